Source: an optimization exercise on an open RTL-to-GDS flow (aim: small area). Production flows keep margins and buffers that such runs may drop. In this exercise RTL edits were held to simulation tests only and were not proved equivalent to the original. Order is by start time. A run may have started before the one above it ended, and the first run may already hold edits. Not every run is shown, and edits may drop behaviour that the tests do not exercise. Power and IR drop assume default switching activity.

`flow/design.v`:
```
module adder #(parameter WIDTH = 32) (
    input       [WIDTH-1:0] a, b,
    output      [WIDTH-1:0] sum
);
assign sum = a + b;
endmodule
module mux2 #(parameter WIDTH = 32) (
    input       [WIDTH-1:0] d0, d1,
    input       sel,
    output      [WIDTH-1:0] y
);
assign y = sel ? d1 : d0;
endmodule
module mux4 #(parameter WIDTH = 32) (
    input       [WIDTH-1:0] d0, d1, d2, d3,
    input       [1:0] sel,
    output      [WIDTH-1:0] y
);
assign y = sel[1] ? (sel[0] ? d3 : d2) : (sel[0] ? d1 : d0);
endmodule
module reset_ff #(parameter WIDTH = 32) (
    input       clk, rst,
    input       [WIDTH-1:0] d,
    output reg  [WIDTH-1:0] q
);
always @(posedge clk or posedge rst) begin
    if (rst) q <= 0;
    else     q <= d;
end
endmodule
module reg_file #(parameter DATA_WIDTH = 32) (
    input       clk,
    input       wr_en,
    input       [4:0] rd_addr1, rd_addr2, wr_addr,
    input       [DATA_WIDTH-1:0] wr_data,
    output      [DATA_WIDTH-1:0] rd_data1, rd_data2
);
reg [DATA_WIDTH-1:0] reg_file_arr [0:31];
always @(posedge clk) begin
    if (wr_en) reg_file_arr[wr_addr] <= wr_data;
end
assign rd_data1 = ( rd_addr1 != 0 ) ? reg_file_arr[rd_addr1] : 0;
assign rd_data2 = ( rd_addr2 != 0 ) ? reg_file_arr[rd_addr2] : 0;
endmodule
module imm_extend (
    input  [31:7]     instr,
    input  [ 1:0]     immsrc,
    output reg [31:0] immext
);
always @(*) begin
case (immsrc)
    2'b00: immext = {{20{instr[31]}}, instr[31:20]};
    2'b01: immext = {{20{instr[31]}}, instr[31:25], instr[11:7]};
    2'b10: immext = {{20{instr[31]}}, instr[7], instr[30:25], instr[11:8], 1'b0};
    2'b11: immext = {{12{instr[31]}}, instr[19:12], instr[20], instr[30:21], 1'b0};
    default:immext = 32'bx; 
endcase    
end
endmodule
module alu #(parameter WIDTH = 32) (
    input [WIDTH-1:0] a, b,
    input [2:0] ALUControl,
    output reg [WIDTH-1:0] Result,
    output Zero,
    input funct7b6, funct3_bit
);
always @(*) begin
    case(ALUControl)
        3'b000: Result = a + b;  
        3'b001: Result = a - b;  
        3'b010: Result = a & b;  
        3'b011: Result = a | b;  
        3'b100: Result = a << b[4:0];  
        3'b101: case (funct3_bit)
            1'b0:begin 
                if(a[31]!= b[31]) Result = a[31] ?1:0; 
                else Result = (a < b) ? 1:0;
            end 
            1'b1: Result = (a < b) ? 1 : 0;  
                endcase
        3'b110: begin
            if(funct7b6) Result = $signed(a) >>> b[4:0];  
            else Result = a >> b[4:0];  
        end
        3'b111: Result = a ^ b;  
        default: Result = 32'b0;
        endcase
end
assign Zero = (Result == 0)?1:0;
endmodule
module alu_decoder (
    input            opb5,
    input [2:0]      funct3,
    input            funct7b5,
    input [1:0]      ALUOp,
    output reg [2:0] ALUControl
);
always @(*) begin
    case (ALUOp)
        2'b00: ALUControl = 3'b000;              
        2'b01: ALUControl = 3'b001;              
        2'b10: begin case (funct3)  
                3'b000: begin
                    if   (funct7b5 & opb5) ALUControl = 3'b001;  
                    else                   ALUControl = 3'b000;  
                end
                3'b001:  ALUControl = 3'b100; 
                3'b010:  ALUControl = 3'b101;  
				3'b011:  ALUControl = 3'b101;  
                3'b100:  ALUControl = 3'b111; 
				3'b101:  ALUControl = 3'b110;  
                3'b110:  ALUControl = 3'b011;  
                3'b111:  ALUControl = 3'b010;  
                default: ALUControl = 3'bxxx;  
            endcase
        end
        default: ALUControl = 3'b000;
    endcase
end
endmodule
module main_decoder (
    input  [6:0] op,
	 input  [2:0] funct3,
	 input        Zero,Lt,Ltu,
    output [1:0] ResultSrc,
    output       MemWrite, Branch, ALUSrc,
    output       RegWrite, Jump,jalr,
    output [1:0] ImmSrc,
    output [1:0] ALUOp
);
reg [10:0] controls;
reg Takebranch;
always @(*) begin
    Takebranch = 0;
    casez (op)
        7'b0000011: controls = 11'b1_00_1_0_01_00_0_0;  
        7'b0100011: controls = 11'b0_01_1_1_00_00_0_0;  
        7'b0110011: controls = 11'b1_xx_0_0_00_10_0_0;  
        7'b1100011: begin  
		  controls = 11'b0_10_0_0_00_01_0_0; 
		  case(funct3)
		  3'b000: Takebranch =Zero; 
		  3'b001: Takebranch =!Zero; 
		  3'b101: Takebranch =!Lt; 
		  3'b111: Takebranch =!Ltu; 
		  3'b100: Takebranch =Lt; 
		  3'b110: Takebranch =Ltu; 
		  endcase
		  end
        7'b0010011: controls = 11'b1_00_1_0_00_10_0_0;  
		7'b0?10111: controls = 11'b1_xx_x_0_11_xx_0_0;   
		7'b1100111: controls = 11'b1_00_1_0_10_00_0_1;   
        7'b1101111: controls = 11'b1_11_0_0_10_00_1_0;  
        default:    controls = 11'bx_xx_x_x_xx_xx_x_x;  
    endcase
end
assign Branch = Takebranch;
assign {RegWrite, ImmSrc, ALUSrc, MemWrite, ResultSrc, ALUOp, Jump,jalr} = controls;
endmodule
module controller (
    input [6:0]  op,
    input [2:0]  funct3,
    input        funct7b5,
    input        Zero,Lt,Ltu,
    output       [1:0] ResultSrc,
    output       MemWrite,
    output       PCSrc, ALUSrc,
    output       RegWrite, Jump, jalr,
    output [1:0] ImmSrc,
    output [2:0] ALUControl
);
wire [1:0] ALUOp;
wire       Branch;
main_decoder    md (op, funct3,Zero,Lt,Ltu,ResultSrc, MemWrite, Branch,
                    ALUSrc, RegWrite, Jump,jalr, ImmSrc, ALUOp);
alu_decoder     ad (op[5], funct3, funct7b5, ALUOp, ALUControl);
assign PCSrc = Branch | Jump;
endmodule
	module datapath(
    input         clk, reset,
    input [1:0]   ResultSrc,
    input         PCSrc, ALUSrc,
    input         RegWrite,
    input [1:0]   ImmSrc,
    input [2:0]   ALUControl,
	 input         jalr,
    output        Zero,Lt,Ltu,
    output [31:0] PC,
    input  [31:0] Instr,
    output [31:0] Mem_WrAddr, Mem_WrData,
    input  [31:0] ReadData,
    output [31:0] Result
);
wire [31:0] PCPlus4, PCTarget, PCNext,WriteData,ImmExt,ALUResult;
wire [31:0] Auipc,lAuipc,PCjalr,SrcA,SrcB;
wire [4:0]  rs1,rs2,rd;
mux2  pcmux(PCPlus4, PCTarget, PCSrc, PCNext);
mux2 jalrmux(PCNext, {ALUResult[31:1],1'b0}, jalr, PCjalr);
reset_ff pcff(clk, reset,PCjalr,PC);
adder pcadd4(PC, 32'd4, PCPlus4);
reg_file  rf (clk, RegWrite, rs1, rs2, rd, Result, SrcA, WriteData);
imm_extend imm( Instr[31:7], ImmSrc,ImmExt);
adder pcaddbranch(PC, ImmExt, PCTarget);
mux2  srcbmux(WriteData, ImmExt, ALUSrc, SrcB);
alu alu( SrcA, SrcB, ALUControl, ALUResult, Zero, Instr[30], Instr[12]);
adder auipcadder({Instr[31:12],12'b0},PC,Auipc);
mux2 luipcmux(Auipc,{Instr[31:12],12'b0},Instr[5],lAuipc);
mux4 Resmux(ALUResult, ReadData, PCPlus4,lAuipc, ResultSrc, Result);
assign Mem_WrAddr = ALUResult;
assign Mem_WrData = WriteData;
assign Lt  = $signed(SrcA) < $signed(SrcB);
assign Ltu = SrcA < SrcB;
assign rs1 = Instr[19:15];
assign rs2 = Instr[24:20];
assign rd = Instr[11:7];
endmodule
module riscv_cpu (
    input         clk, reset,
    output [31:0] PC,
    input  [31:0] Instr,
    output        MemWrite,
    output [31:0] Mem_WrAddr, Mem_WrData,
    input  [31:0] ReadData,
    output [31:0] Result
);
wire        funct7b5,ALUSrc, RegWrite, Jump, jalr,Zero,Lt,Ltu,PCSrc;
wire [1:0]  ResultSrc, ImmSrc;
wire [2:0]  ALUControl,funct3;
controller  c   (Instr[6:0], funct3, funct7b5, Zero,Lt,Ltu,
                ResultSrc, MemWrite, PCSrc, ALUSrc, RegWrite, Jump,jalr,
                ImmSrc, ALUControl);
datapath    dp  (clk, reset, ResultSrc, PCSrc,
                ALUSrc, RegWrite, ImmSrc, ALUControl,jalr,
                Zero, Lt, Ltu,PC, Instr, Mem_WrAddr, Mem_WrData, ReadData, Result);
assign funct3 = Instr[14:12];
assign funct7b5 = Instr[30];
endmodule
```
`flow/run.sh`:
```
#!/bin/bash
# synth_recipe.tcl (not shown) runs the flow's synth.tcl, then flattens the netlist and writes it again
# the make line also repeats each setting of config.mk as NAME=value (left out here)
make -C /OpenROAD-flow-scripts/flow DESIGN_CONFIG=/design/flow/config.mk WORK_HOME=/design/flow/orfs CLKGATE_MAP_FILE= SYNTH_SCRIPT=/design/flow/synth_recipe.tcl finish
```
`flow/config.mk`:
```
export PLATFORM = sky130hd
export DESIGN_NAME = riscv_cpu
export DESIGN_NICKNAME = riscv_cpu
export VERILOG_FILES = /design/flow/design.v
export SDC_FILE = /design/flow/constraint.sdc
export NUM_CORES = 4
export LEC_CHECK = 0
export CAP_MARGIN = 20
export CORE_MARGIN = 2
export CORE_UTILIZATION = 40
export SETUP_SLACK_MARGIN = 0.5
export SLEW_MARGIN = 20
```
`flow/constraint.sdc`:
```
create_clock -name core_clock -period 12.0 [get_ports {clk}]
set_input_delay 2.4000 -clock core_clock [delete_from_list [all_inputs] [get_ports {clk}]]
set_output_delay 2.4000 -clock core_clock [all_outputs]
set_load 0.01 [all_outputs]
```
==> results of run 1 <==
[stage by stage]
step / instances / TNS [ns] / util
after floorplan: 4719 / 0 / -
after global placement: 6989 / -0.3144 / 0.4409
after detailed placement: 6989 / -0.2197 / 0.4410
after CTS: 7194 / 0 / 0.4649
after global routing: 7201 / 0 / 0.4668
final: 7206 / 0 / 0.4669
[registers in the layout, summed over array words and instances, names as in the netlist]
| name | count |
|---|---|
| dp.pcff.q | 32 |
| dp.rf.reg_file_arr | 1024 |
[synth_stat cells, types with 53 or more instances]
cell type | instances | area (um^2)
xnor2_1 | 54 | 473.0
mux2i_1 | 333 | 3333
edfxtp_1 | 1024 | 30750
inv_1 | 131 | 491.7
nor3_1 | 66 | 330.3
a21o_1 | 53 | 397.9
buf_2 | 66 | 330.3
o22ai_1 | 76 | 475.5
ha_1 | 150 | 1877
clkbuf_1 | 190 | 713.2
nand2_1 | 294 | 1104
o21ai_0 | 156 | 780.8
a21oi_1 | 242 | 1211
a211oi_1 | 77 | 578.1
mux4_2 | 488 | 10990
a22oi_1 | 62 | 465.5
nand3_1 | 72 | 360.4
nor2_1 | 275 | 1032
[area by class of cell]
class,instances,share of cell area
flip-flops and latches,1056,0.4267
diodes,5,0.0001692
clock inverters,77,0.01147
clock buffers,128,0.03785
repair inverters,1,0.0001184
inverters,141,0.007529
well taps,2072,0.03506
repair buffers,564,0.06865
multi-input cells,3162,0.4125
[timing repair]
item	in CTS	in global routing
pin swaps	1	6
resized for setup	29	40
setup buffers	0	3
endpoints found under the setup margin	18	24
hold buffers	0	0
gates cloned	0	4
[power breakdown]
group          switching, mW  total [mW]  internal, mW  leakage [nW]
Sequential             0.160        4.36          4.20          9.60
Combinational           2.03        3.33          1.29          14.3
Clock                   1.53        3.47          1.95          1.78
[critical path: stages]
cell,delay [ns]
buf_12,0.20
buf_12,0.25
mux4_2,0.53
mux4_2,0.49
mux2i_1,0.32
buf_4,0.19
nor3_1,0.04
a21oi_1,0.23
ha_1,0.33
and3_1,0.24
a221oi_1,0.40
o21ai_0,0.26
o21ai_0,0.32
a211oi_2,0.15
a31oi_2,0.23
o21ai_1,0.18
a31o_2,0.31
a31o_2,0.29
a221o_1,0.33
a221o_1,0.37
mux2i_1,0.15
o211ai_1,0.10
o21a_2,0.26
clkdlybuf4s50_1,0.52
[cell usage in the layout (no fill, tap or decap), drive strengths merged, types with 43 or more instances in the layout]
cell type,instances
edfxtp,1024
mux4,488
buf,377
mux2i,334
nand2,294
nor2,276
a21oi,245
clkdlybuf4s50,180
o21ai,160
ha,150
inv,147
clkbuf,131
a211oi,91
o22ai,76
nand3,72
nor3,68
a22oi,62
clkinv,56
xnor2,54
a21o,53
and3,44
a211o,44
nor2b,44
mux2,43
[how the worst max path moves through the flow]
stage	startpoint	endpoint	slack, ns
2_1_floorplan	Instr[21]	Result[31]	0.50
3_3_place_gp	Instr[23]	Result[22]	-0.20
3_5_place_dp	Instr[23]	Result[22]	-0.16
4_1_cts	Instr[20]	Result[29]	0.46
5_1_grt	Instr[20]	Result[29]	0.29
6_report	Instr[20]	Result[29]	0.42
[layer usage]
| metal | global-route usage | up-vias | routed length, um |
|---|---|---|---|
| met1 | 0.4288 | 24947 | 101100 |
| li1 | - | 19688 | - |
| met3 | 0.06690 | 664 | 29030 |
| met4 | 0.1710 | 6 | 16890 |
| met5 | 0 | - | 36 |
| met2 | 0.4950 | 3235 | 119400 |
[cell families (layout without fill, tap and decap cells)]
logic type,Yosys count,count (layout),share of synthesized area
xor+xnor,88,88,0.01209
simple gates,981,981,0.07376
mux,865,865,0.2326
buf+inv,501,911,0.03812
fa+ha+maj,154,154,0.03070
other cells,0,5,0
compound gates,1074,1074,0.1177
flops,1056,1056,0.4950
==> results.cfg, run 1 <==
[status]
outcome = finished clean

[layout]
drive_gt1_frac = 0.2474
layout-area-overhead-vs-synth_pct = 16.02
finalInstanceArea_um2 = 73950
final-seq-area_um2 = 31550
fill_cells = 13882
multi_input_area_um2 = 30500
nNetsFinal = 5255

[sta]
finClkSkew_ns = 0.05186
fin_crit_ns = 11.58
layout_setup_ws_ns = 0.4191
worst_pin_slew_ns = 1.093
fin_hold_ws_ns = 0.7381
slew_viol_final = 0
rsz0062_at_grt = yes
hold_viol_final = 0
max_freq_mhz = 86.35
finalCritPeriodShare = 0.9651
slew_headroom = 0.2682
setup_viol = 0

[die]
core_um2 = 158400
num_rows = 146
dieArea_um2 = 162500
start_util = 0.4024
dieWidth_um = 403.2
ios = 195
die_y_um = 403.2

[worst_setup_path]
reg2reg_slack_ns = 3.93
cp-end-kind = output pin
r2r-end = dp.pcff.q[7]
critPathLaunchType = input pin
setup.worst_path.class = in2out
crit_path_max_fanout = 20
required_ns = 9.60
r2r_cells = 29
r2r_start = dp.rf.reg_file_arr[30][0]
arrival_ns = 9.18

[clock_tree]
ctsRootBufferMaster = clkbuf_16
clock_latency_ns = 0.77
cts.sinks = 1056
cts_tree = done
path_clk_slew_ns = 0.07
cts_buffer_depth = 3
htreeDepth = 3
cts_buffers = 109

[synthesis]
synthArstFlopShare = 0.03030
netlist_instances = 4719
ys_seq_area_frac = 0.4950
ys.flop_type = edfxtp_1
yosysWarnings = 6
avgSynthCellArea_um2 = 13.51
ys_ff_latch = 1056
yosysUniqueCellTypes = 109
synth_edf_count = 1024
synth_area_um2 = 63730

[global_route]
grt_start_max_net_pins = 91
grt_first_pass_wirelength_um = 369000
grtUsageTotal = 0.3215
grt_pass1_vias = 46788
grt_overflow = 0
antenna_found_initial = 7

[drt]
dr.first_iter.drc_count = 6938
wl_um = 266500
wl_per_cell_um = 36.98
ant_nets = 0
vias = 48540
first_pass_iters = 6
vias_per_cell = 6.736
drc_errors = 0

[place]
dp_slack_ns = -0.1571
dpl.hpwl_um = 180200
place_congestion = 1.056
io_buffers = 194
placed_area_um2 = 69840

[min_path]
worstHoldEndpoint = dp.pcff.q[0]
hold_class = reg2reg
hold_path.startpoint = dp.pcff.q[0]
min_path_cells = 1

[pwr]
p_leak_nw = 25.69
p_per_area_nw_per_um2 = 150.9
ir_worst_vdd_v = 0.0001208
fin_total_pwr_mw = 11.16

[job]
maxCapViolations = 0
==> run 2: changes to the inputs <==
==> flow/design.v (replaced) <==
module reg_file (
    input             clk,
    input      [31:0] we,       
    input      [31:0] wd,
    input      [31:0] sel1,     
    input      [31:0] sel2,
    output reg [31:0] rd1,
    output reg [31:0] rd2
);
reg [31:0] r [1:31];
integer i;
genvar g;
generate for (g = 1; g < 32; g = g + 1) begin : row
    always @(posedge clk)
        if (we[g]) r[g] <= wd;
end endgenerate
always @(*) begin
    rd1 = 32'b0;
    rd2 = 32'b0;
    for (i = 1; i < 32; i = i + 1) begin
        rd1 = rd1 | (r[i] & {32{sel1[i]}});
        rd2 = rd2 | (r[i] & {32{sel2[i]}});
    end
end
endmodule
module riscv_cpu (
    input         clk, reset,
    output [31:0] PC,
    input  [31:0] Instr,
    output        MemWrite,
    output [31:0] Mem_WrAddr, Mem_WrData,
    input  [31:0] ReadData,
    output [31:0] Result
);
wire b2 = Instr[2], b3 = Instr[3], b4 = Instr[4], b5 = Instr[5], b6 = Instr[6];
wire [2:0] f3 = Instr[14:12];
wire isJ    = b6 & b3;               
wire isJR   = b6 & b2 & ~b3;         
wire isBr   = b6 & ~b2;              
wire isU    = ~b6 & b2;              
wire isLUI  = isU & b5;
wire isAUI  = isU & ~b5;
wire isLd   = ~b6 & ~b4 & ~b5;       
wire isSt   = ~b6 & ~b4 & b5;        
wire isAlu  = ~b6 & b4 & ~b2;        
wire isOp   = isAlu & b5;            
assign MemWrite = isSt;
wire regWrite = ~(isBr | isSt);
reg [31:1] pcq;
assign PC = {pcq, 1'b0};
wire [4:0] rs1 = Instr[19:15], rs2 = Instr[24:20], rd = Instr[11:7];
wire useRs1 = ~(isU | isJ);
wire [31:0] sel1, sel2, we;
genvar g;
generate for (g = 0; g < 32; g = g + 1) begin : dec
    assign sel1[g] = (rs1 == g) & useRs1;
    assign sel2[g] = (rs2 == g);
    assign we[g]   = (rd == g) & regWrite;
end endgenerate
wire [31:0] r1, r2;
reg_file rf (.clk(clk), .we(we), .wd(Result), .sel1(sel1), .sel2(sel2), .rd1(r1), .rd2(r2));
wire i31 = Instr[31];
reg [31:0] imm;
always @(*) begin
    if (isU)       imm = {Instr[31:12], 12'b0};
    else if (isJ)  imm = {{12{i31}}, Instr[19:12], Instr[20], Instr[30:21], 1'b0};
    else if (isBr) imm = {{20{i31}}, Instr[7], Instr[30:25], Instr[11:8], 1'b0};
    else if (isSt) imm = {{20{i31}}, Instr[31:25], Instr[11:7]};
    else           imm = {{20{i31}}, Instr[31:20]};
end
wire usePC = isBr | isJ | isAUI;
wire [31:0] A = usePC ? PC : r1;            
wire [31:0] srcB = isOp ? r2 : imm;
wire sub = isAlu & ((f3 == 3'b010) | (f3 == 3'b011) | (isOp & (f3 == 3'b000) & Instr[30]));
wire [31:0] Bx = srcB ^ {32{sub}};
wire [32:0] sum = {1'b0, A} + {1'b0, Bx} + {32'b0, sub};
wire ltu_s = ~sum[32];
wire lt_s  = (A[31] ^ srcB[31]) ? A[31] : sum[31];
wire slt   = f3[0] ? ltu_s : lt_s;
wire [4:0] sh = srcB[4:0];
wire left = ~f3[2];
function [31:0] rev(input [31:0] x);
    integer k;
    for (k = 0; k < 32; k = k + 1) rev[k] = x[31-k];
endfunction
wire [31:0] shIn = left ? rev(r1) : r1;
wire fill = Instr[30] & r1[31] & ~left;
wire [63:0] shX = {{32{fill}}, shIn} >> sh;
wire [31:0] shR = shX[31:0];
wire [31:0] shOut = left ? rev(shR) : shR;
wire [31:0] lg = f3[1] ? (f3[0] ? (r1 & srcB) : (r1 | srcB)) : (r1 ^ srcB);
wire eq  = (r1 == r2);
wire ltu = r1 < r2;
wire lt  = (r1[31] ^ r2[31]) ? r1[31] : ltu;
reg take;
always @(*) begin
    case ({f3[2], f3[1]})
        2'b00: take = eq;
        2'b10: take = lt;
        2'b11: take = ltu;
        default: take = 1'bx;
    endcase
    take = take ^ f3[0];
end
wire [31:2] pc4 = pcq[31:2] + 30'd1;
wire [31:0] pcPlus4 = {pc4, pcq[1], 1'b0};
wire aluSum   = isU | (isAlu & (f3 == 3'b000));
wire aluShift = isAlu & (f3[1:0] == 2'b01);
wire aluSlt   = isAlu & (f3[2:1] == 2'b01);
wire aluLog   = isAlu & f3[2] & (f3[1] | ~f3[0]);
wire link     = isJ | isJR;
assign Result = ({32{aluSum}} & sum[31:0])
              | ({32{aluShift}} & shOut)
              | ({31'b0, aluSlt & slt})
              | ({32{aluLog}} & lg)
              | ({32{link}} & pcPlus4)
              | ReadData;     
assign Mem_WrAddr = sum[31:0];
assign Mem_WrData = r2;
wire jump = isJ | isJR | (isBr & take);
wire [31:1] pcNext = jump ? sum[31:1] : {pc4, pcq[1]};
always @(posedge clk or posedge reset)
    if (reset) pcq <= 31'b0;
    else       pcq <= pcNext;
endmodule
--- a/flow/config.mk
+++ b/flow/config.mk
@@ -7,6 +7,10 @@
 export LEC_CHECK = 0
 export CAP_MARGIN = 20
 export CORE_MARGIN = 2
-export CORE_UTILIZATION = 40
-export SETUP_SLACK_MARGIN = 0.5
+export CORE_UTILIZATION = 60
+export CTS_BUF_LIST = sky130_fd_sc_hd__clkbuf_4 sky130_fd_sc_hd__clkbuf_8
+export CTS_CLUSTER_DIAMETER = 60
+export CTS_CLUSTER_SIZE = 20
+export GPL_TIMING_DRIVEN = 0
+export SETUP_SLACK_MARGIN = 0.1
 export SLEW_MARGIN = 20
==> run 2 against run 1 <==
- the flow now stops in global routing (5_1_grt)
- area after synthesis decreased by 13%
- synthesized cell count increased by 2.6%
==> results.cfg, run 2 <==
[synthesis]
yosysUniqueCellTypes = 98
synthMuxAreaShare = 0.04499
yosysWarnings = 3
ys_top_cells_by_count = edfxtp_1, a22oi_1, nand2_1
synth_top_family_by_area = compound AO/OA/AOI/OAI gates
synth_xor_area_frac = 0.01391
ys_seq_area_frac = 0.5514
synth.top_cell.area_share = 0.5374
synth_area_leaders = edfxtp_1, a22oi_1, ha_1, nand2_1, a21oi_1
synthArstFlopShare = 0.03030
synthSimpleGateAreaFrac = 0.1178
synth_compound_area_frac = 0.2039
ys_ff_latch = 1023
netlist_instances = 4841
synth_edf_count = 992
synth_area_um2 = 55430
ys.flop_type = edfxtp_1
yosys.area.top_type = edfxtp_1
synthAdderAreaFrac = 0.02926
avgSynthCellArea_um2 = 11.45
synth_most_common_cell = edfxtp_1

[die]
dieWidth_um = 307.9
die_y_um = 307.9
ios = 195
num_rows = 111
start_util = 0.6047

[place]
dpl.hpwl_um = 254900
place_congestion = 1.233
io_buffers = 185

[global_route]
grt_start_max_net_pins = 33
grt_overflow = 18
grtUsageTotal = 0.8248

[clock_tree]
cts.sinks = 1023
htreeDepth = 3
cts_buffers = 81
cts_buffer_depth = 3
ctsRootBufferMaster = clkbuf_8

[status]
haltStage = global routing (5_1_grt)
error = [ERROR GRT-0232] Routing congestion too high. Check the congestion heatmap in the GUI.
outcome = stopped before the end
-- run 2: cell types whose count changed after synthesis, sizes merged, moves of 32 or more --
| cell | previous run | this run |
|---|---|---|
| a211oi | 91 | 57 |
| nand4 | 22 | 100 |
| o22ai | 76 | 43 |
| a222oi | 3 | 42 |
| nand2 | 294 | 339 |
| a221oi | 25 | 71 |
| edfxtp | 1024 | 992 |
| mux4 | 488 | 25 |
| mux2i | 334 | 119 |
| nand3 | 72 | 212 |
| clkbuf | 190 | 259 |
| a22oi | 62 | 534 |
| and3 | 44 | 99 |
-- run 2: stage by stage --
| step | power, mW | worst slack, ns | cell area, um^2 | std cells | hold WS, ns |
|---|---|---|---|---|---|
| after floorplan | 5.825 | 1.328 | 55430 | 4841 | 0.5528 |
| after global placement | 7.223 | -6.640 | 58760 | 6212 | 0.5443 |
| after detailed placement | 7.377 | -3.384 | 62080 | 6346 | 0.5573 |
| after CTS | 9.647 | 0.04278 | 65570 | 6522 | 0.5832 |
-- run 2: worst max-delay path by stage --
stage / from / to / slack [ns] / depth (start not counted)
after global placement: Instr[15] / Result[17] / -6.64 / 16
after CTS: Instr[23] / Result[29] / 0.04 / 28
after detailed placement: Instr[20] / Result[30] / -3.38 / 28
after floorplan: Instr[22] / Result[0] / 1.33 / 24
-- run 2: repair_timing --
action | CTS
cloned | 4
endpoints found under the setup margin | 60
hold buffers | 0
gates resized for setup | 442
setup buffers | 40
pin swaps | 19
-- run 2: power groups by stage --
stage	Sequential (mW)	Combinational, mW	Clock, mW
after floorplan	4.43	1.39	0
after global placement	4.46	2.76	0
after detailed placement	4.43	2.95	0
after CTS	4.34	3.15	2.16
-- run 2: per-layer routing --
metal  GRT usage  overflow
met4      0.7825         4
met3      0.7555         5
met5      0.5793         0
met1      0.8373         1
met2      0.9079         8
-- run 2: logic make-up after synthesis --
logic type / count (synthesis)
AOI/OAI and AO/OA: 1554
xor gates and xnor gates: 88
adders and majority gates: 129
buffers and inverters: 535
DFF: 1023
muxes: 209
other: 1
and+or+nand+nor: 1302
==> run 3: changes to the inputs <==
==> flow/design.v (replaced) <==
module k_wr (input q, nwe, d, we, output y);
assign y = (q & nwe) | (d & we);
endmodule
module k_aoi222 (input a1, a2, b1, b2, c1, c2, output y);
assign y = ~((a1 & a2) | (b1 & b2) | (c1 & c2));
endmodule
module k_aoi2221 (input a1, a2, b1, b2, c1, c2, d, output y);
assign y = ~((a1 & a2) | (b1 & b2) | (c1 & c2) | d);
endmodule
module k_or3n (input an, b, c, output y);
assign y = ~(~an & b & c);
endmodule
module k_a21o (input a1, a2, b1, output y);
assign y = (a1 & a2) | b1;
endmodule
module k_nor2 (input a, b, output y);
assign y = ~(a | b);
endmodule
module k_nand2 (input a, b, output y);
assign y = ~(a & b);
endmodule
module k_or11n (input [10:0] t, output y);
assign y = ~&t;
endmodule
module rd_bit (input [31:1] d, input [31:1] s, output y);
wire [10:0] t;
genvar g;
generate for (g = 0; g < 10; g = g + 1) begin : grp
    k_aoi222 a (.a1(d[3*g+1]), .a2(s[3*g+1]), .b1(d[3*g+2]), .b2(s[3*g+2]),
                .c1(d[3*g+3]), .c2(s[3*g+3]), .y(t[g]));
end endgenerate
k_nand2 n31 (.a(d[31]), .b(s[31]), .y(t[10]));
k_or11n o (.t(t), .y(y));
endmodule
module reg_file (
    input         clk,
    input  [31:1] we,       
    input  [31:1] nwe,      
    input  [31:0] wd,
    input  [31:1] sel1,     
    input  [31:1] sel2,
    output [31:0] rd1,
    output [31:0] rd2
);
genvar i, b;
generate for (i = 1; i < 32; i = i + 1) begin : row
    reg  [31:0] q;
    wire [31:0] nx;
    for (b = 0; b < 32; b = b + 1) begin : col
        k_wr w (.q(q[b]), .nwe(nwe[i]), .d(wd[b]), .we(we[i]), .y(nx[b]));
    end
    always @(posedge clk) q <= nx;
end endgenerate
generate for (b = 0; b < 32; b = b + 1) begin : rbit
    wire [31:1] d;
    for (i = 1; i < 32; i = i + 1) begin : g
        assign d[i] = row[i].q[b];
    end
    rd_bit p1 (.d(d), .s(sel1), .y(rd1[b]));
    rd_bit p2 (.d(d), .s(sel2), .y(rd2[b]));
end endgenerate
endmodule
module bk_add (input [31:0] p0, g0, input cin, output [31:0] s, output cout);
wire [31:0] G [0:5];
wire [31:0] P [0:5];
assign G[0] = {g0[31:1], g0[0] | (p0[0] & cin)};
assign P[0] = p0;
genvar l, i;
generate
for (l = 1; l <= 5; l = l + 1) begin : up
    for (i = 0; i < 32; i = i + 1) begin : n
        if ((i % (1 << l)) == ((1 << l) - 1)) begin : node
            assign G[l][i] = G[l-1][i] | (P[l-1][i] & G[l-1][i-(1<<(l-1))]);
            assign P[l][i] = P[l-1][i] & P[l-1][i-(1<<(l-1))];
        end else begin : pass
            assign G[l][i] = G[l-1][i];
            assign P[l][i] = P[l-1][i];
        end
    end
end
endgenerate
wire [31:0] C [0:4];
assign C[4] = G[5];
generate
for (l = 4; l >= 1; l = l - 1) begin : dn
    for (i = 0; i < 32; i = i + 1) begin : n
        if (((i + 1) % (1 << l)) == (1 << (l - 1)) && i >= (1 << l)) begin : node
            assign C[l-1][i] = C[l][i] | (P[l-1][i] & C[l][i-(1<<(l-1))]);
        end else begin : pass
            assign C[l-1][i] = C[l][i];
        end
    end
end
endgenerate
assign s = p0 ^ {C[0][30:0], cin};
assign cout = C[0][31];
endmodule
module cmp32 (input [31:0] a, b, output lt, eq);
wire [31:0] g0 = ~a & b, e0 = ~(a ^ b);
wire [31:0] G [0:5];
wire [31:0] E [0:5];
assign G[0] = g0;
assign E[0] = e0;
genvar l, i;
generate
for (l = 1; l <= 5; l = l + 1) begin : up
    for (i = 0; i < (32 >> l); i = i + 1) begin : n
        assign G[l][i] = G[l-1][2*i+1] | (E[l-1][2*i+1] & G[l-1][2*i]);
        assign E[l][i] = E[l-1][2*i+1] & E[l-1][2*i];
    end
    for (i = (32 >> l); i < 32; i = i + 1) begin : z
        assign G[l][i] = 1'b0;
        assign E[l][i] = 1'b0;
    end
end
endgenerate
assign lt = G[5][0];
assign eq = E[5][0];
endmodule
module k_mux2i (input a, b, s, output y);
assign y = ~(s ? b : a);
endmodule
module shf32 (input [31:0] x, input left, input [4:0] sh, input fill,
              output [31:0] y);
wire [31:0] s0, s1, s2, s3, s4, s5;
wire fn = ~fill;
genvar i;
generate for (i = 0; i < 32; i = i + 1) begin : b
    k_mux2i m0 (.a(x[i]), .b(x[31-i]), .s(left), .y(s0[i]));                           
    k_mux2i m1 (.a(s0[i]), .b(i + 1 < 32 ? s0[i+1] : fn), .s(sh[0]), .y(s1[i]));       
    k_mux2i m2 (.a(s1[i]), .b(i + 2 < 32 ? s1[i+2] : fill), .s(sh[1]), .y(s2[i]));     
    k_mux2i m3 (.a(s2[i]), .b(i + 4 < 32 ? s2[i+4] : fn), .s(sh[2]), .y(s3[i]));       
    k_mux2i m4 (.a(s3[i]), .b(i + 8 < 32 ? s3[i+8] : fill), .s(sh[3]), .y(s4[i]));     
    k_mux2i m5 (.a(s4[i]), .b(i + 16 < 32 ? s4[i+16] : fn), .s(sh[4]), .y(s5[i]));     
    assign y[i] = s5[i];
end endgenerate
endmodule
module riscv_cpu (
    input         clk, reset,
    output [31:0] PC,
    input  [31:0] Instr,
    output        MemWrite,
    output [31:0] Mem_WrAddr, Mem_WrData,
    input  [31:0] ReadData,
    output [31:0] Result
);
wire b2 = Instr[2], b3 = Instr[3], b4 = Instr[4], b5 = Instr[5], b6 = Instr[6];
wire [2:0] f3 = Instr[14:12];
wire isJ    = b6 & b3;               
wire isJR   = b6 & b2 & ~b3;         
wire isBr   = b6 & ~b2;              
wire isU    = ~b6 & b2;              
wire isAUI  = isU & ~b5;
wire isSt   = ~b6 & ~b4 & b5;        
wire isAlu  = ~b6 & b4 & ~b2;        
wire isOp   = isAlu & b5;            
assign MemWrite = isSt;
wire regWrite = ~(isBr | isSt);
reg [31:1] pcq;
assign PC = {pcq, 1'b0};
wire [4:0] rs1 = Instr[19:15], rs2 = Instr[24:20], rd = Instr[11:7];
wire [31:1] sel1, sel2, we, nwe;
genvar g;
wire [3:0] a_lo_n, b_lo_n, d_lo, d_lo_n;
wire [7:0] a_hi_n, b_hi_n, d_hi, d_hi_n;
generate for (g = 0; g < 4; g = g + 1) begin : plo
    assign a_lo_n[g] = ~(rs1[1:0] == g);
    assign b_lo_n[g] = ~(rs2[1:0] == g);
    assign d_lo[g]   = (rd[1:0] == g);
    assign d_lo_n[g] = ~d_lo[g];
end endgenerate
generate for (g = 0; g < 8; g = g + 1) begin : phi
    assign a_hi_n[g] = ~(rs1[4:2] == g);
    assign b_hi_n[g] = ~(rs2[4:2] == g);
    assign d_hi[g]   = (rd[4:2] == g) & regWrite;
    assign d_hi_n[g] = ~d_hi[g];
end endgenerate
generate for (g = 1; g < 32; g = g + 1) begin : dec
    k_nor2  s1 (.a(a_lo_n[g%4]), .b(a_hi_n[g/4]), .y(sel1[g]));
    k_nor2  s2 (.a(b_lo_n[g%4]), .b(b_hi_n[g/4]), .y(sel2[g]));
    k_nor2  w  (.a(d_lo_n[g%4]), .b(d_hi_n[g/4]), .y(we[g]));
    k_nand2 nw (.a(d_lo[g%4]),   .b(d_hi[g/4]),   .y(nwe[g]));
end endgenerate
wire [31:0] r1, r2;
reg_file rf (.clk(clk), .we(we), .nwe(nwe), .wd(Result), .sel1(sel1), .sel2(sel2), .rd1(r1), .rd2(r2));
wire i31 = Instr[31];
reg [31:0] imm;
always @(*) begin
    if (isU)       imm = {Instr[31:12], 12'b0};
    else if (isJ)  imm = {{12{i31}}, Instr[19:12], Instr[20], Instr[30:21], 1'b0};
    else if (isBr) imm = {{20{i31}}, Instr[7], Instr[30:25], Instr[11:8], 1'b0};
    else if (isSt) imm = {{20{i31}}, Instr[31:25], Instr[11:7]};
    else           imm = {{20{i31}}, Instr[31:20]};
end
wire usePC = isBr | isJ | isAUI;
wire useR1 = ~(isU | isJ | isBr);            
wire [31:0] A = ({32{usePC}} & PC) | ({32{useR1}} & r1);
wire [31:0] immz = isOp ? 32'b0 : imm;
wire [31:0] srcB;
generate for (g = 0; g < 32; g = g + 1) begin : sb
    k_a21o m (.a1(r2[g]), .a2(isOp), .b1(immz[g]), .y(srcB[g]));
end endgenerate
wire sub = isAlu & (((f3[2:1] == 2'b01)) | (isOp & (f3 == 3'b000) & Instr[30]));
wire [31:0] Bx = srcB ^ {32{sub}};
wire [31:0] pg = A & Bx;      
wire [31:0] pp = A ^ Bx;      
wire [31:0] sum;
wire cout;
bk_add add (.p0(pp), .g0(pg), .cin(sub), .s(sum), .cout(cout));
wire ltu_s = ~cout;
wire lt_s  = (A[31] ^ srcB[31]) ? A[31] : ltu_s;    
wire slt   = f3[0] ? ltu_s : lt_s;
wire left = ~f3[2];
wire fill = Instr[30] & r1[31] & ~left;
wire [31:0] shR, shL;
wire [4:0] shamt;
generate for (g = 0; g < 5; g = g + 1) begin : sa
    k_a21o m (.a1(r2[g]), .a2(isOp), .b1(immz[g]), .y(shamt[g]));
end endgenerate
shf32 shf (.x(r1), .left(left), .sh(shamt), .fill(fill), .y(shR));
generate for (g = 0; g < 32; g = g + 1) begin : shl
    assign shL[g] = shR[31-g];
end endgenerate
wire ltu, eq;
cmp32 cmp (.a(r1), .b(r2), .lt(ltu), .eq(eq));
wire lt = (r1[31] ^ r2[31]) ? r1[31] : ltu;
reg take;
always @(*) begin
    case ({f3[2], f3[1]})
        2'b00: take = eq;
        2'b10: take = lt;
        2'b11: take = ltu;
        default: take = 1'bx;
    endcase
    take = take ^ f3[0];
end
wire [31:2] pc4;
wire [31:2] c4;
assign c4[2] = 1'b1;
generate for (g = 3; g < 32; g = g + 1) begin : inc
    assign c4[g] = c4[g-1] & pcq[g-1];
end endgenerate
assign pc4 = pcq[31:2] ^ c4;
wire [31:0] pcPlus4 = {pc4, pcq[1], 1'b0};
wire aluSum = isU | (isAlu & (f3 == 3'b000));
wire aluSR  = isAlu & (f3 == 3'b101);
wire aluSL  = isAlu & (f3 == 3'b001);
wire aluSlt = isAlu & (f3[2:1] == 2'b01);
wire aluX   = isAlu & f3[2] & ~f3[0];       
wire aluG   = isAlu & f3[2] & f3[1];        
wire link   = isJ | isJR;
wire [31:0] t1, t2;
generate for (g = 0; g < 32; g = g + 1) begin : res
    k_aoi222 a1 (.a1(sum[g]), .a2(aluSum), .b1(pp[g]), .b2(aluX), .c1(pg[g]), .c2(aluG), .y(t1[g]));
    if (g == 0) begin : b0
        k_aoi2221 a2 (.a1(shR[g]), .a2(aluSR), .b1(shL[g]), .b2(aluSL), .c1(pcPlus4[g]), .c2(link),
                      .d(aluSlt & slt), .y(t2[g]));
    end else begin : bn
        k_aoi222 a2 (.a1(shR[g]), .a2(aluSR), .b1(shL[g]), .b2(aluSL), .c1(pcPlus4[g]), .c2(link), .y(t2[g]));
    end
    k_or3n o (.an(ReadData[g]), .b(t1[g]), .c(t2[g]), .y(Result[g]));    
end endgenerate
assign Mem_WrAddr = sum;
assign Mem_WrData = r2;
wire jump = isJ | isJR | (isBr & take);
wire njump = ~jump;
wire [31:1] pcSeq = {pc4, pcq[1]};
wire [31:1] pcNext;
generate for (g = 1; g < 32; g = g + 1) begin : np
    k_wr m (.q(pcSeq[g]), .nwe(njump), .d(sum[g]), .we(jump), .y(pcNext[g]));
end endgenerate
always @(posedge clk or posedge reset)
    if (reset) pcq <= 31'b0;
    else       pcq <= pcNext;
endmodule
==> flow/flow/run.sh (new file) <==
#!/bin/bash
# Layout flow: the standard flow (standard.sh) with the standard synthesis
# unchanged; after synthesis two changes:
#  - placement, CTS and routing may not use buffers or inverters larger than
#    size 4, nor the delay cells, so port and repair buffers are small cells;
#  - CTS inserts no dummy loads.
# Each make run's full output goes to its own log here; ORFS's own logs are
# under orfs/logs.
set -euo pipefail
cd "$(dirname "$0")/.."
PLATFORM_DONT_USE=$(sed -n '/export DONT_USE_CELLS/,/[^\\]$/p' "$FLOW_HOME/platforms/$FLOW_PLATFORM/config.mk" \
  | grep -o 'sky130_fd_sc_hd__[A-Za-z0-9_]*' | tr '\n' ' ')
EXTRA=""
for c in buf_6 buf_8 buf_12 buf_16 bufbuf_8 bufbuf_16 bufinv_8 bufinv_16 \
         inv_6 inv_8 inv_12 inv_16 clkinv_8 clkinv_16 clkinvlp_4 clkbuf_16 \
         clkdlybuf4s15_1 clkdlybuf4s15_2 clkdlybuf4s18_1 clkdlybuf4s18_2 \
         clkdlybuf4s25_1 clkdlybuf4s25_2 clkdlybuf4s50_1 clkdlybuf4s50_2 dlygate4sd1_1 dlygate4sd2_1 \
         dlygate4sd3_1 dlymetal6s2s_1 dlymetal6s4s_1 dlymetal6s6s_1; do
  EXTRA="$EXTRA sky130_fd_sc_hd__$c"
done
CTS="-sink_clustering_enable -repair_clock_nets -sink_clustering_size 16 -sink_clustering_max_diameter 45"
CTS="$CTS -buf_list sky130_fd_sc_hd__clkbuf_8 -dont_use_dummy_load"
# 1. the standard synthesis, unchanged
bash standard.sh synth > synth.log 2>&1
# 2. the rest of the standard flow with the changes above
bash standard.sh "DONT_USE_CELLS=$PLATFORM_DONT_USE $EXTRA" "CTS_ARGS=$CTS" finish > layout.log 2>&1
==> flow/standard.sh (new file) <==
#!/bin/bash
# synth_recipe.tcl (not shown) runs the flow's synth.tcl, then flattens the netlist and writes it again
# the make line also repeats each setting of config.mk as NAME=value (left out here)
make -C /OpenROAD-flow-scripts/flow DESIGN_CONFIG=/design/flow/config.mk WORK_HOME=/design/flow/orfs CLKGATE_MAP_FILE= SYNTH_SCRIPT=/design/flow/synth_recipe.tcl "${@:-finish}"
==> flow/config.mk (replaced) <==
export PLATFORM = sky130hd
export DESIGN_NAME = riscv_cpu
export DESIGN_NICKNAME = riscv_cpu
export VERILOG_FILES = /design/flow/design.v
export SDC_FILE = /design/flow/constraint.sdc
export NUM_CORES = 4
export LEC_CHECK = 0
export CAP_MARGIN = 0
export CORE_MARGIN = 2
export CORE_UTILIZATION = 55
export GPL_TIMING_DRIVEN = 0
export SETUP_SLACK_MARGIN = 0.5
export SLEW_MARGIN = 0
export SYNTH_HIERARCHICAL = 1
export SYNTH_MINIMUM_KEEP_SIZE = 0
removed: flow/run.sh
==> run 3 against run 2 <==
- now fails the layout checks on capacitance limit, slew limit
- synthesized cell count shrank 17%
- area after synthesis decreased by 18%
==> results.cfg, run 3 <==
[status]
outcome = finished with violations
violations = capacitance limit, slew limit

[layout]
reg_top3 = rf.row.q x992, pcq x31
final_util = 0.6351
nNetsFinal = 4735
largest_reg_flops = 992
finalInstanceArea_um2 = 52150
layout_commonest_cell = a22o_1
final_cell_mix = a22o_1, dfxtp_1, a222oi_1
layout-area-overhead-vs-synth_pct = 14.42
largest_register = rf.row.q
drive_gt1_frac = 0.1226

[drt]
vias = 48677
wl_um = 238700
first_pass_iters = 17
vias_per_cell = 8.585
wl_per_cell_um = 42.09
dr.first_iter.drc_count = 12961
drc_errors = 0
ant_nets = 0

[pwr]
p_leak_nw = 20.41
p_per_area_nw_per_um2 = 216.5
ir_worst_vdd_v = 0.0001406

[global_route]
grt_pass1_vias = 43469
grt_overflow = 0
grtUsageTotal = 0.5260
grt_start_max_net_pins = 47
grt_first_pass_wirelength_um = 325500
antenna_found_initial = 46

[place]
dpl.hpwl_um = 155100
dp_slack_ns = -1.132
place_congestion = 1.023
placed_area_um2 = 49630
io_buffers = 183

[sta]
rsz0062_at_grt = no
fin_hold_ws_ns = 0.5133
worst_pin_slew_ns = 1.568
slew_headroom = -0.04527
slew_viol_final = 33
layout_setup_ws_ns = 0.3357
finalCritPeriodShare = 0.9720
max_freq_mhz = 85.73
fin_crit_ns = 11.66
finClkSkew_ns = 0.1403
hold_viol_final = 0
setup_viol = 0
finalSetupTns_ns = 0

[clock_tree]
cts_buffer_depth = 3
cts_buffers = 116
htreeDepth = 3
cts.sinks = 1023
path_clk_slew_ns = 0.05
clock_latency_ns = 0.86
cts_tree = done
ctsRootBufferMaster = clkbuf_8
postCtsHoldBufs = 0

[worst_setup_path]
r2r_cells = 33
critical-path-max-stage-delay_ns = 0.67
crit_path_max_fanout = 17
critPathLaunchType = input pin
reg2reg_slack_ns = 4.43
cp-end-kind = output pin
required_ns = 9.60
crit_end = Result[31]
r2r-end = rf.row[21].q[29]
critPathLaunch = Instr[20]
cpMaxStageDelayCell = or3_1
setup.worst_path.class = in2out
r2r_start = pcq[2]
arrival_ns = 9.26

[synthesis]
ys_top_cells_by_count = a22o_1, dfxtp_1, a222oi_1
synthAdderAreaFrac = 0.02993
synth_area_leaders = dfxtp_1, a22o_1, a222oi_1, mux2i_1, ha_1
synthMuxAreaShare = 0.04349
synth_area_um2 = 45570
avgSynthCellArea_um2 = 11.38
yosysUniqueCellTypes = 63
synth_edf_count = 0
yosysWarnings = 10
yosys.area.top_type = dfxtp_1
ys.flop_type = dfxtp_1
synthArstFlopShare = 0.03030
synth_top_family_by_area = compound AO/OA/AOI/OAI gates
netlist_instances = 4005
synthSimpleGateAreaFrac = 0.07317
synth_xor_area_frac = 0.01235
ys_ff_latch = 1023
synth.top_cell.area_share = 0.4358
synth_most_common_cell = a22o_1
ys_seq_area_frac = 0.4528
synth_compound_area_frac = 0.3803

[die]
num_rows = 105
start_util = 0.5550
dieWidth_um = 291.9
ios = 195
die_y_um = 291.9
core_um2 = 82110
dieArea_um2 = 85180

[job]
maxCapViolations = 1

[min_path]
hold_class = reg2reg
-- run 3: cell types whose count changed after synthesis, sizes merged, moves of 125 or more --
| cell | previous run | this run |
|---|---|---|
| nor2 | 263 | 131 |
| clkbuf | 259 | 13 |
| dfxtp | 0 | 992 |
| nand3 | 212 | 72 |
| a22oi | 534 | 0 |
| a222oi | 42 | 703 |
| a22o | 36 | 1054 |
| edfxtp | 992 | 0 |
| a21oi | 250 | 43 |
| nand2 | 339 | 136 |
| buf | 139 | 14 |
-- run 3: how the worst min path moves through the flow --
stage | depth (start not counted) | startpoint | slack [ns] | endpoint
2_1_floorplan | 1 | rf.row[10].q[0] | 0.48 | rf.row[10].q[0]
3_3_place_gp | 1 | rf.row[22].q[1] | 0.49 | rf.row[22].q[1]
3_5_place_dp | 1 | rf.row[19].q[18] | 0.49 | rf.row[19].q[18]
4_1_cts | 1 | rf.row[31].q[13] | 0.51 | rf.row[31].q[13]
5_1_grt | 1 | rf.row[20].q[7] | 0.52 | rf.row[20].q[7]
6_report | 1 | rf.row[15].q[23] | 0.51 | rf.row[15].q[23]
-- run 3: metrics by stage --
stage	instances	power (mW)
floorplan	4006	7.439
global placement	5259	8.720
detailed placement	5422	8.887
CTS	5578	10.91
global route	5637	11.56
finish	5670	11.29
-- run 3: critical path, delay by kind of cell --
| kind | cells | cell delay, ns |
|---|---|---|
| XOR/XNOR | 2 | 0.87 |
| adder cells (fa/ha/maj) | 2 | 0.45 |
| AO/OA/AOI/OAI | 7 | 2.08 |
| AND/OR/NAND/NOR | 9 | 2.24 |
| buffers and inverters | 5 | 1.14 |
-- run 3: area by class of cell --
| type | instances | area (um^2) |
|---|---|---|
| antenna | 42 | 105.1 |
| buffer | 27 | 172.7 |
| clock buffer | 116 | 1597 |
| fill | 6773 | 29970 |
| inverter | 55 | 206.4 |
| multi-input combinational | 2902 | 25580 |
| sequential | 1023 | 20630 |
| tap | 1070 | 1339 |
| timing repair buffer | 435 | 2514 |
-- run 3: modules after synthesis, one instance, submodules excluded, a selection --
| module | area [um^2] | times used |
|---|---|---|
| shf32 | 3.754 | 1 |
| riscv_cpu | 3387 | 1 |
| k_or3n | 7.507 | 32 |
| cmp32 | 794.5 | 1 |
| k_a21o | 7.507 | 37 |
| k_or11n | 23.77 | 64 |
-- run 3: report_power, final --
group          switching (mW)  internal, mW
Combinational            2.23          1.59
Sequential              0.900          4.50
Clock                    1.22         0.849
-- run 3: repair_timing --
item / CTS / global route
endpoints found under the setup margin: 45 / 22
setup buffers: 39 / 43
resized for setup: 32 / 54
gates cloned: 1 / 6
pin swaps: 19 / 29
-- run 3: metal layers --
metal  share of wire  track usage  wire (um)
met3            0.18       0.2702      43170
met1            0.34       0.6375      81410
met4           0.089       0.3719      21340
met5          0.0012      0.02269        293
met2            0.39       0.7104      92460
-- run 3: kinds of logic (layout without fill, tap and decap cells) --
logic type,after synthesis,after routing
multiplexers,198,198
AO/OA/AOI/OAI,1908,1908
other,1,44
flip-flops,1023,1023
buffers and inverters,82,633
AND/OR/NAND/NOR,636,637
adder cells (fa/ha/maj),109,109
XOR/XNOR,48,48
==> run 4: changes to the inputs <==
--- a/flow/design.v
+++ b/flow/design.v
@@ -182,7 +182,8 @@
     k_nand2 nw (.a(d_lo[g%4]),   .b(d_hi[g/4]),   .y(nwe[g]));
 end endgenerate
 wire [31:0] r1, r2;
-reg_file rf (.clk(clk), .we(we), .nwe(nwe), .wd(Result), .sel1(sel1), .sel2(sel2), .rd1(r1), .rd2(r2));
+wire [31:0] wd;
+reg_file rf (.clk(clk), .we(we), .nwe(nwe), .wd(wd), .sel1(sel1), .sel2(sel2), .rd1(r1), .rd2(r2));
 wire i31 = Instr[31];
 reg [31:0] imm;
 always @(*) begin
@@ -258,7 +259,8 @@
     end else begin : bn
         k_aoi222 a2 (.a1(shR[g]), .a2(aluSR), .b1(shL[g]), .b2(aluSL), .c1(pcPlus4[g]), .c2(link), .y(t2[g]));
     end
-    k_or3n o (.an(ReadData[g]), .b(t1[g]), .c(t2[g]), .y(Result[g]));    
+    k_or3n o (.an(ReadData[g]), .b(t1[g]), .c(t2[g]), .y(Result[g]));
+    k_or3n w (.an(ReadData[g]), .b(t1[g]), .c(t2[g]), .y(wd[g]));
 end endgenerate
 assign Mem_WrAddr = sum;
 assign Mem_WrData = r2;
--- a/flow/flow/run.sh
+++ b/flow/flow/run.sh
@@ -18,7 +18,7 @@
          dlygate4sd3_1 dlymetal6s2s_1 dlymetal6s4s_1 dlymetal6s6s_1; do
   EXTRA="$EXTRA sky130_fd_sc_hd__$c"
 done
-CTS="-sink_clustering_enable -repair_clock_nets -sink_clustering_size 16 -sink_clustering_max_diameter 45"
+CTS="-sink_clustering_enable -repair_clock_nets -sink_clustering_size 16 -sink_clustering_max_diameter 80"
 CTS="$CTS -buf_list sky130_fd_sc_hd__clkbuf_8 -dont_use_dummy_load"
 # 1. the standard synthesis, unchanged
 bash standard.sh synth > synth.log 2>&1
==> run 4 against run 3 <==
- still fails the layout checks on capacitance limit, slew limit
- die area is 0.52% higher
- via count shrank 3.7%
- area after synthesis increased by 0.53%
- setup slack gained 0.20 ns
- clock power down 17%
- highest routed layer unchanged
- critical endpoint is now Result[27]
==> results.cfg, run 4 <==
[status]
outcome = finished with violations
violations = capacitance limit, slew limit

[clock_tree]
path_clk_slew_ns = 0.07
ctsRootBufferMaster = clkbuf_8
htreeDepth = 3
cts_buffer_depth = 3
cts_buffers = 75
clock_latency_ns = 0.78
cts_tree = done
postCtsHoldBufs = 0
cts.sinks = 1023

[layout]
reg_top3 = rf.row.q x992, pcq x31
largest_reg_flops = 992
finalInstanceArea_um2 = 50990
largest_register = rf.row.q
fill_cells = 6926
nNetsFinal = 4639
drive_gt1_frac = 0.1002
final_cell_mix = a22o_1, dfxtp_1, a222oi_1
layout-area-overhead-vs-synth_pct = 11.29
layout_commonest_cell = a22o_1

[global_route]
antenna_found_initial = 28
grt_overflow = 0
grt_start_max_net_pins = 47
grtUsageTotal = 0.4869
grt_pass1_vias = 43372
grt_util_met1 = 0.6013
gr-usage-met2 = 0.6825
top_usage_layer = met2
grt_first_pass_wirelength_um = 306800
grtUsageMet3 = 0.1933

[sta]
fin_crit_ns = 11.46
setup_viol = 0
slew_viol_final = 33
rsz0062_at_grt = no
max_freq_mhz = 87.25
slew_headroom = -0.01626
finalCritPeriodShare = 0.9551
worst_pin_slew_ns = 1.524
finClkSkew_ns = 0.09808
hold_viol_final = 0

[worst_setup_path]
critPathTopFamily = simple AND/OR/NAND/NOR gates
r2r_start = pcq[2]
arrival_ns = 9.06
required_ns = 9.60
critPathLaunchType = input pin
critPathBufInv = 4
cpMaxStageDelayCell = or3b_2
critical-path-max-stage-delay_ns = 0.63
crit_path_max_fanout = 17
cp_common_cell = ha_1
reg2reg_slack_ns = 3.77
r2r_cells = 33
r2r-end = rf.row[4].q[31]
setup.worst_path.class = in2out
cp-end-kind = output pin

[synthesis]
synth_area_um2 = 45810
netlist_instances = 4037
synth_area_leaders = dfxtp_1, a22o_1, a222oi_1, mux2i_1, ha_1
synthArstFlopShare = 0.03030
synth.top_cell.area_share = 0.4335
yosysWarnings = 10
synth_most_common_cell = a22o_1
ys.flop_type = dfxtp_1
ys_ff_latch = 1023
yosys.area.top_type = dfxtp_1
ys_top_cells_by_count = a22o_1, dfxtp_1, a222oi_1
yosysUniqueCellTypes = 63
synth_edf_count = 0
avgSynthCellArea_um2 = 11.35
ys_seq_area_frac = 0.4504

[pwr]
ir_worst_vdd_v = 0.0001221
p_leak_nw = 19.87
p_per_area_nw_per_um2 = 209.4
fin_total_pwr_mw = 10.68

[min_path]
worstHoldEndpoint = rf.row[22].q[23]
hold_class = reg2reg
hold_path.startpoint = rf.row[22].q[23]
min_path_cells = 1

[drt]
wl_um = 219400
wl_per_cell_um = 39.56
vias = 46878
vias_per_cell = 8.451
ant_nets = 0
first_pass_iters = 22
dr.first_iter.drc_count = 12234
drc_errors = 0

[die]
ios = 195
dieWidth_um = 292.6
start_util = 0.5571
core_um2 = 82240
dieArea_um2 = 85620
num_rows = 105
die_y_um = 292.6

[job]
maxCapViolations = 1

[place]
io_buffers = 183
place_congestion = 1.008
placed_area_um2 = 49710
dpl.hpwl_um = 144600
## run 4: worst max-delay path by stage
stage,startpoint,endpoint,slack (ns),cells after the start
5_1_grt,Instr[20],Result[27],0.51,26
3_3_place_gp,Instr[23],Result[31],-1.80,25
2_1_floorplan,Instr[24],Result[21],1.46,24
6_report,Instr[18],Result[27],0.54,25
4_1_cts,Instr[16],Result[27],0.51,25
3_5_place_dp,Instr[20],Result[31],-0.09,26
## run 4: kinds of logic (layout without fill, tap and decap cells)
logic type,count (synthesis),after routing,synth area share
flops,1023,1023,0.4504
compound gates,1908,1908,0.3783
simple gates,668,668,0.07803
buf+inv,82,506,0.007866
mux,198,198,0.04326
fa+ha+maj,109,109,0.02977
other cells,1,17,0.00008185
xor+xnor,48,48,0.01229
## run 4: area by class of cell
type	instances	area (um^2)	share of cell area
buffer	27	162.7	0.003190
antenna	15	37.54	0.0007362
sequential	1023	20630	0.4047
inverter	55	206.4	0.004049
timing repair buffer	349	1882	0.03691
multi-input combinational	2933	25690	0.5039
tap	1070	1339	0.02626
clock buffer	75	1032	0.02025
## run 4: modules after synthesis, one instance, submodules excluded, a selection
| module | flops+latches | cell area, um^2 | times used | cells inside |
|---|---|---|---|---|
| k_nand2 | 0 | 3.754 | 95 | 1 |
| k_aoi222 | 0 | 10.01 | 703 | 1 |
| reg_file | 992 | 19860 | 1 | 992 |
| k_aoi2221 | 0 | 21.27 | 1 | 2 |
| riscv_cpu | 31 | 3387 | 1 | 358 |
| bk_add | 0 | 844.6 | 1 | 111 |
| cmp32 | 0 | 794.5 | 1 | 110 |
| k_nor2 | 0 | 3.754 | 93 | 1 |
| shf32 | 0 | 3.754 | 1 | 1 |
| k_or3n | 0 | 7.507 | 64 | 1 |
| k_a21o | 0 | 7.507 | 37 | 1 |
| k_mux2i | 0 | 10.01 | 192 | 1 |
| k_wr | 0 | 8.758 | 1023 | 1 |
| k_or11n | 0 | 23.77 | 64 | 4 |
## run 4: worst reg2reg max path: cells and delay by family (launching register included)
kind            cells  cell delay, ns
fa+ha+maj          28            5.35
compound gates      2            0.96
simple gates        1            0.77
buf+inv             1            0.50
flops               1            0.41
xor+xnor            1            0.18
## run 4: what timing repair did
item	CTS	global route
setup endpoints to repair	20	17
buffers inserted	10	13
pin swaps	5	5
gates resized for setup	16	16
## run 4: routing by layer
metal / part of all wire / wire length [um]
met1: 0.35 / 77250
met2: 0.40 / 88130
met3: 0.16 / 34770
met4: 0.087 / 18990
met5: 0.0014 / 305
## run 4: power breakdown
| part | leakage, nW | internal, mW | switching [mW] |
|---|---|---|---|
| Sequential | 8.69 | 4.50 | 0.898 |
| Combinational | 10.6 | 1.54 | 2.04 |
| Clock | 0.539 | 0.563 | 1.14 |
## run 4: through the flow
step	std cells	hold slack [ns]	utilization	setup WS (ns)	TNS, ns
5_1_grt	5537	0.5339	0.6196	0.5099	0
3_5_place_dp	5434	0.4944	0.6045	-0.09350	-0.09350
2_1_floorplan	4038	0.4769	-	1.459	0
3_3_place_gp	5291	0.4875	0.5817	-1.798	-676.48
6_report	5547	0.5151	0.6199	0.5385	0
4_1_cts	5519	0.5157	0.6184	0.5068	0
==> run 5: changes to the inputs <==
==> flow/config.mk (replaced) <==
export PLATFORM = sky130hd
export DESIGN_NAME = riscv_cpu
export DESIGN_NICKNAME = riscv_cpu
export VERILOG_FILES = /design/flow/design.v
export SDC_FILE = /design/flow/constraint.sdc
export NUM_CORES = 4
export LEC_CHECK = 0
export CAP_MARGIN = 10
export CORE_MARGIN = 2
export CORE_UTILIZATION = 55
export GPL_TIMING_DRIVEN = 0
export SETUP_SLACK_MARGIN = 0.4
export SLEW_MARGIN = 10
export SYNTH_HIERARCHICAL = 1
export SYNTH_MINIMUM_KEEP_SIZE = 0
==> run 5 against run 4 <==
- sequential power barely moved
- largest power group unchanged
- sequential cell count unchanged
- hold slack worse by 0.0018 ns
- now clean on timing, DRC and antenna
- total power increased by 0.22%
- cell area up 0.61%
- clock-buffer cell count up 1
- combinational power barely moved
- global-route usage fell by 0.15 points
- utilization is 0.38 points higher
- sequential share of layout area fell by 0.25 points
- cell count increased by 0.70%
- clock skew down 0.0097 ns
==> results.cfg, run 5 <==
[layout]
nNetsFinal = 4676
finalInstanceArea_um2 = 51300
reg_top3 = rf.row.q x992, pcq x31
drive_gt1_frac = 0.1076
fill_cells = 6961
largest_reg_flops = 992
layout_commonest_cell = a22o_1
layout-area-overhead-vs-synth_pct = 11.97
final_cell_mix = a22o_1, dfxtp_1, a222oi_1
largest_register = rf.row.q

[die]
start_util = 0.5571
dieArea_um2 = 85620
die_y_um = 292.6
dieWidth_um = 292.6
ios = 195
core_um2 = 82240
num_rows = 105

[min_path]
hold_class = reg2reg
min_path_cells = 1

[clock_tree]
htreeDepth = 3
cts_buffer_depth = 3
cts_buffers = 76
cts.sinks = 1023
clock_latency_ns = 0.78
cts_tree = done
ctsRootBufferMaster = clkbuf_8
path_clk_slew_ns = 0.05

[place]
dpl.hpwl_um = 147300
placed_area_um2 = 50010
io_buffers = 183
place_congestion = 1.008

[synthesis]
ys_ff_latch = 1023
ys_seq_area_frac = 0.4504
ys.flop_type = dfxtp_1
synth_most_common_cell = a22o_1
synth_area_um2 = 45810
ys_top_cells_by_count = a22o_1, dfxtp_1, a222oi_1
synthArstFlopShare = 0.03030
netlist_instances = 4037
yosysWarnings = 10
yosysUniqueCellTypes = 63
yosys.area.top_type = dfxtp_1
synth_edf_count = 0
avgSynthCellArea_um2 = 11.35
synth_area_leaders = dfxtp_1, a22o_1, a222oi_1, mux2i_1, ha_1
synth.top_cell.area_share = 0.4335

[sta]
finalCritPeriodShare = 0.9553
slew_viol_final = 0
slew_headroom = 0.1526
rsz0062_at_grt = no
worst_pin_slew_ns = 1.271
fin_crit_ns = 11.46
hold_viol_final = 0
fin_hold_ws_ns = 0.5133
max_freq_mhz = 87.24
finClkSkew_ns = 0.08841
setup_viol = 0

[worst_setup_path]
r2r-end = rf.row[24].q[29]
cp-end-kind = output pin
setup.worst_path.class = in2out
crit_end = Result[23]
critPathLaunch = Instr[19]
crit_path_max_fanout = 17
required_ns = 9.60
r2r_cells = 31
r2r_start = pcq[2]
arrival_ns = 9.06
reg2reg_slack_ns = 4.17
critPathLaunchType = input pin

[pwr]
ir_worst_vdd_v = 0.0001314
p_leak_nw = 20.04
p_per_area_nw_per_um2 = 208.6

[drt]
vias_per_cell = 8.426
dr.first_iter.drc_count = 12176
wl_um = 219600
vias = 47070
ant_nets = 0
wl_per_cell_um = 39.31
drc_errors = 0
first_pass_iters = 15

[global_route]
grt_overflow = 0
grt_pass1_vias = 43499
antenna_found_initial = 26
grt_first_pass_wirelength_um = 306200
grt_start_max_net_pins = 47
grtUsageTotal = 0.4854

[job]
maxCapViolations = 0

[status]
outcome = finished clean
run 5: cell types whose count changed in the layout (fill, tap and decap cells not counted), moves of 2 or more:
cell	before	now
nand2_2	32	34
diode_2	15	17
buf_4	149	184
buf_2	17	15
nor2_2	3	0
nor2_4	93	96
nand2_1	103	100
buf_1	190	193
run 5: layout make-up:
cell class / count / area (um^2) / share of cell area
Antenna cell: 17 / 42.54 / 0.0008293
Inverter: 55 / 206.4 / 0.004024
Clock buffer: 76 / 1046 / 0.02039
Tap cell: 1070 / 1339 / 0.02610
Multi-Input combinational cell: 2933 / 25720 / 0.5014
Sequential cell: 1023 / 20630 / 0.4023
Timing Repair Buffer: 385 / 2146 / 0.04183
Buffer: 27 / 162.7 / 0.003171
run 5: per-module statistics from Yosys (local to each module, per instance), a selection:
module / flip-flops and latches / cells / cell area, um^2 / copies in the design
k_nor2: 0 / 1 / 3.754 / 93
cmp32: 0 / 110 / 794.5 / 1
k_or11n: 0 / 4 / 23.77 / 64
k_aoi2221: 0 / 2 / 21.27 / 1
k_mux2i: 0 / 1 / 10.01 / 192
reg_file: 992 / 992 / 19860 / 1
shf32: 0 / 1 / 3.754 / 1
k_nand2: 0 / 1 / 3.754 / 95
k_a21o: 0 / 1 / 7.507 / 37
k_aoi222: 0 / 1 / 10.01 / 703
k_or3n: 0 / 1 / 7.507 / 64
bk_add: 0 / 111 / 844.6 / 1
riscv_cpu: 31 / 358 / 3387 / 1
k_wr: 0 / 1 / 8.758 / 1023
run 5: kinds of logic after synthesis:
logic type | Yosys count | synth area share
buf+inv | 82 | 0.007866
other cells | 1 | 0.00008185
fa+ha+maj | 109 | 0.02977
xor+xnor | 48 | 0.01229
mux | 198 | 0.04326
compound gates | 1908 | 0.3783
simple gates | 668 | 0.07803
flops | 1023 | 0.4504
run 5: power by group:
part	internal, mW	leakage (nW)	switching [mW]	total (mW)
clock network	0.570	0.547	1.14	1.71
logic	1.55	10.8	2.04	3.59
registers	4.50	8.69	0.903	5.40
run 5: critical path, cell delays in order:
cell and delay (ns):
clkbuf_2 0.24, or3b_2 0.66, nor2_4 0.57, buf_4 0.47
a222oi_1 0.16, nand4_1 0.30, or3_4 0.29, and2_1 0.15
ha_1 0.24, ha_1 0.19, or2_2 0.34, ha_1 0.21
o211ai_1 0.31, a211oi_2 0.15, nor3_4 0.27, o31ai_4 0.12
a31o_2 0.29, a211oi_1 0.26, o21bai_1 0.12, ha_1 0.18
nor2_1 0.12, xnor2_1 0.14, a222oi_1 0.49, nand3b_1 0.19
buf_1 0.17
run 5: layer usage:
metal	vias up	GRT usage	wire length (um)
met2	4278	0.6831	88380
met1	22765	0.6014	77520
met5	-	0.03063	462
met3	1008	0.1880	34650
li1	18996	-	-
met4	23	0.3487	18550
run 5: worst min path at each step:
stage | startpoint | end | slack (ns)
2_1_floorplan | rf.row[10].q[0] | rf.row[10].q[0] | 0.48
3_3_place_gp | rf.row[22].q[22] | rf.row[22].q[22] | 0.49
3_5_place_dp | rf.row[31].q[0] | rf.row[31].q[0] | 0.49
4_1_cts | rf.row[13].q[6] | rf.row[13].q[6] | 0.52
5_1_grt | rf.row[8].q[22] | rf.row[8].q[22] | 0.53
6_report | rf.row[22].q[21] | rf.row[22].q[21] | 0.51
run 5: what timing repair did:
action,CTS,global route
hold buffers,0,0
endpoints found under the hold margin,0,0
buffers inserted,1,22
pin swaps,2,3
resized for setup,10,25
endpoints found under the setup margin,15,17
run 5: metrics by stage:
step | total power [mW] | TNS, ns | utilization | worst slack (ns) | std cells
2_1_floorplan | 7.458 | 0 | - | 1.459 | 4038
3_3_place_gp | 8.639 | -676.48 | 0.5817 | -1.798 | 5291
3_5_place_dp | 8.811 | -0.01357 | 0.6080 | -0.01357 | 5470
4_1_cts | 10.45 | 0 | 0.6212 | 0.4034 | 5547
5_1_grt | 11.05 | 0 | 0.6235 | 0.4287 | 5579
6_report | 10.70 | 0 | 0.6237 | 0.5370 | 5586
==> run 6: changes to the inputs <==
==> flow/config.mk (replaced) <==
export PLATFORM = sky130hd
export DESIGN_NAME = riscv_cpu
export DESIGN_NICKNAME = riscv_cpu
export VERILOG_FILES = /design/flow/design.v
export SDC_FILE = /design/flow/constraint.sdc
export NUM_CORES = 4
export LEC_CHECK = 0
export CAP_MARGIN = 20
export CORE_MARGIN = 2
export CORE_UTILIZATION = 50
export GPL_TIMING_DRIVEN = 0
export SETUP_SLACK_MARGIN = 0.5
export SLEW_MARGIN = 20
export SYNTH_HIERARCHICAL = 1
export SYNTH_MINIMUM_KEEP_SIZE = 0
==> run 6 against run 5 <==
- still clean
- clock skew rose by 0.012 ns
- utilization fell by 5.7 points
- register-to-register slack got worse by 0.47 ns
- cell count rose by 2.9%
- cell area rose by 0.79%
- wire length rose by 4.7%
- critical path depth rose by 1
- total power rose by 0.77%
- clock-buffer cell count rose by 1
- largest cell class unchanged
- highest routed layer unchanged
==> results.cfg, run 6 <==
[status]
outcome = finished clean

[drt]
wl_per_cell_um = 40.01
ant_nets = 0
vias_per_cell = 8.210
dr.first_iter.drc_count = 12040
vias = 47172
wl_um = 229900
drc_errors = 0
first_pass_iters = 17

[clock_tree]
cts.sinks = 1023
htreeDepth = 3
cts_buffer_depth = 3
ctsRootBufferMaster = clkbuf_8
path_clk_slew_ns = 0.07
cts_buffers = 77
clock_latency_ns = 0.82
cts_tree = done

[die]
num_rows = 111
dieArea_um2 = 94060
start_util = 0.5021
dieWidth_um = 306.7
die_y_um = 306.7
ios = 195
core_um2 = 91250

[pwr]
p_leak_nw = 20.20
p_per_area_nw_per_um2 = 208.6
ir_worst_vdd_v = 0.0001330
fin_total_pwr_mw = 10.78

[synthesis]
yosys.area.top_type = dfxtp_1
netlist_instances = 4037
synth_xor_area_frac = 0.01229
synth_compound_area_frac = 0.3783
synthMuxAreaShare = 0.04326
synthArstFlopShare = 0.03030
synth_top_family_by_area = compound AO/OA/AOI/OAI gates
synthSimpleGateAreaFrac = 0.07803
ys_top_cells_by_count = a22o_1, dfxtp_1, a222oi_1
yosysUniqueCellTypes = 63
synthAdderAreaFrac = 0.02977
synth_area_um2 = 45810
synth.top_cell.area_share = 0.4335
avgSynthCellArea_um2 = 11.35
ys_seq_area_frac = 0.4504
ys.flop_type = dfxtp_1
ys_ff_latch = 1023
synth_area_leaders = dfxtp_1, a22o_1, a222oi_1, mux2i_1, ha_1
synth_most_common_cell = a22o_1
yosysWarnings = 10
synth_edf_count = 0

[layout]
finalInstanceArea_um2 = 51700
final_util = 0.5666
layout-area-overhead-vs-synth_pct = 12.85
fill_cells = 8003
largest_reg_flops = 992
finalNonFillerCells = 5746
layout_commonest_cell = a22o_1
reg_top3 = rf.row.q x992, pcq x31
drive_gt1_frac = 0.1139
nNetsFinal = 4717
final_cell_mix = a22o_1, dfxtp_1, a222oi_1
largest_register = rf.row.q

[sta]
slew_headroom = 0.2302
layout_setup_ws_ns = 0.6403
fin_hold_ws_ns = 0.5189
worst_pin_slew_ns = 1.153
finClkSkew_ns = 0.1001
hold_viol_final = 0
rsz0062_at_grt = no
fin_crit_ns = 11.36
finalSetupTns_ns = 0
slew_viol_final = 0
setup_viol = 0
finalCritPeriodShare = 0.9466
max_freq_mhz = 88.03

[worst_setup_path]
r2r-end = rf.row[17].q[31]
r2r_cells = 34
critPathLaunchType = input pin
reg2reg_slack_ns = 3.70
crit_end = Result[23]
critPathLaunch = Instr[24]
required_ns = 9.60
r2r_start = pcq[2]
crit_path_max_fanout = 17
arrival_ns = 8.96
setup.worst_path.class = in2out
cp-end-kind = output pin

[place]
dpl.hpwl_um = 155600
placed_area_um2 = 50340
dp.cells = 5612
io_buffers = 183
place_congestion = 0.9972
dp_slack_ns = -0.08961

[min_path]
min_path_cells = 1
hold_path.startpoint = rf.row[22].q[16]
hold_class = reg2reg

[job]
maxCapViolations = 0

[global_route]
grtUsageTotal = 0.4644
grt_start_max_net_pins = 33
grt_first_pass_wirelength_um = 318100
antenna_found_initial = 31
grt_pass1_vias = 43250
grt_overflow = 0
run 6: modules after synthesis (local to each module, per instance), excerpt:
module | flip-flops and latches | cells | cell area (um^2)
riscv_cpu | 31 | 358 | 3387
bk_add | 0 | 111 | 844.6
cmp32 | 0 | 110 | 794.5
k_or11n | 0 | 4 | 23.77
k_aoi2221 | 0 | 2 | 21.27
k_wr | 0 | 1 | 8.758
k_or3n | 0 | 1 | 7.507
k_a21o | 0 | 1 | 7.507
shf32 | 0 | 1 | 3.754
k_nand2 | 0 | 1 | 3.754
run 6: repair_timing:
action | CTS | global route
cloned | 3 | 0
gates resized for setup | 21 | 5
buffers inserted | 12 | 22
pin swaps | 11 | 8
hold buffers | 0 | 0
endpoints found under the setup margin | 23 | 10
run 6: routing by layer:
metal  GRT usage  vias up  share of wire
li1            -    19097              -
met1      0.5882    22835           0.37
met2      0.6647     4319           0.41
met3      0.1775      899           0.15
met4      0.2848       22          0.073
met5           0        -        0.00061
run 6: logic make-up (layout without fill, tap and decap cells):
group           Yosys count  after routing
compound gates         1908           1908
flops                  1023           1023
simple gates            668            671
mux                     198            198
fa+ha+maj               109            109
buf+inv                  82            581
xor+xnor                 48             48
other cells               1             22
run 6: how the worst min path moves through the flow:
stage,to
after floorplan,rf.row[10].q[0]
after global placement,rf.row[28].q[11]
after detailed placement,rf.row[22].q[23]
after CTS,rf.row[22].q[22]
after global routing,rf.row[13].q[10]
final,rf.row[22].q[16]
run 6: critical path, stage by stage:
cell,delay [ns]
clkbuf_2,0.27
nand3b_1,0.40
nor2_4,0.23
buf_4,0.29
a222oi_1,0.35
nand4_1,0.33
or3_4,0.52
a21o_1,0.24
xor2_2,0.17
ha_1,0.30
ha_1,0.19
or2_2,0.29
ha_1,0.25
o211ai_1,0.31
a211oi_2,0.14
nor3_4,0.24
o31ai_4,0.12
a31o_2,0.30
a211oi_1,0.25
o21bai_1,0.11
ha_1,0.18
nor2_1,0.11
xnor2_1,0.14
a222oi_1,0.46
nand3b_1,0.18
buf_1,0.17
run 6: final cells by class:
type	instances	area [um^2]	area share
Tap cell	1186	1484	0.02870
Sequential cell	1023	20630	0.3991
Multi-Input combinational cell	2936	25720	0.4976
Antenna cell	20	50.05	0.0009680
Clock buffer	77	1060	0.02050
Timing Repair Buffer	422	2379	0.04601
Buffer	27	162.7	0.003146
Inverter	55	206.4	0.003993
run 6: where the power goes:
| group | internal [mW] | switching (mW) |
|---|---|---|
| clock network | 0.577 | 1.17 |
| logic | 1.57 | 2.07 |
| registers | 4.50 | 0.904 |
==> run 7: changes to the inputs <==
==> flow/config.mk (replaced) <==
export PLATFORM = sky130hd
export DESIGN_NAME = riscv_cpu
export DESIGN_NICKNAME = riscv_cpu
export VERILOG_FILES = /design/flow/design.v
export SDC_FILE = /design/flow/constraint.sdc
export NUM_CORES = 4
export LEC_CHECK = 0
export CAP_MARGIN = 10
export CORE_MARGIN = 2
export CORE_UTILIZATION = 55
export GPL_TIMING_DRIVEN = 0
export SETUP_SLACK_MARGIN = 0.25
export SLEW_MARGIN = 10
export SYNTH_HIERARCHICAL = 1
export SYNTH_MINIMUM_KEEP_SIZE = 0
==> run 7 against run 6 <==
- still clean
- cell area shrank 0.99%
- synthesized cell count did not move
- via count shrank 0.57%
==> results.cfg, run 7 <==
[place]
place_congestion = 1.008
dpl.hpwl_um = 147300
dp_slack_ns = -0.01357
dp.cells = 5470
io_buffers = 183
placed_area_um2 = 50010

[die]
dieWidth_um = 292.6
core_um2 = 82240
start_util = 0.5571
ios = 195
die_y_um = 292.6
dieArea_um2 = 85620
num_rows = 105

[layout]
finalInstanceArea_um2 = 51190
layout_commonest_cell = a22o_1
finalNonFillerCells = 5566
final_cell_mix = a22o_1, dfxtp_1, a222oi_1
layout-area-overhead-vs-synth_pct = 11.73
largest_reg_flops = 992
fill_cells = 6979
reg_top3 = rf.row.q x992, pcq x31
drive_gt1_frac = 0.1053
largest_register = rf.row.q
nNetsFinal = 4660

[synthesis]
netlist_instances = 4037
synth.top_cell.area_share = 0.4335
synth_most_common_cell = a22o_1
yosysUniqueCellTypes = 63
avgSynthCellArea_um2 = 11.35
yosys.area.top_type = dfxtp_1
ys_ff_latch = 1023
synthArstFlopShare = 0.03030
ys_top_cells_by_count = a22o_1, dfxtp_1, a222oi_1
synth_edf_count = 0
ys.flop_type = dfxtp_1
synth_area_um2 = 45810
synth_area_leaders = dfxtp_1, a22o_1, a222oi_1, mux2i_1, ha_1
ys_seq_area_frac = 0.4504
yosysWarnings = 10

[sta]
finClkSkew_ns = 0.08604
rsz0062_at_grt = no
slew_viol_final = 0
fin_crit_ns = 11.67
worst_pin_slew_ns = 1.290
layout_setup_ws_ns = 0.3304
fin_hold_ws_ns = 0.5082
max_freq_mhz = 85.69
hold_viol_final = 0
setup_viol = 0
finalCritPeriodShare = 0.9725
slew_headroom = 0.1402

[global_route]
grtUsageTotal = 0.4857
grt_pass1_vias = 43482
grt_start_max_net_pins = 47
grt_overflow = 0
antenna_found_initial = 27
grt_first_pass_wirelength_um = 306300

[clock_tree]
ctsRootBufferMaster = clkbuf_8
path_clk_slew_ns = 0.05
cts_buffer_depth = 3
cts.sinks = 1023
postCtsHoldBufs = 0
cts_buffers = 76
htreeDepth = 3
clock_latency_ns = 0.76
cts_tree = done

[drt]
first_pass_iters = 15
ant_nets = 0
vias_per_cell = 8.427
dr.first_iter.drc_count = 12531
vias = 46905
wl_per_cell_um = 39.39
wl_um = 219200
drc_errors = 0

[worst_setup_path]
critical-path-max-stage-delay_ns = 0.62
setup.worst_path.class = in2out
critPathBufInv = 3
arrival_ns = 9.27
cpMaxStageDelayCell = a222oi_1
r2r_start = pcq[2]
cp-end-kind = output pin
required_ns = 9.60
critPathLaunchType = input pin
critPathLaunch = Instr[21]
cp_common_cell = ha_1
critPathTopFamily = simple AND/OR/NAND/NOR gates
path_depth = 26
r2r_cells = 31
crit_path_max_fanout = 21

[min_path]
hold_class = reg2reg
min_path_cells = 1
hold_path.startpoint = rf.row[22].q[21]

[pwr]
p_leak_nw = 19.98
p_per_area_nw_per_um2 = 209.0
ir_worst_vdd_v = 0.0001306
fin_total_pwr_mw = 10.70

[job]
maxCapViolations = 0

[status]
outcome = finished clean
run 7: cell counts after synthesis:
Identical to the previous run, type by type.
run 7: per-layer routing:
layer / wire length (um) / global-route usage / share of wire
met3: 35560 / 0.1930 / 0.16
met4: 18860 / 0.3502 / 0.086
met5: 277 / 0.01305 / 0.0013
met1: 76730 / 0.6000 / 0.35
met2: 87820 / 0.6831 / 0.40
run 7: repair_timing:
item                                    CTS  global route
pin swaps                                 2             3
resized for setup                         6            21
endpoints found under the setup margin   11            13
buffers inserted                          0             7
run 7: path summary, 6_finish.rpt:
kind / endpoint / slack (ns)
max reg2reg: rf.row[24].q[29] / 4.15
min in group asynchronous: pcq[12] / 1.80
min: rf.row[22].q[21] / 0.51
max: Result[31] / 0.33
max in group asynchronous: pcq[1] / 9.69
min reg2reg: rf.row[22].q[21] / 0.51
run 7: area by class of cell:
type / count / area, um^2 / share of cell area
Antenna cell: 13 / 32.53 / 0.0006355
Buffer: 27 / 161.4 / 0.003153
Clock buffer: 76 / 1046 / 0.02044
Inverter: 55 / 206.4 / 0.004033
Multi-Input combinational cell: 2933 / 25700 / 0.5020
Sequential cell: 1023 / 20630 / 0.4031
Tap cell: 1070 / 1339 / 0.02615
Timing Repair Buffer: 369 / 2069 / 0.04043
run 7: through the flow:
stage | utilization | setup TNS, ns
after global routing | 0.6222 | 0
final | 0.6224 | 0
after global placement | 0.5817 | -676.48
after floorplan | - | 0
after CTS | 0.6209 | 0
after detailed placement | 0.6080 | -0.01357
run 7: logic make-up after synthesis:
group / share of synthesized area
adder cells (fa/ha/maj): 0.02977
XOR/XNOR: 0.01229
AND/OR/NAND/NOR: 0.07803
other: 0.00008185
AO/OA/AOI/OAI: 0.3783
buffers and inverters: 0.007866
flip-flops: 0.4504
multiplexers: 0.04326
run 7: where the power goes:
part / internal [mW] / switching [mW]
sequential: 4.50 / 0.902
combinational: 1.55 / 2.04
clock: 0.570 / 1.14
run 7: modules after synthesis, one instance, submodules excluded, a selection:
module | times used | area (um^2) | cells inside | flip-flops and latches
cmp32 | 1 | 794.5 | 110 | 0
shf32 | 1 | 3.754 | 1 | 0
k_wr | 1023 | 8.758 | 1 | 0
k_or3n | 64 | 7.507 | 1 | 0
k_nor2 | 93 | 3.754 | 1 | 0
k_or11n | 64 | 23.77 | 4 | 0
k_a21o | 37 | 7.507 | 1 | 0
k_nand2 | 95 | 3.754 | 1 | 0
k_aoi222 | 703 | 10.01 | 1 | 0
riscv_cpu | 1 | 3387 | 358 | 31
bk_add | 1 | 844.6 | 111 | 0
k_aoi2221 | 1 | 21.27 | 2 | 0
==> run 8: changes to the inputs <==
--- a/flow/flow/run.sh
+++ b/flow/flow/run.sh
@@ -18,7 +18,7 @@
          dlygate4sd3_1 dlymetal6s2s_1 dlymetal6s4s_1 dlymetal6s6s_1; do
   EXTRA="$EXTRA sky130_fd_sc_hd__$c"
 done
-CTS="-sink_clustering_enable -repair_clock_nets -sink_clustering_size 16 -sink_clustering_max_diameter 80"
+CTS="-sink_clustering_enable -repair_clock_nets -sink_clustering_size 18 -sink_clustering_max_diameter 80"
 CTS="$CTS -buf_list sky130_fd_sc_hd__clkbuf_8 -dont_use_dummy_load"
 # 1. the standard synthesis, unchanged
 bash standard.sh synth > synth.log 2>&1
--- a/flow/config.mk
+++ b/flow/config.mk
@@ -9,7 +9,7 @@
 export CORE_MARGIN = 2
 export CORE_UTILIZATION = 55
 export GPL_TIMING_DRIVEN = 0
-export SETUP_SLACK_MARGIN = 0.25
+export SETUP_SLACK_MARGIN = 0.15
 export SLEW_MARGIN = 10
 export SYNTH_HIERARCHICAL = 1
 export SYNTH_MINIMUM_KEEP_SIZE = 0
==> run 8 against run 7 <==
- clock skew grew 0.024 ns
- area after synthesis is the same
- setup slack lost 0.12 ns
- clock power shrank 5%
- wire length is essentially flat
- register-to-register slack gained 0.02 ns
- sequential share of layout area grew 0.078 points
- via count grew 0.32%
- hold slack gained 0.015 ns
- clock-buffer cell count shrank 8
- first-iteration DRC count grew 1.4%
==> results.cfg, run 8 <==
[status]
outcome = finished clean

[clock_tree]
path_clk_slew_ns = 0.06
cts_buffer_depth = 3
cts.sinks = 1023
htreeDepth = 3
cts_buffers = 68
clock_latency_ns = 0.75
ctsRootBufferMaster = clkbuf_8
postCtsHoldBufs = 0
cts_tree = done

[synthesis]
synth_area_um2 = 45810
synth.top_cell.area_share = 0.4335
ys_ff_latch = 1023
synth_area_leaders = dfxtp_1, a22o_1, a222oi_1, mux2i_1, ha_1
avgSynthCellArea_um2 = 11.35
yosysWarnings = 10
yosysUniqueCellTypes = 63
synth_most_common_cell = a22o_1
ys_seq_area_frac = 0.4504
netlist_instances = 4037
synthArstFlopShare = 0.03030
synth_edf_count = 0
ys.flop_type = dfxtp_1
ys_top_cells_by_count = a22o_1, dfxtp_1, a222oi_1
yosys.area.top_type = dfxtp_1

[global_route]
antenna_found_initial = 23
grtUsageTotal = 0.4850
grt_overflow = 0
grt_start_max_net_pins = 47
grt_first_pass_wirelength_um = 306400
grt_pass1_vias = 43568

[sta]
setup_viol = 0
slew_viol_final = 0
worst_pin_slew_ns = 1.273
max_freq_mhz = 84.85
slew_headroom = 0.1511
finalCritPeriodShare = 0.9821
fin_crit_ns = 11.79
rsz0062_at_grt = no
finClkSkew_ns = 0.1097
hold_viol_final = 0

[worst_setup_path]
setup.worst_path.class = in2out
crit_path_max_fanout = 13
r2r_cells = 31
cp-end-kind = output pin
reg2reg_slack_ns = 4.17
r2r_start = pcq[2]
required_ns = 9.60
arrival_ns = 9.39
r2r-end = rf.row[5].q[29]
critPathLaunchType = input pin

[die]
start_util = 0.5571
ios = 195
core_um2 = 82240
dieWidth_um = 292.6
die_y_um = 292.6
dieArea_um2 = 85620
num_rows = 105

[drt]
vias = 47056
drc_errors = 0
wl_per_cell_um = 39.41
dr.first_iter.drc_count = 12702
ant_nets = 0
vias_per_cell = 8.456
first_pass_iters = 19
wl_um = 219300

[min_path]
hold_class = reg2reg
worstHoldEndpoint = rf.row[10].q[10]
min_path_cells = 1
hold_path.startpoint = rf.row[10].q[10]

[layout]
largest_reg_flops = 992
final_util = 0.6212
nNetsFinal = 4656
fill_cells = 6980
multi_input_area_um2 = 25690
layout_commonest_cell = a22o_1
layout-area-overhead-vs-synth_pct = 11.51
drive_gt1_frac = 0.1031
largest_register = rf.row.q
reg_top3 = rf.row.q x992, pcq x31
final-seq-area_um2 = 20630
final_cell_mix = a22o_1, dfxtp_1, a222oi_1

[pwr]
p_per_area_nw_per_um2 = 208.0
fin_total_pwr_mw = 10.62
ir_worst_vdd_v = 0.0001360
p_leak_nw = 19.92

[job]
maxCapViolations = 0

[place]
place_congestion = 1.008
dpl.hpwl_um = 147300
io_buffers = 183
run 8: cell counts after synthesis:
Identical to the previous run, type by type.
run 8: Yosys stat by module (local to each module, per instance), excerpt:
module     times used  area (um^2)  cells  flip-flops and latches
k_aoi222          703        10.01      1                       0
reg_file            1        19860    992                     992
k_wr             1023        8.758      1                       0
k_nor2             93        3.754      1                       0
riscv_cpu           1         3387    358                      31
k_or11n            64        23.77      4                       0
k_a21o             37        7.507      1                       0
shf32               1        3.754      1                       0
bk_add              1        844.6    111                       0
k_nand2            95        3.754      1                       0
k_mux2i           192        10.01      1                       0
k_aoi2221           1        21.27      2                       0
cmp32               1        794.5    110                       0
k_or3n             64        7.507      1                       0
run 8: worst max-delay path, stage by stage:
cell,delay (ns)
clkbuf_1,0.38
nand3b_1,0.38
buf_1,0.32
nor2_4,0.18
a222oi_1,0.36
nand4_1,0.37
or3_4,0.59
a21o_1,0.24
xor2_2,0.18
ha_1,0.31
ha_1,0.19
or2_2,0.34
ha_1,0.21
o211ai_1,0.31
a211oi_2,0.12
nor3_2,0.35
o31ai_4,0.13
a41oi_2,0.28
o211a_1,0.23
nor2_1,0.06
ha_1,0.18
nor2_1,0.12
xnor2_1,0.16
a222oi_1,0.63
nand3b_1,0.15
buf_1,0.17
run 8: through the flow:
step	instances	instance area, um^2	setup slack (ns)	setup TNS, ns	hold WS (ns)
floorplan	4038	45820	1.459	0	0.4769
global placement	5291	47840	-1.798	-676.48	0.4875
detailed placement	5470	50010	-0.01357	-0.01357	0.4927
CTS	5538	50950	0.2019	0	0.5164
global route	5556	51070	0.1033	0	0.5331
finish	5565	51090	0.2142	0	0.5232
run 8: timing repair:
action / CTS / global route
setup endpoints to repair: 8 / 13
gates resized for setup: 4 / 17
setup buffers: 0 / 11
pin swaps: 0 / 6
run 8: cell type report:
type	instances	share of cell area
timing repair buffer	373	0.04078
multi-input combinational	2933	0.5029
clock buffer	68	0.01832
tap	1070	0.02621
antenna	16	0.0007837
buffer	27	0.003110
sequential	1023	0.4039
inverter	55	0.004041
run 8: metal layers:
layer	share of wire	global-route usage
met5	0.0015	0.009075
met1	0.35	0.6042
met2	0.40	0.6812
met4	0.085	0.3486
met3	0.16	0.1872
run 8: worst max-delay path by stage:
stage | start | end | slack, ns | cells past startpoint
after floorplan | Instr[24] | Result[21] | 1.46 | 24
after global placement | Instr[23] | Result[31] | -1.80 | 25
after detailed placement | Instr[20] | Result[31] | -0.01 | 26
after CTS | Instr[20] | Result[31] | 0.20 | 26
after global routing | Instr[24] | Result[27] | 0.10 | 26
final | Instr[23] | Result[31] | 0.21 | 26
run 8: power by group:
| group | total, mW | switching [mW] | internal (mW) |
|---|---|---|---|
| sequential | 5.40 | 0.905 | 4.49 |
| combinational | 3.59 | 2.04 | 1.55 |
| clock | 1.63 | 1.12 | 0.513 |
run 8: logic make-up (layout without fill, tap and decap cells):
kind of cell	Yosys count	count (layout)	synth area share
AOI/OAI and AO/OA	1908	1908	0.3783
DFF	1023	1023	0.4504
xor gates and xnor gates	48	48	0.01229
other	1	18	0.00008185
muxes	198	198	0.04326
adders and majority gates	109	109	0.02977
and+or+nand+nor	668	668	0.07803
buffers and inverters	82	523	0.007866

re-timing with driven ports:
Ports are ideal in the flow. The routed layouts listed here were re-timed in OpenROAD. Step 1 assumes that a clkbuf_16 drives the clock port and a buf_2 every other input. Step 2, shift: input delay + t, output delay - t, t = (earliest + latest rising clock arrival at the registers) / 2. This alone moves slack from input paths to output paths. Three values: ideal, step 1, step 2; two values: the first two.
run	t (ns)	setup slack, ns	hold slack, ns	worst setup path after step 2	worst data-port slew with drivers (ns)
run 1	0.825	0.419 / 0.349 / 0.349	0.738 / 0.738 / 0.738	input to output	0.09
run 3	0.861	0.336 / 0.205 / 0.205	0.513 / 0.513 / 0.513	input to output	0.17
run 4	0.802	0.538 / 0.425 / 0.425	0.515 / 0.515 / 0.515	input to output	0.24
run 5	0.797	0.537 / 0.370 / 0.370	0.513 / 0.513 / 0.513	input to output	0.21
run 6	0.844	0.640 / 0.460 / 0.460	0.519 / 0.519 / 0.519	input to output	0.23
run 7	0.797	0.330 / 0.176 / 0.176	0.508 / 0.508 / 0.508	input to output	0.22
run 8	0.768	0.214 / 0.036 / 0.036	0.523 / 0.523 / 0.523	input to output	0.22
The setup slack of run 6, which loses most, moves by -0.180 ns with the drivers and by -0.180 ns with both steps.
